This design comes from an exercise in tuning for small area and a short achievable clock period on the open sky130 flow, not from production work.
RTL that was checked went through simulation tests only; none was proved equivalent to the original.
The runs stand in the order in which they began. Some may have run side by side, so a run need not build on the results above it, and the first need not be the original design.
The series may have gaps, and a smaller design here may also do less where the tests do not look.
Function not checked in run 2: the RTL went through the layout flow alone.
Power figures rest on the tool's default switching activity, not on a simulated workload.

File: flow/config.mk
export PLATFORM = sky130hd
export DESIGN_NAME = risc_kgp
export DESIGN_NICKNAME = risc_kgp
export VERILOG_FILES = /design/flow/design.v
export SDC_FILE = /design/flow/constraint.sdc
export NUM_CORES = 4
export LEC_CHECK = 0
export CAP_MARGIN = 20
export CORE_MARGIN = 2
export CORE_UTILIZATION = 30
export SLEW_MARGIN = 20
File: flow/constraint.sdc
create_clock -name core_clock -period 30.0 [get_ports {clk}]
set_input_delay 6.0000 -clock core_clock [delete_from_list [all_inputs] [get_ports {clk}]]
set_output_delay 6.0000 -clock core_clock [all_outputs]
set_load 0.01 [all_outputs]
File: flow/design.v
module FA_Struct(a, b, cin, cout, sum);
    input  a, b, cin;       
    output cout, sum;       
    assign sum = a^b^cin;
    assign cout = (a&b) | ((a^b)&cin);
endmodule
module rca32(A, B, cin, S, cout);
    input[31:0] A, B;
    input cin;
    output[31:0] S;
    output cout;
    wire[31:0] c;
    assign c[0] = cin;
    FA_Struct fa[31:0](A, B, c, {cout, c[31:1]}, S);
endmodule 
module Multiplexer(
		input x,
		input u,
		input v,
		output z
	 );
		assign z = x ? u : v;
endmodule
module BarrelShifter(
		input [31:0] in,
		input [4:0] shamt,
		input dir,  
		input feedinbit,
		output [31:0] out
	 );
	 wire[31:0] in1_u, in1_v, in2_u, in2_v, in3_u, in3_v, in4_u, in4_v, in5_u, in5_v;
	 wire[31:0] out1, out2, out3, out4, out5;
	 wire[31:0] temp1, temp2, temp3, temp4;
	 assign in1_u = {in[15:0], 16'b0};	 
	 assign in1_v = {{16{feedinbit}}, in[31:16]};  
	 Multiplexer mux_choose1[31:0](dir, in1_u, in1_v, out1);	 
	 Multiplexer mux_shift1[31:0](shamt[4], out1, in, temp1);	 
	 assign in2_u = {temp1[23:0], 8'b0};	 
	 assign in2_v = {{8{feedinbit}}, temp1[31:8]}; 	 
	 Multiplexer mux_choose2[31:0](dir, in2_u, in2_v, out2);	 
	 Multiplexer mux_shift2[31:0](shamt[3], out2, temp1, temp2);	 
	 assign in3_u = {temp2[27:0], 4'b0};	 
	 assign in3_v = {{4{feedinbit}}, temp2[31:4]}; 	 
	 Multiplexer mux_choose3[31:0](dir, in3_u, in3_v, out3);	 
	 Multiplexer mux_shift3[31:0](shamt[2], out3, temp2, temp3);	 
	 assign in4_u = {temp3[29:0], 2'b0};	 
	 assign in4_v = {{2{feedinbit}}, temp3[31:2]};	 
	 Multiplexer mux_choose4[31:0](dir, in4_u, in4_v, out4);	
	 Multiplexer mux_shift4[31:0](shamt[1], out4, temp3, temp4);	
	 assign in5_u = {temp4[30:0], 1'b0};	 
	 assign in5_v = {{feedinbit}, temp4[31:1]}; 	 
	 Multiplexer mux_choose5[31:0](dir, in5_u, in5_v, out5);	
	 Multiplexer mux_shift5[31:0](shamt[0], out5, temp4, out);
endmodule
module TwosComp (
            input[31:0] B, 
            output[31:0] TwosCompOut
            );
    wire[31:0] BXOR;
    assign BXOR = 32'b11111111111111111111111111111111 ^ B;
    wire cout;
    rca32 R1(32'b0, BXOR, 1'b1, TwosCompOut, cout);
endmodule
module AND(
            input[31:0] A, 
            input[31:0] B,
            output[31:0] And_out
            );
    assign And_out = A & B;
endmodule  
module XOR (
            input[31:0] A, 
            input[31:0] B,
            output[31:0] Xor_out
            );
    assign Xor_out = A ^ B;
endmodule
module LeftShift (
            input[31:0] A,
            input[31:0] B, 
            output reg[31:0] LeftShifted_A
            );
    reg [4:0] shamt;
    wire[31:0] BarrelOut;
    BarrelShifter b1(.in(A), .shamt(shamt), .dir(1'b1), .feedinbit(1'b0), .out(BarrelOut));
    always @(*) begin
        if( B > 31)
            begin
                shamt = B[4:0];
                LeftShifted_A = 0;
            end
        else
            begin
                shamt = B[4:0];
                LeftShifted_A = BarrelOut;
            end
    end
endmodule
module RightShift (
            input[31:0] A,
            input[31:0] B, 
            output reg[31:0] RightShifted_A
            );
    reg [4:0] shamt;
    wire[31:0] BarrelOut;
	 BarrelShifter b1(.in(A), .shamt(shamt), .dir(1'b0),.feedinbit(1'b0), .out(BarrelOut));
    always @(*) begin
        if( B > 31)
            begin
                shamt = B[4:0];
                RightShifted_A = 0;
            end
        else
            begin
                shamt = B[4:0];
                RightShifted_A = BarrelOut;
            end
    end
endmodule
module RightShiftArithmetic (
            input[31:0] A,
            input[31:0] B, 
            output reg[31:0] RightShiftedArithmetic_A
            );
    reg [4:0] shamt;
    wire[31:0] BarrelOut;
    BarrelShifter b1(.in(A), .shamt(shamt), .dir(1'b0), .feedinbit(A[31]), .out(BarrelOut));
    always @(*) begin
        if(B > 31)
            begin
                shamt = B[4:0];
                RightShiftedArithmetic_A = {32{A[31]}};
            end
        else
            begin
                shamt = B[4:0];
                RightShiftedArithmetic_A = BarrelOut;
            end
    end
endmodule
module LessThanZero (
            input[31:0] A, 
            output LessThanZeroFlag
            );
    assign LessThanZeroFlag = (A[31] == 1) ? 1'b1 : 1'b0;
endmodule
module EqualToZero (
            input[31:0] A, 
            output ZeroFlag
            );
    assign ZeroFlag = (A == 32'b0) ? 1'b1 : 1'b0;
endmodule
module Mux7To1 (
        input[31:0] i_a,
        input[31:0] i_b,
        input[31:0] i_c,
        input[31:0] i_d,
        input[31:0] i_e,
        input[31:0] i_f,
        input[31:0] i_g,
        input[3:0] i_sel,
        output reg[31:0] o
    );
    always @(*) begin
        case (i_sel)
            0: o = i_a;
            1: o = i_b;
            2: o = i_c;
            3: o = i_d;
            4: o = i_e;
            5: o = i_f;
            6: o = i_g;
            default: o = i_a;
        endcase
    end
endmodule
module ALU (
            input[31:0] A,
            input[31:0] B,
            input[3:0] Sel,
            output[31:0] result,
            output sign,
            output carry,
            output zero
            );
    wire [31:0] Add_out, TwosComp_out, And_out, Xor_out, LeftShift_out, RightShift_out, RightShiftArr_out; 
    wire carryInternal;
    rca32 adder(.A(A), .B(B), .cin(1'b0), .S(Add_out), .cout(carryInternal));
    TwosComp twosComp(.B(B), .TwosCompOut(TwosComp_out));
    AND and1(.A(A), .B(B), .And_out(And_out));
    XOR xor1(.A(A), .B(B), .Xor_out(Xor_out));
    LeftShift leftShift(.A(A), .B(B), .LeftShifted_A(LeftShift_out));
    RightShift rightShift(.A(A), .B(B), .RightShifted_A(RightShift_out));
    RightShiftArithmetic rightShiftArithmetic(.A(A), .B(B), .RightShiftedArithmetic_A(RightShiftArr_out));
    LessThanZero lessThanZero(.A(A), .LessThanZeroFlag(sign));
    EqualToZero equalToZero(.A(A), .ZeroFlag(zero));
    Mux7To1 muxSevenToOne(
        .i_a(Add_out),
        .i_b(TwosComp_out),
        .i_c(And_out),
        .i_d(Xor_out),
        .i_e(LeftShift_out),
        .i_f(RightShift_out),
        .i_g(RightShiftArr_out),
        .i_sel(Sel),
        .o(result)
    );
    assign carry = carryInternal;
endmodule
module ALU_control(
    input [1:0] AluOp,
    input [4:0] FuncCode,
    output reg[3:0] AluControlLine
);
    always @(*) begin
        case (AluOp)
            0:  AluControlLine = 4'b0000;
            1:  AluControlLine = {FuncCode[3:0]};
            2:  AluControlLine = 4'b0001;
            default: AluControlLine = 4'b0000;
        endcase
    end
endmodule 
module Control(
        input [4:0] opCode,
        output reg WriteData,
        output reg [1:0] Branch,
        output reg MemWrite,
        output reg MemReg,
        output reg MemRead,
        output reg [1:0] AluOp,
        output reg [1:0] AluSrc,
        output reg RegWrite,
        output reg [1:0] RegDest
    );
    always @(opCode) begin
        case (opCode)
            0: begin
                WriteData = 1'b0;
                AluSrc = 2'b00;
                MemReg = 1'b0;
                RegWrite = 1'b1;
                MemRead = 1'b1;
                MemWrite = 1'b0;
                Branch = 2'b0;
                AluOp = 2'b01;
                RegDest = 2'b00;
            end
            1: begin
                WriteData = 1'b0;
                AluSrc = 2'b10;
                MemReg = 1'b0;
                RegWrite = 1'b1;
                MemRead = 1'b1;
                MemWrite = 1'b0;
                Branch = 2'b0;
                AluOp = 2'b01;
                RegDest = 2'b00;
            end
            2: begin
                WriteData = 1'b0;
                AluSrc = 2'b01;
                MemReg = 1'b1;
                RegWrite = 1'b1;
                MemRead = 1'b1;
                MemWrite = 1'b0;
                Branch = 2'b00;
                AluOp = 2'b00;
                RegDest = 2'b01;
            end
            3: begin
                WriteData = 1'b0;
                AluSrc = 2'b01;
                MemReg = 1'b0;
                RegWrite = 1'b0;
                MemRead = 1'b1;
                MemWrite = 1'b1;
                Branch = 2'b00;
                AluOp = 2'b00;
                RegDest = 2'b00;
            end
            4: begin
                WriteData = 1'b0;
                AluSrc = 2'b01;
                MemReg = 1'b0;
                RegWrite = 1'b1;
                MemRead = 1'b1;
                MemWrite = 1'b0;
                Branch = 2'b00;
                AluOp = 2'b00;
                RegDest = 2'b00;
            end
            5: begin
                WriteData = 1'b0;
                AluSrc = 2'b01;
                MemReg = 1'b0;
                RegWrite = 1'b1;
                MemRead = 1'b1;
                MemWrite = 1'b0;
                Branch = 2'b00;
                AluOp = 2'b10;
                RegDest = 2'b00;
            end 
            6: begin
                WriteData = 1'b0;
                AluSrc = 2'b00;
                MemReg = 1'b0;
                RegWrite = 1'b0;
                MemRead = 1'b1;
                MemWrite = 1'b0;
                Branch = 2'b11;
                AluOp = 2'b00;
                RegDest = 2'b00;
            end  
            7: begin
                WriteData = 1'b0;
                AluSrc = 2'b00;
                MemReg = 1'b0;
                RegWrite = 1'b0;
                MemRead = 1'b1;
                MemWrite = 1'b0;
                Branch = 2'b01;
                AluOp = 2'b00;
                RegDest = 2'b00;
            end
            8: begin
                WriteData = 1'b0;
                AluSrc = 2'b00;
                MemReg = 1'b0;
                RegWrite = 1'b0;
                MemRead = 1'b1;
                MemWrite = 1'b0;
                Branch = 2'b11;
                AluOp = 2'b00;
                RegDest = 2'b00;
            end
            9: begin
                WriteData = 1'b1;
                AluSrc = 2'b00;
                MemReg = 1'b0;
                RegWrite = 1'b1;
                MemRead = 1'b1;
                MemWrite = 1'b0;
                Branch = 2'b11;
                AluOp = 2'b00;
                RegDest = 2'b10;
            end
            default:  begin
                WriteData = 1'b0;
                AluSrc = 2'b00;
                MemReg = 1'b0;
                RegWrite = 1'b1;
                MemRead = 1'b1;
                MemWrite = 1'b0;
                Branch = 2'b0;
                AluOp = 2'b01;
                RegDest = 2'b00;
            end
        endcase
    end
endmodule 
module Register(
        input[31:0] writeToReg,
        input enable,
        input clk,
        input reset,
        output reg [31:0] data
    );
    always @(posedge clk or posedge reset) begin
        if (reset) begin
            data <= 32'b0;
        end else begin
            if (enable) begin
                data <= writeToReg;
            end
        end
    end
endmodule 
module RegisterFile(
        input reg_write,
        input clk,
        input reset,
        input[4:0] read_register1,
        input[4:0] read_register2,
        input[4:0] write_register,
        input[31:0] write_data,
        output reg[31:0] read_data1,
        output reg[31:0] read_data2
    );
    reg[0:31] enableSignals;
    wire[31:0] data_bus[0:31];
	 always @(*) begin
			enableSignals = {32{1'b0}};
			if (reg_write) begin
					enableSignals[write_register] = 1'b1;
			end
			read_data1 = data_bus[read_register1];
         read_data2 = data_bus[read_register2];
	 end
    Register register0 (write_data, enableSignals[0], clk, reset, data_bus[0]);
    Register register1 (write_data, enableSignals[1], clk, reset, data_bus[1]);
    Register register2 (write_data, enableSignals[2], clk, reset, data_bus[2]);
    Register register3 (write_data, enableSignals[3], clk, reset, data_bus[3]);
    Register register4 (write_data, enableSignals[4], clk, reset, data_bus[4]);
    Register register5 (write_data, enableSignals[5], clk, reset, data_bus[5]);
    Register register6 (write_data, enableSignals[6], clk, reset, data_bus[6]);
    Register register7 (write_data, enableSignals[7], clk, reset, data_bus[7]);
    Register register8 (write_data, enableSignals[8], clk, reset, data_bus[8]);
    Register register9 (write_data, enableSignals[9], clk, reset, data_bus[9]);
    Register register10 (write_data, enableSignals[10], clk, reset, data_bus[10]);
    Register register11 (write_data, enableSignals[11], clk, reset, data_bus[11]);
    Register register12 (write_data, enableSignals[12], clk, reset, data_bus[12]);
    Register register13 (write_data, enableSignals[13], clk, reset, data_bus[13]);
    Register register14 (write_data, enableSignals[14], clk, reset, data_bus[14]);
    Register register15 (write_data, enableSignals[15], clk, reset, data_bus[15]);
    Register register16 (write_data, enableSignals[16], clk, reset, data_bus[16]);
    Register register17 (write_data, enableSignals[17], clk, reset, data_bus[17]);
    Register register18 (write_data, enableSignals[18], clk, reset, data_bus[18]);
    Register register19 (write_data, enableSignals[19], clk, reset, data_bus[19]);
    Register register20 (write_data, enableSignals[20], clk, reset, data_bus[20]);
    Register register21 (write_data, enableSignals[21], clk, reset, data_bus[21]);
    Register register22 (write_data, enableSignals[22], clk, reset, data_bus[22]);
    Register register23 (write_data, enableSignals[23], clk, reset, data_bus[23]);
    Register register24 (write_data, enableSignals[24], clk, reset, data_bus[24]);
    Register register25 (write_data, enableSignals[25], clk, reset, data_bus[25]);
    Register register26 (write_data, enableSignals[26], clk, reset, data_bus[26]);
    Register register27 (write_data, enableSignals[27], clk, reset, data_bus[27]);
    Register register28 (write_data, enableSignals[28], clk, reset, data_bus[28]);
    Register register29 (write_data, enableSignals[29], clk, reset, data_bus[29]);
    Register register30 (write_data, enableSignals[30], clk, reset, data_bus[30]);
    Register register31 (write_data, enableSignals[31], clk, reset, data_bus[31]);
endmodule 
module ProgramCounter(
        input[31:0] in,
        input clk,
		  input reset,
        output reg [31:0] out
    );
    always @(posedge clk or posedge reset) begin
			if (reset) begin
				out <= 32'b0;
			end
			else begin
				out <= in;
			end
	 end
endmodule 
module SignExtend17to32(input [16:0] in, output [31:0] out);
    assign out = {{15{in[16]}}, in};
endmodule
module WidthExtend5to32(input [4:0] in, output [31:0] out);
    assign out = {27'b0, in};
endmodule
module Mux3To1_5 (
        input[4:0] i_a,
        input[4:0] i_b,
        input[4:0] i_c,
        input[1:0] i_sel,
        output reg[4:0] o
    );
    always @(*) begin
        case (i_sel)
            0: o = i_a; 
            1: o = i_b; 
            2: o = i_c; 
            default: o = i_a;    
        endcase
    end
endmodule 
module Mux3To1_32 (
        input[31:0] i_a,
        input[31:0] i_b,
        input[31:0] i_c,
        input[1:0] i_sel,
        output reg[31:0] o
    );
    always @(*) begin
        case (i_sel)
            0: o = i_a; 
            1: o = i_b; 
            2: o = i_c; 
            default: o = i_a;    
        endcase
    end
endmodule 
module Mux2To1 (
        input[31:0] i_a,
        input[31:0] i_b,
        input i_sel,
        output [31:0] o
    ); 
    assign o = (i_sel)? i_a : i_b;
endmodule 
module Mux6To1 (
        input i_a,
        input i_b,
        input i_c,
        input i_d,
        input i_e,
        input i_f,
        input[4:0] i_sel,
        output reg o
    );
    always @(*) begin
        case (i_sel)
            1: o = i_b;  
            2: o = i_a;  
            3: o = i_e;  
            4: o = i_c;  
            5: o = i_f;  
            default: o = i_d;    
        endcase
    end
endmodule 
module branching(
        input [31:0] pc,
        input [31:0] read_data1,
        input [31:0] label,
        input [4:0] fcode,
        input branch,
        input branchSrc,
        input sign,
        input zero,
        input carry,
        output [31:0] next_pc,
        output [31:0] writeRegData
    );
    wire [31:0] w1, w2, w3;
    wire w4, w5;
    wire t1, t2;
    Mux2To1 branchtype(.i_a(label), .i_b(read_data1), .i_sel(branchSrc), .o(w1));
    rca32 full_adder_1(.A(32'b100), .B(pc), .cin(1'b0), .S(w2), .cout(t1));
    rca32 full_adder_2(.A(w2), .B(w1), .cin(1'b0), .S(w3), .cout(t2));
    Mux6To1 mux_6to1(.i_a(~carry), .i_b(carry), .i_c(sign), .i_d(1'b1), .i_e(zero), .i_f(~zero), .i_sel(fcode), .o(w4));
    assign w5 = w4&branch;
    Mux2To1 mux_2to1(.i_a(w3), .i_b(w2), .i_sel(w5), .o(next_pc));
    assign writeRegData = w2;    
endmodule 
module risc_kgp(input clk,
                input reset,
                output [31:0] imem_addr,
                input [31:0] imem_data,
                output [31:0] dmem_addr,
                output [31:0] dmem_wdata,
                output dmem_we,
                input [31:0] dmem_rdata);
        wire[31:0] next_pc, curr_pc;
        ProgramCounter pc(.in(next_pc), 
                        .clk(clk),
                        .reset(reset),
                        .out(curr_pc));
        wire[31:0] instr;
        assign imem_addr = curr_pc;
        assign instr = imem_data;
        wire WriteData;
        wire[1:0] Branch;
        wire MemWrite, MemReg, MemRead;
        wire[1:0] AluOp, AluSrc;
        wire RegWrite;
        wire[1:0] RegDest;
        Control cu(.opCode(instr[31:27]), 
                .WriteData(WriteData), 
                .Branch(Branch), 
                .MemWrite(MemWrite), 
                .MemReg(MemReg), 
                .MemRead(MemRead), 
                .AluOp(AluOp), 
                .AluSrc(AluSrc), 
                .RegWrite(RegWrite), 
                .RegDest(RegDest) );
        wire[4:0] write_reg_source;
        Mux3To1_5 mux3to1_5(
                        .i_a(instr[26:22]), 
                        .i_b(instr[21:17]), 
                        .i_c(5'b11111), 
                        .i_sel(RegDest), 
                        .o(write_reg_source));
        wire[31:0] read_data1, read_data2, write_back_data;
        RegisterFile rf(.reg_write(RegWrite), 
                        .clk(clk), .reset(reset), 
                        .read_register1(instr[26:22]), 
                        .read_register2(instr[21:17]), 
                        .write_register(write_reg_source), 
                        .write_data(write_back_data), 
                        .read_data1(read_data1), 
                        .read_data2(read_data2));
        wire[3:0] ALUControlLine_e;
		  wire [3:0] myAryanWire;
        ALU_control aluc(.AluOp(AluOp), 
                        .FuncCode(instr[11:7]), 
                        .AluControlLine(myAryanWire));
        wire[31:0] extendedOutput1;
        WidthExtend5to32 we5to32(.in(instr[16:12]), .out(extendedOutput1));
        wire[31:0] extendedOutput2;
        SignExtend17to32 se17to32(.in(instr[16:0]), .out(extendedOutput2));
        wire[31:0] AluInput2;
        Mux3To1_32 mux3to1_32(.i_a(read_data2), 
                                .i_b(extendedOutput2), 
                                .i_c(extendedOutput1), 
                                .i_sel(AluSrc), 
                                .o(AluInput2));
        wire[31:0] ALUResult;
        wire sign, carry, zero;
        ALU alu(.A(read_data1), 
                .B(AluInput2), 
                .Sel(myAryanWire), 
                .result(ALUResult), 
                .sign(sign), 
                .carry(carry), 
                .zero(zero));
        wire[31:0] writeRegData;
        branching branchmodule(.pc(curr_pc), 
                                .read_data1(read_data1), 
                                .label(extendedOutput2), 
                                .fcode(instr[21:17]), 
                                .branch(Branch[0]), 
                                .branchSrc(Branch[1]), 
                                .sign(sign), 
                                .zero(zero), 
                                .carry(carry), 
                                .next_pc(next_pc), 
                                .writeRegData(writeRegData));
        wire[31:0] read_data_mem;
        assign dmem_addr = ALUResult;
        assign dmem_wdata = read_data2;
        assign dmem_we = MemWrite;
        assign read_data_mem = dmem_rdata;
        wire [31:0] mux2to1_out1;
        Mux2To1 mux2to1_1(.i_a(read_data_mem), 
                        .i_b(ALUResult), 
                        .i_sel(MemReg), 
                        .o(mux2to1_out1)); 
        Mux2To1 mux2to1_2(.i_a(writeRegData), 
                        .i_b(mux2to1_out1), 
                        .i_sel(WriteData), 
                        .o(write_back_data));
endmodule
File: flow/run.sh
#!/bin/bash
# synth_recipe.tcl (not shown) runs the flow's synth.tcl, then flattens the netlist and writes it again
# the make line also repeats each setting of config.mk as NAME=value (left out here)
make -C /OpenROAD-flow-scripts/flow DESIGN_CONFIG=/design/flow/config.mk WORK_HOME=/design/flow/orfs CLKGATE_MAP_FILE= SYNTH_SCRIPT=/design/flow/synth_recipe.tcl finish
==> impl_metrics.ini, run 1 <==
[timing]
fmaxAchievable_mhz = 34.8
clock_skew_ps = 84.0
fin_crit_ps = 28730
setup_violations = 0
fin_ws_ps = 1270
slew_viol_final = 0
worst_pin_slew_ps = 1360
slew_headroom = 0.0824
finalSetupTns_ps = 0
fin_crit_sh = 0.958
rsz0062_at_grt = false
hold_violations = 0

[clocking]
cts_buffer_depth = 3
cts_tree = done
ctsHoldBuffers = 0
cts_resized = 0
cts_sinks = 1056
worst_skew_pair.late_latency_ps = 880
clk_pin_slew_ps = 60
cts_made_buffers = 120
ctsRootBufferMaster = clkbuf_16
postCtsSetupBuffers = 0
cts_max_level = 3

[pwr]
switchingPower_mw = 4.51
peakVddDrop_mv = 0.0711
power.density_nw_per_um2 = 114
internal-power_mw = 4.13
clock_power_share = 0.183
p_leak_nw = 31.4
sw_frac_of_total = 0.522
pwr-share-seq = 0.380
total_power_mw = 8.64
pwr-share-comb = 0.437

[outcome]
status = complete, no violations

[global_routing]
grt_pass1_vias = 67902
grt_max_degree = 161
grt.overflow.total = 0
grt_usage = 0.447
antenna_found_initial = 74
grt_pass1_wl_um = 674000

[setup_path]
path_class = input pin to output pin
r2r_end = pc.out[0]
worst_setup_path_end_kind = output pin
critical_path_buf_inv_count = 7
cp_top_family = adder cells
worst-path-stages = 44
cp-start-kind = input pin
worstPathRequired_ps = 24000
critical-path-max-stage-delay_ps = 600
path_common_cell = fa_1
crit_path_max_fanout = 32
critPathSlowestCell = buf_4
reg2reg_from = rf.register31.data[1]
cp.arrival_ps = 22730
worstRegToRegCells = 45
r2r_setup_slack_ps = 12010

[floorplanning]
core_um2 = 220000
die_area_um2 = 225000
io_pins = 163
die_x_um = 474
rows = 172
start_util = 0.302
die_h_um = 474

[yosys]
synth_warnings = 12
async_flop_share = 1.00
synth_cell_types = 115
syn-cell-area_um2 = 66300
syn_inst = 7782
yosysTopAreaCellShare = 0.398
synth_area_leaders = dfrtp_1, nand3_1, a21oi_1
yosys_register_bits = 1056
yosysTopAreaCell = dfrtp_1
yosysSeqAreaShare = 0.398
ys.flop_type = dfrtp_1
avgSynthCellArea_um2 = 8.52
synth_edf_count = 0

[detailed_routing]
drcViolationCount = 0
vias_per_cell = 6.88
drt_first_iter_violations = 12487
vias = 74123
post_drt_wl_per_cell_um = 48.0
drt-total-wl_um = 517000
firstDrtPassIters = 9
ant_nets = 0

[min_path]
whs_path_depth = 2
hold_end = rf.register23.data[24]
hold_path_class = flip-flop to flip-flop
hp-start = rf.register23.data[24]

[placed_design]
dp_slack_ps = 1780
dp_hpwl_um = 374000
placed_cells = 10510
globalplace.congestion = 1.08
port_buffers = 162
post_dp_cell_area_um2 = 71700

[finish]
final_cell_mix = dfrtp_1, nand3_1, nor2_1
drive_gt1_frac = 0.141
fin_area_um2 = 76000
nNetsFinal = 7906
layout_commonest_cell = dfrtp_1
area_delta_synth_final_pct = 14.6
fin_cells = 10775

[run]
cap_violations = 0
## routing by layer
layer  track usage  vias up  part of all wire
li1              -    28531                 -
met1         0.577    37541              0.39
met2         0.627     6301              0.40
met3         0.157     1708              0.12
met4         0.294       42             0.081
met5             0        -           0.00060
## power by group through the flow
stage | combinational [mW] | clock [mW] | sequential, mW
after floorplan | 2.10 | 0 | 2.49
after global placement | 3.58 | 0 | 3.21
after detailed placement | 3.61 | 0 | 3.18
after CTS | 3.62 | 1.59 | 3.16
after global routing | 3.91 | 1.64 | 3.23
final | 3.78 | 1.58 | 3.28
## kinds of logic after synthesis
family          synth area share
compound gates             0.211
xor+xnor                0.000924
fa+ha+maj                 0.0378
buf+inv                   0.0638
flops                      0.398
mux                       0.0591
simple gates               0.229
## stage by stage
step                      hold slack [ps]  utilization
after CTS                             510        0.345
after detailed placement              496        0.326
final                                 513        0.346
after floorplan                       455            -
after global placement                483        0.326
after global routing                  516        0.346
## synth_stat cells (41+ instances only)
cell	count
a2111oi_0	67
a211oi_1	41
a21oi_1	786
a22o_1	48
a22oi_1	306
a31oi_1	83
and3_1	218
buf_1	49
buf_2	202
buf_4	76
clkbuf_1	427
dfrtp_1	1056
fa_1	61
ha_1	103
inv_1	120
mux2_2	220
mux2i_1	137
nand2_1	525
nand3_1	839
nand4_1	272
nor2_1	873
nor3_1	67
nor4_1	72
o211ai_1	68
o21ai_0	320
o21ai_1	62
## area by class of cell
| cell class | count | area (µm²) |
|---|---|---|
| Antenna cell | 41 | 103 |
| Clock buffer | 151 | 3280 |
| Clock inverter | 71 | 828 |
| Fill cell | 22881 | 144000 |
| Inverter | 131 | 498 |
| Multi-Input combinational cell | 5808 | 36500 |
| Sequential cell | 1056 | 26400 |
| Tap cell | 2958 | 3700 |
| Timing Repair Buffer | 559 | 4720 |
## tightest hold or removal path, cell delays in order (launching register included)
cell and delay, ps:
dfrtp_1 370, nand2_1 50, o21ai_0 60
## worst max path at each step
| stage | start | endpoint | slack, ps |
|---|---|---|---|
| 2_1_floorplan | imem_data[20] | dmem_addr[31] | 3310 |
| 3_3_place_gp | imem_data[24] | dmem_addr[31] | 1840 |
| 3_5_place_dp | imem_data[24] | dmem_addr[31] | 1780 |
| 4_1_cts | imem_data[24] | dmem_addr[31] | 1730 |
| 5_1_grt | imem_data[24] | dmem_addr[31] | 1280 |
| 6_report | imem_data[24] | dmem_addr[31] | 1270 |
==> run 2, diff against run 1 <==
==> flow/design.v (replaced) <==
module rf_aoi222(input s0, input s1, input s2,
                 input [31:0] d0, input [31:0] d1, input [31:0] d2,
                 output [31:0] y);
    assign y = ~(({32{s0}} & d0) | ({32{s1}} & d1) | ({32{s2}} & d2));
endmodule
module rf_aoi22(input s0, input s1, input [31:0] d0, input [31:0] d1,
                output [31:0] y);
    assign y = ~(({32{s0}} & d0) | ({32{s1}} & d1));
endmodule
module rf_nand11(input [351:0] a, output [31:0] y);
    genvar i;
    generate
        for (i = 0; i < 32; i = i + 1) begin : g
            assign y[i] = ~&{a[i], a[32+i], a[64+i], a[96+i], a[128+i], a[160+i],
                             a[192+i], a[224+i], a[256+i], a[288+i], a[320+i]};
        end
    endgenerate
endmodule
module rf_read(input [31:0] sel, input [1023:0] q, output [31:0] y);
    wire [351:0] p;
    genvar k;
    generate
        for (k = 0; k < 10; k = k + 1) begin : g
            rf_aoi222 u(.s0(sel[3*k]), .s1(sel[3*k+1]), .s2(sel[3*k+2]),
                        .d0(q[3*k*32 +: 32]), .d1(q[(3*k+1)*32 +: 32]), .d2(q[(3*k+2)*32 +: 32]),
                        .y(p[k*32 +: 32]));
        end
    endgenerate
    rf_aoi22 u10(.s0(sel[30]), .s1(sel[31]), .d0(q[30*32 +: 32]), .d1(q[31*32 +: 32]),
                 .y(p[320 +: 32]));
    rf_nand11 un(.a(p), .y(y));
endmodule
module add32(input [31:0] a, input [31:0] b, output [31:0] s);
    assign s = a + b;
endmodule
module add32c(input [31:0] a, input [31:0] b, output [31:0] s, output co);
    assign {co, s} = {1'b0, a} + {1'b0, b};
endmodule
module neg32(input [31:0] x, output [31:0] y);
    assign y = 32'd0 - x;
endmodule
module risc_kgp(input clk,
                input reset,
                output [31:0] imem_addr,
                input [31:0] imem_data,
                output [31:0] dmem_addr,
                output [31:0] dmem_wdata,
                output dmem_we,
                input [31:0] dmem_rdata);
    wire [31:0] instr = imem_data;
    wire [4:0]  op = instr[31:27];
    wire [4:0]  rs = instr[26:22];
    wire [4:0]  rt = instr[21:17];
    wire [4:0]  sh = instr[16:12];
    wire [3:0]  fn = instr[10:7];
    wire [31:0] imm = {{15{instr[16]}}, instr[16:0]};
    wire op_sh   = (op == 5'd1);
    wire op_lw   = (op == 5'd2);
    wire op_sw   = (op == 5'd3);
    wire op_addi = (op == 5'd4);
    wire op_comp = (op == 5'd5);
    wire op_br   = (op == 5'd7);
    wire op_bal  = (op == 5'd9);
    wire is_branch = (op == 5'd6) | op_br | (op == 5'd8) | op_bal;
    wire op_fn   = (op == 5'd0) | op_sh | op[4] | (op[3] & op[1]) | (op[3] & op[2]);
    reg [31:0] pc;
    assign imem_addr = pc;
    wire [31:0] pc4 = {pc[31:2] + 30'd1, pc[1:0]};
    reg  [31:0]   valid;
    wire [1023:0] rfq;
    wire        rf_we = ~(op_sw | (op == 5'd6) | op_br | (op == 5'd8));
    wire [4:0]  rf_wa = op_lw ? rt : (op_bal ? 5'd31 : rs);
    wire [31:0] rf_wd;
    wire [31:0] sel_a, sel_b;
    genvar gi;
    generate
        for (gi = 0; gi < 32; gi = gi + 1) begin : g_reg
            reg [31:0] q;
            always @(posedge clk)
                if (rf_we & (rf_wa == gi)) q <= rf_wd;
            assign rfq[gi*32 +: 32] = q;
            assign sel_a[gi] = valid[gi] & (rs == gi);
            assign sel_b[gi] = valid[gi] & (rt == gi);
        end
    endgenerate
    always @(posedge clk or posedge reset) begin
        if (reset)
            valid <= 32'd0;
        else if (rf_we)
            valid[rf_wa] <= 1'b1;
    end
    wire [31:0] ra, rb;
    rf_read rda(.sel(sel_a), .q(rfq), .y(ra));
    rf_read rdb(.sel(sel_b), .q(rfq), .y(rb));
    wire [31:0] addr;
    add32 aadd(.a(ra), .b(imm), .s(addr));
    wire [31:0] X = op_sh ? {27'd0, sh} : rb;
    wire [31:0] sum;
    wire        carry;
    add32c alu_add(.a(ra), .b(X), .s(sum), .co(carry));
    wire [31:0] neg;
    neg32 alu_neg(.x(op_comp ? imm : X), .y(neg));
    wire        sh_left = (fn == 4'd4);
    wire        sh_arith = (fn == 4'd6);
    wire        sh_big = |X[31:5];
    wire        fill = sh_arith & ra[31];
    reg  [31:0] ra_rev;
    integer j;
    always @(*) for (j = 0; j < 32; j = j + 1) ra_rev[j] = ra[31 - j];
    wire [31:0] sh_in = sh_left ? ra_rev : ra;
    wire [63:0] sh_ext = {{32{fill}}, sh_in};
    wire [31:0] sh_r = sh_ext >> X[4:0];
    wire [31:0] sh_rr = sh_big ? {32{fill}} : sh_r;
    reg  [31:0] sh_out_rev;
    always @(*) for (j = 0; j < 32; j = j + 1) sh_out_rev[j] = sh_rr[31 - j];
    wire [31:0] sh_out = sh_left ? sh_out_rev : sh_rr;
    reg [31:0] alu;
    always @(*) begin
        if (op_fn) begin
            case (fn)
                4'd1: alu = neg;
                4'd2: alu = ra & X;
                4'd3: alu = ra ^ X;
                4'd4, 4'd5, 4'd6: alu = sh_out;
                default: alu = sum;
            endcase
        end else if (op_comp)
            alu = neg;
        else
            alu = addr;
    end
    assign rf_wd = op_lw ? dmem_rdata : (op_bal ? pc4 : alu);
    assign dmem_addr  = addr;
    assign dmem_wdata = rb;
    assign dmem_we    = op_sw;
    wire zero = (ra == 32'd0);
    wire sign = ra[31];
    reg  cond;
    always @(*) begin
        case (rt)
            5'd1: cond = carry;
            5'd2: cond = ~carry;
            5'd3: cond = zero;
            5'd4: cond = sign;
            5'd5: cond = ~zero;
            default: cond = 1'b1;
        endcase
    end
    wire taken = is_branch & cond;
    wire [31:0] target;
    add32 tadd(.a(pc4), .b(op_br ? ra : imm), .s(target));
    always @(posedge clk or posedge reset) begin
        if (reset)
            pc <= 32'd0;
        else
            pc <= taken ? target : pc4;
    end
endmodule
--- a/flow/config.mk
+++ b/flow/config.mk
@@ -9,3 +9,4 @@
 export CORE_MARGIN = 2
-export CORE_UTILIZATION = 30
+export CORE_UTILIZATION = 50
 export SLEW_MARGIN = 20
+export SYNTH_HIERARCHICAL = 1
==> run 2 against run 1 <==
Critical endpoint is now dmem_addr[18]. Clock power fell by 13%. Sequential power decreased by about 40%. Maximum frequency grew 57%. Non-clock buffer count down 222.
==> impl_metrics.ini, run 2 <==
[outcome]
status = complete, no violations

[floorplanning]
die_x_um = 344
io_pins = 163
core_um2 = 115000
die_h_um = 344
rows = 124
start_util = 0.505
die_area_um2 = 118000

[setup_path]
reg2reg_from = valid[4]
path_class = input pin to output pin
critPathSlowestCell = and3_2
worstRegToRegCells = 23
critical-path-max-stage-delay_ps = 940
worstPathCellList = clkdlybuf4s50_1, nor2b_1, nor2b_1, and3_2, a222oi_1, nand4_1, or3_1, ha_1, fa_1, a21o_1, a31o_2, nand4_1, a21oi_1, nand3_1, a311oi_1, xor2_1, clkdlybuf4s50_1
r2r_setup_slack_ps = 21990
cp.arrival_ps = 12350
cp-start-kind = input pin
r2r_end = g_reg[15].q[25]
crit_path_max_fanout = 32
worstPathRequired_ps = 24000
worst_setup_path_end_kind = output pin

[pwr]
power.density_nw_per_um2 = 80.9
total_power_mw = 5.21
peakVddDrop_mv = 0.0615
p_leak_nw = 22.2

[timing]
fin_crit_sh = 0.612
fmaxAchievable_mhz = 54.5
fin_crit_ps = 18350
slew_viol_final = 0
worst_pin_slew_ps = 1240
hold_violations = 0
finalSetupTns_ps = 0
clock_skew_ps = 49.9
fin_ws_ps = 11650
rsz0062_at_grt = false
setup_violations = 0
slew_headroom = 0.163

[clocking]
postCtsSetupBuffers = 0
cts_resized = 0
cts_sinks = 1088
clk_pin_slew_ps = 60
ctsRootBufferMaster = clkbuf_16
cts_made_buffers = 109
worst_skew_pair.late_latency_ps = 740
cts_tree = done
cts_buffer_depth = 3
cts_max_level = 3
ctsHoldBuffers = 0

[global_routing]
antenna_found_initial = 18
grt_usage = 0.422
grt_max_degree = 65
grt_pass1_vias = 45218
grt_pass1_wl_um = 351000
grt.overflow.total = 0

[finish]
fin_util = 0.562
final_cell_mix = edfxtp_1, a222oi_1, nand2_1
layout_commonest_cell = edfxtp_1
largest_register_ffs = 1024
area_delta_synth_final_pct = 11.4
top_regs = g.q (1024), pc (32), valid (32)
nNetsFinal = 4828
regMostFlops = g.q
drive_gt1_frac = 0.126

[yosys]
synthAdderAreaFrac = 0.0301
synth_top_cells_by_count = edfxtp_1, a222oi_1, nand2_1
synth_simple_gate_area_share = 0.111
yosysMostFrequentCell = edfxtp_1
synth_warnings = 7
synth_cell_types = 110
yosysTopAreaCellShare = 0.532
synth.area.mux_share = 0.0243
synth_top_family_by_area = compound AO/OA/AOI/OAI gates
ys.flop_type = edfxtp_1
yosysTopAreaCell = edfxtp_1
synth_compound_area_frac = 0.208
yosys_register_bits = 1088
syn-cell-area_um2 = 57800
async_flop_share = 0.0588
synth_area_leaders = edfxtp_1, a222oi_1, ha_1
synth_xor_area_frac = 0.0218
synth_edf_count = 1024
syn_inst = 4530
yosysSeqAreaShare = 0.560
avgSynthCellArea_um2 = 12.8

[min_path]
hold_end = valid[10]
hold_path_class = flip-flop to flip-flop
hp-start = valid[10]
whs_path_depth = 1

[detailed_routing]
ant_nets = 0
drcViolationCount = 0
vias_per_cell = 7.89
firstDrtPassIters = 14
drt-total-wl_um = 255000
vias = 49164
drt_first_iter_violations = 11430
post_drt_wl_per_cell_um = 40.9

[run]
cap_violations = 0

[placed_design]
globalplace.congestion = 1.07
dp_hpwl_um = 166000
port_buffers = 162
dp_slack_ps = 11940
## run 2: power breakdown
group	switching, mW	total (mW)	internal [mW]
Combinational	1.28	1.88	0.599
Sequential	0.0645	1.96	1.90
Clock	0.599	1.37	0.769
Total	1.94	5.21	3.27
## run 2: worst max-delay path: cells and delay by family
| family | cells | cell delay, ps |
|---|---|---|
| buffers and inverters | 2 | 1410 |
| adders and majority gates | 2 | 540 |
| and+or+nand+nor | 7 | 2710 |
| xor gates and xnor gates | 1 | 410 |
| AOI/OAI and AO/OA | 5 | 1250 |
## run 2: worst max path at each step
stage                              from             to  slack [ps]  cells past startpoint
after detailed placement  imem_data[26]  dmem_addr[18]       11940                     17
after CTS                 imem_data[26]  dmem_addr[18]       11930                     17
final                     imem_data[26]  dmem_addr[18]       11650                     17
after floorplan           imem_data[25]  dmem_addr[26]       14260                     17
after global routing      imem_data[26]  dmem_addr[18]       11500                     17
after global placement    imem_data[26]  dmem_addr[22]       12010                     17
## run 2: final cells by class
cell class / instances / area, µm²
Inverter: 43 / 161
Clock inverter: 55 / 551
Multi-Input combinational cell: 3046 / 23400
Sequential cell: 1088 / 32400
Timing Repair Buffer: 337 / 2980
Clock buffer: 142 / 2990
Antenna cell: 12 / 30.0
Tap cell: 1512 / 1890
Fill cell: 9454 / 50100
## run 2: per-module statistics from Yosys (local to each module, per instance), a selection
module / copies in the design / flip-flops and latches / cells inside / cell area [µm²]
rf_nand11: 2 / 0 / 128 / 761
add32: 2 / 0 / 241 / 1740
rf_aoi22: 2 / 0 / 38 / 289
rf_aoi222: 20 / 0 / 41 / 403
neg32: 1 / 0 / 88 / 718
add32c: 1 / 0 / 272 / 1930
risc_kgp: 1 / 1088 / 2536 / 41500
## run 2: cells by family after synthesis
logic type / Yosys count
XOR/XNOR: 144
AO/OA/AOI/OAI: 1436
multiplexers: 119
AND/OR/NAND/NOR: 1210
flip-flops: 1088
adder cells (fa/ha/maj): 137
buffers and inverters: 396
## run 2: metrics by stage
step	area, µm²	instances	hold WS, ps
after global placement	60800	6024	462
after global routing	64300	6223	499
after CTS	64300	6221	476
after detailed placement	60800	6024	463
final	64400	6235	479
after floorplan	57800	4530	433
## run 2: per-layer routing
layer	routed length [µm]	track usage	part of all wire
met2	104000	0.593	0.41
met5	117	0	0.00046
met4	21800	0.291	0.086
met1	89400	0.557	0.35
met3	40100	0.133	0.16
==> run 3, diff against run 2 <==
--- a/flow/design.v
+++ b/flow/design.v
@@ -9,3 +9,3 @@
 endmodule
-module rf_nand11(input [351:0] a, output [31:0] y);
+module rf_nand11(input [351:0] a, output [95:0] h);
     genvar i;
@@ -13,4 +13,5 @@
         for (i = 0; i < 32; i = i + 1) begin : g
-            assign y[i] = ~&{a[i], a[32+i], a[64+i], a[96+i], a[128+i], a[160+i],
-                             a[192+i], a[224+i], a[256+i], a[288+i], a[320+i]};
+            assign h[i]      = ~&{a[i], a[32+i], a[64+i], a[96+i]};
+            assign h[32+i]   = ~&{a[128+i], a[160+i], a[192+i], a[224+i]};
+            assign h[64+i]   = ~&{a[256+i], a[288+i], a[320+i]};
         end
@@ -18,3 +19,6 @@
 endmodule
-module rf_read(input [31:0] sel, input [1023:0] q, output [31:0] y);
+module or3x32(input [95:0] h, output [31:0] y);
+    assign y = h[31:0] | h[63:32] | h[95:64];
+endmodule
+module rf_read(input [31:0] sel, input [1023:0] q, output [95:0] h);
     wire [351:0] p;
@@ -30,12 +34,60 @@
                  .y(p[320 +: 32]));
-    rf_nand11 un(.a(p), .y(y));
+    rf_nand11 un(.a(p), .h(h));
+endmodule
+module pg32(input [31:0] a, input [31:0] b, output [31:0] g, output [31:0] p);
+    assign g = a & b;
+    assign p = a ^ b;
+endmodule
+module xor32(input [31:0] a, input [31:0] b, output [31:0] y);
+    assign y = a ^ b;
+endmodule
+module sk32(input [31:0] g0, input [31:0] p0, output [31:0] G);
+    reg [31:0] g, p;
+    integer l, i;
+    always @(*) begin
+        g = g0;
+        p = p0;
+        for (l = 0; l < 5; l = l + 1)
+            for (i = 0; i < 32; i = i + 1)
+                if ((i >> l) & 1) begin
+                    g[i] = g[i] | (p[i] & g[((i >> l) << l) - 1]);
+                    p[i] = p[i] & p[((i >> l) << l) - 1];
+                end
+    end
+    assign G = g;
+endmodule
+module skand32(input [31:0] x, output [31:0] A);
+    reg [31:0] p;
+    integer l, i;
+    always @(*) begin
+        p = x;
+        for (l = 0; l < 5; l = l + 1)
+            for (i = 0; i < 32; i = i + 1)
+                if ((i >> l) & 1)
+                    p[i] = p[i] & p[((i >> l) << l) - 1];
+    end
+    assign A = p;
 endmodule
 module add32(input [31:0] a, input [31:0] b, output [31:0] s);
-    assign s = a + b;
+    wire [31:0] g, p, G;
+    pg32 u0(.a(a), .b(b), .g(g), .p(p));
+    sk32 u1(.g0(g), .p0(p), .G(G));
+    xor32 u2(.a(p), .b({G[30:0], 1'b0}), .y(s));
 endmodule
 module add32c(input [31:0] a, input [31:0] b, output [31:0] s, output co);
-    assign {co, s} = {1'b0, a} + {1'b0, b};
+    wire [31:0] g, p, G;
+    pg32 u0(.a(a), .b(b), .g(g), .p(p));
+    sk32 u1(.g0(g), .p0(p), .G(G));
+    xor32 u2(.a(p), .b({G[30:0], 1'b0}), .y(s));
+    assign co = G[31];
 endmodule
 module neg32(input [31:0] x, output [31:0] y);
-    assign y = 32'd0 - x;
+    wire [31:0] z;
+    skand32 u0(.x(~x), .A(z));
+    xor32 u1(.a(x), .b({~z[30:0], 1'b0}), .y(y));
+endmodule
+module inc4(input [31:0] x, output [31:0] y);
+    wire [31:0] z;
+    skand32 u0(.x({2'b11, x[31:2]}), .A(z));
+    xor32 u1(.a(x), .b({z[28:0], 3'b100}), .y(y));
 endmodule
@@ -67,3 +119,4 @@
     assign imem_addr = pc;
-    wire [31:0] pc4 = {pc[31:2] + 30'd1, pc[1:0]};
+    wire [31:0] pc4;
+    inc4 pcinc(.x(pc), .y(pc4));
     reg  [31:0]   valid;
@@ -91,7 +144,11 @@
     end
-    wire [31:0] ra, rb;
-    rf_read rda(.sel(sel_a), .q(rfq), .y(ra));
-    rf_read rdb(.sel(sel_b), .q(rfq), .y(rb));
+    wire [95:0] ha, hb;
+    wire [31:0] ra, rb, ra_addr;
+    rf_read rda(.sel(sel_a), .q(rfq), .h(ha));
+    rf_read rdb(.sel(sel_b), .q(rfq), .h(hb));
+    or3x32 ora(.h(ha), .y(ra));
+    or3x32 ora2(.h(ha), .y(ra_addr));
+    or3x32 orb(.h(hb), .y(rb));
     wire [31:0] addr;
-    add32 aadd(.a(ra), .b(imm), .s(addr));
+    add32 aadd(.a(ra_addr), .b(imm), .s(addr));
     wire [31:0] X = op_sh ? {27'd0, sh} : rb;
==> flow/flow/run.sh (new file) <==
#!/bin/bash
# Own layout flow: the standard ORFS flow (standard.sh, standard synthesis
# unchanged) with different optimisation settings:
#  - timing repair aims for a setup margin, so that the resizer works on the
#    input-to-output paths even though the 30 ns clock is met without it;
#  - ports are buffered with buf_4 rather than the default delay cell;
#  - a clock tree of clkbuf_8 leaf buffers without dummy loads.
# Every ORFS step keeps its own full log under orfs/logs/; make's output is in
# run_make.log.
set -euo pipefail
cd "$(dirname "$0")/.."
MARGIN=${MARGIN:-15}
export CTS_ARGS="-sink_clustering_enable -repair_clock_nets -dont_use_dummy_load -buf_list {sky130_fd_sc_hd__clkbuf_8 sky130_fd_sc_hd__clkbuf_16} -root_buf sky130_fd_sc_hd__clkbuf_16"
bash standard.sh \
    SETUP_SLACK_MARGIN=$MARGIN \
    "BUFFER_PORTS_ARGS=-buffer_cell sky130_fd_sc_hd__buf_4" \
    finish > run_make.log 2>&1
==> flow/standard.sh (new file) <==
#!/bin/bash
# synth_recipe.tcl (not shown) runs the flow's synth.tcl, then flattens the netlist and writes it again
# the make line also repeats each setting of config.mk as NAME=value (left out here)
make -C /OpenROAD-flow-scripts/flow DESIGN_CONFIG=/design/flow/config.mk WORK_HOME=/design/flow/orfs CLKGATE_MAP_FILE= SYNTH_SCRIPT=/design/flow/synth_recipe.tcl "${@:-finish}"
--- a/flow/config.mk
+++ b/flow/config.mk
@@ -9,3 +9,3 @@
 export CORE_MARGIN = 2
-export CORE_UTILIZATION = 50
+export CORE_UTILIZATION = 45
 export SLEW_MARGIN = 20
removed: flow/run.sh
==> run 3 against run 2 <==
Critical path depth stayed put. Global-route usage is 3.5 points lower. Final cell count increased by 0.98%. Cell area up 1.9%. Synthesized cell count decreased by 4.7%. Highest routed layer unchanged. Area after synthesis shrank 2.5%. Sequential power is 3% higher. Clock power is 15% lower.
==> impl_metrics.ini, run 3 <==
[outcome]
status = complete, no violations

[timing]
setup_violations = 0
fin_ws_ps = 13890
slew_headroom = 0.0557
rsz0062_at_grt = true
slew_viol_final = 0
clock_skew_ps = 53.4
hold_violations = 0
fin_crit_sh = 0.537
worst_pin_slew_ps = 1410
fmaxAchievable_mhz = 62.1
finalSetupTns_ps = 0
fin_crit_ps = 16110

[finish]
area_delta_synth_final_pct = 16.4
final_cell_mix = edfxtp_1, a222oi_1, buf_4
top_regs = g.q (1024), pc (32), valid (32)
regMostFlops = g.q
fill_cells = 10311
drive_gt1_frac = 0.222
layout_commonest_cell = edfxtp_1
nNetsFinal = 4853
largest_register_ffs = 1024

[detailed_routing]
drt-total-wl_um = 255000
post_drt_wl_per_cell_um = 40.5
vias = 48266
vias_per_cell = 7.67
drt_first_iter_violations = 11508
drcViolationCount = 0
firstDrtPassIters = 14
ant_nets = 0

[pwr]
switchingPower_mw = 1.72
pwr-share-comb = 0.342
pwr-share-seq = 0.417
clock_power_share = 0.241
power.density_nw_per_um2 = 73.5
total_power_mw = 4.82
p_leak_nw = 23.6
internal-power_mw = 3.11
sw_frac_of_total = 0.356
peakVddDrop_mv = 0.0464

[clocking]
worst_skew_pair.late_latency_ps = 740
cts_sinks = 1088
cts_max_level = 3
cts_buffer_depth = 3
cts_tree = done
ctsRootBufferMaster = clkbuf_16
ctsHoldBuffers = 0
clk_pin_slew_ps = 60
cts_made_buffers = 108

[placed_design]
dp_hpwl_um = 147000
globalplace.congestion = 1.04
port_buffers = 162
dp_slack_ps = 13310

[setup_path]
cp_top_family = simple AND/OR/NAND/NOR gates
cp-start-kind = input pin
cp.arrival_ps = 10110
path_common_cell = buf_4
worst_setup_path_end_kind = output pin
critical-path-max-stage-delay_ps = 560
critPathSlowestCell = o31ai_4
worstPathRequired_ps = 24000
critical_path_buf_inv_count = 5
worstPathCellList = clkbuf_16, nor3_4, buf_6, and3_4, buf_4, a222oi_1, nand4_1, or3_4, ha_4, nand4_1, o31ai_4, buf_4, nand3_4, and3_4, o31ai_4, xor2_2, buf_4
path_class = input pin to output pin
crit_path_max_fanout = 8

[yosys]
syn_inst = 4319
synth_warnings = 9
syn-cell-area_um2 = 56400
avgSynthCellArea_um2 = 13.1

[global_routing]
grt_max_degree = 65
grt.overflow.total = 0
antenna_found_initial = 22
grt_usage = 0.387
grt_pass1_vias = 44855
grt_pass1_wl_um = 347000

[min_path]
hold_path_class = flip-flop to flip-flop

[run]
cap_violations = 0

[floorplanning]
die_h_um = 358
core_um2 = 124000
io_pins = 163
die_x_um = 358
start_util = 0.455
rows = 129
die_area_um2 = 128000
-- run 3: path summary, 6_finish.rpt --
path	to	from	slack, ps	cells past startpoint
setup / recovery	dmem_addr[23]	imem_data[24]	13890	17
hold / removal	valid[25]	valid[25]	510	1
setup reg to reg	pc[22]	valid[6]	20830	20
hold reg to reg	valid[25]	valid[25]	510	1
max in group asynchronous	valid[16]	reset	23780	3
min in group asynchronous	pc[0]	reset	5570	3
-- run 3: power by group through the flow --
stage	registers [mW]	clock network, mW	logic [mW]
after detailed placement	2.00	0	1.47
after global placement	2.00	0	1.46
after global routing	2.01	1.22	1.73
after floorplan	2.00	0	0.863
final	2.01	1.16	1.65
after CTS	2.00	1.16	1.55
-- run 3: layout make-up --
type	count	area, µm²	share of cell area
clock buffer	108	2700	0.0412
multi-input combinational	2831	23100	0.352
inverter	118	450	0.00687
timing repair buffer	506	4910	0.0748
sequential	1088	32400	0.493
tap	1637	2050	0.0312
antenna	8	20.0	0.000305
-- run 3: stage by stage --
step | instances | util | hold WS [ps] | area [µm²]
finish | 6296 | 0.529 | 506 | 65600
CTS | 6252 | 0.524 | 506 | 64900
floorplan | 4320 | - | 433 | 56800
global route | 6288 | 0.529 | 525 | 65600
detailed placement | 5949 | 0.478 | 487 | 59200
global placement | 5949 | 0.478 | 485 | 59200
-- run 3: metal layers --
metal	part of all wire	track usage	vias to the layer above
met5	0.00041	0	-
met4	0.092	0.281	16
met3	0.15	0.124	1088
met2	0.43	0.587	4631
met1	0.33	0.464	23395
li1	-	-	19136
-- run 3: what timing repair did --
action	4_1_cts	5_1_grt
setup buffers	146	33
gates cloned	49	2
pin swaps	131	70
setup endpoints to repair	38	43
resized for setup	168	63
==> run 4, diff against run 3 <==
==> flow/flow/run.sh (replaced) <==
#!/bin/bash
# Own layout flow: the standard ORFS flow (standard.sh, standard synthesis
# unchanged) with different optimisation settings:
#  - timing repair aims for a setup margin, so that the resizer works on the
#    input-to-output paths even though the 30 ns clock is met without it;
#  - ports are buffered with buf_2 rather than the default delay cell (the
#    resizer upsizes the ones on critical paths);
#  - a clock tree with fewer, larger leaf clusters and no dummy loads.
# Every ORFS step keeps its own full log under orfs/logs/; make's output is in
# run_make.log.
set -euo pipefail
cd "$(dirname "$0")/.."
MARGIN=${MARGIN:-15}
export CTS_ARGS="-sink_clustering_enable -repair_clock_nets -dont_use_dummy_load -buf_list {sky130_fd_sc_hd__clkbuf_16} -root_buf sky130_fd_sc_hd__clkbuf_16 -sink_clustering_size 24 -sink_clustering_max_diameter 120"
bash standard.sh \
    SETUP_SLACK_MARGIN=$MARGIN \
    "BUFFER_PORTS_ARGS=-buffer_cell sky130_fd_sc_hd__buf_2" \
    finish > run_make.log 2>&1
==> run 4 against run 3 <==
Now fails the layout checks on max-capacitance violations, max-slew violations. Critical path depth decreased by 1. Clock-buffer cell count decreased by 55. Register-to-register slack got worse by 930 ps. Final cell count decreased by 0.25%. Non-clock buffer count increased by 32. Utilization decreased by 1.5 points. Synthesized cell count unchanged. Cell area decreased by 2.8%. Via count about the same. Clock power decreased by 32%. Worst hold slack improved by 6.6 ps. Area after synthesis unchanged. Critical path type unchanged. Highest routed layer unchanged.
==> impl_metrics.ini, run 4 <==
[run]
cap_violations = 1

[placed_design]
port_buffers = 162
post_dp_cell_area_um2 = 58800
placed_cells = 5945
dp_hpwl_um = 148000
globalplace.congestion = 1.03
dp_slack_ps = 13270

[global_routing]
antenna_found_initial = 31
grt_pass1_wl_um = 344000
grt.overflow.total = 0
grt_pass1_vias = 45033
grt_usage = 0.382
grt_max_degree = 65

[finish]
fin_cells = 6280
drive_gt1_frac = 0.219
nNetsFinal = 4829
layout_commonest_cell = edfxtp_1
top_regs = g.q (1024), pc (32), valid (32)
fin_area_um2 = 63800
fill_cells = 10508
fin_util = 0.515
final_cell_mix = edfxtp_1, a222oi_1, buf_4
area_delta_synth_final_pct = 13.1
regMostFlops = g.q
largest_register_ffs = 1024

[timing]
whs_ps = 513
clock_skew_ps = 58.2
fmaxAchievable_mhz = 61.9
fin_crit_sh = 0.539
rsz0062_at_grt = true
fin_crit_ps = 16160
worst_pin_slew_ps = 1580
slew_headroom = -0.0652
finalSetupTns_ps = 0
hold_violations = 0
fin_ws_ps = 13840
slew_viol_final = 3
setup_violations = 0

[detailed_routing]
post_drt_wl_per_cell_um = 40.4
ant_nets = 0
firstDrtPassIters = 15
drcViolationCount = 0
vias_per_cell = 7.68
vias = 48235
drt-total-wl_um = 254000
drt_first_iter_violations = 11017

[floorplanning]
die_x_um = 358
die_h_um = 358
core_um2 = 124000
die_area_um2 = 128000
io_pins = 163
rows = 129
start_util = 0.455

[setup_path]
cp-start-kind = input pin
reg2reg_from = valid[12]
r2r_setup_slack_ps = 19900
cp.arrival_ps = 10160
worst_setup_path_end_kind = output pin
crit_start = imem_data[22]
path_class = input pin to output pin
worstPathRequired_ps = 24000
crit_path_max_fanout = 16

[clocking]
ctsRootBufferMaster = clkbuf_16
cts_made_buffers = 53
clk_pin_slew_ps = 110
ctsHoldBuffers = 0
cts_tree = done
worst_skew_pair.late_latency_ps = 700
cts_buffer_depth = 3
cts_max_level = 2
cts_sinks = 1088

[outcome]
failed_layout_checks = max-capacitance violations, max-slew violations
status = complete, but fails checks

[min_path]
hp-start = valid[25]
hold_path_class = flip-flop to flip-flop

[yosys]
syn-cell-area_um2 = 56400
syn_inst = 4319
avgSynthCellArea_um2 = 13.1
synth_warnings = 9

[pwr]
power.density_nw_per_um2 = 69.6
peakVddDrop_mv = 0.0441
p_leak_nw = 22.9
total_power_mw = 4.44
## run 4: cell types whose count changed in the layout (fill, tap and decap cells not counted), sizes merged
cell | before | now
clkbuf | 110 | 53
buf | 497 | 534
diode | 8 | 16
bufbuf | 7 | 4
and2 | 63 | 61
and3 | 119 | 121
a311o | 1 | 2
nor2b | 13 | 12
nor3b | 9 | 8
## run 4: what timing repair did
action | 4_1_cts | 5_1_grt
pin swaps | 148 | 68
resized for setup | 188 | 50
setup buffers | 189 | 36
endpoints found under the setup margin | 34 | 234
cloned | 40 | 1
## run 4: layout make-up
| class | instances | area (µm²) | share of cell area |
|---|---|---|---|
| flip-flops and latches | 1088 | 32400 | 0.507 |
| repair buffers | 538 | 4480 | 0.0702 |
| well taps | 1637 | 2050 | 0.0321 |
| diodes | 16 | 40.0 | 0.000628 |
| clock buffers | 53 | 1330 | 0.0208 |
| multi-input cells | 2830 | 23100 | 0.362 |
| inverters | 118 | 445 | 0.00698 |
## run 4: critical path, cell delays in order
cell and delay [ps]:
buf_12 110, nor2b_4 160, buf_8 150, and3_2 340
a222oi_1 560, nand4_1 340, or3_4 500, ha_1 380
nand3_1 140, o221ai_1 230, a21o_1 190, a31oi_4 60
o211a_1 270, o31ai_2 270, xor2_1 240, buf_2 170
## run 4: metal layers
layer / vias up / track usage / part of all wire
met1: 23647 / 0.459 / 0.33
li1: 19074 / - / -
met4: 18 / 0.281 / 0.093
met2: 4427 / 0.579 / 0.43
met3: 1069 / 0.120 / 0.14
met5: - / 0 / 0.00047
## run 4: report_power, final
group / switching (mW) / leakage (nW) / internal, mW
logic: 1.08 / 12.1 / 0.558
clock network: 0.471 / 0.653 / 0.315
registers: 0.108 / 10.1 / 1.90
total: 1.66 / 22.9 / 2.77
## run 4: final timing paths
path	to	depth (start not counted)
setup / recovery	dmem_addr[31]	16
hold / removal	valid[25]	1
setup reg to reg	pc[14]	47
hold reg to reg	valid[25]	1
max in group asynchronous	valid[3]	3
min in group asynchronous	pc[9]	3
==> run 5, diff against run 4 <==
--- a/flow/design.v
+++ b/flow/design.v
@@ -153,3 +153,3 @@
     add32 aadd(.a(ra_addr), .b(imm), .s(addr));
-    wire [31:0] X = op_sh ? {27'd0, sh} : rb;
+    wire [31:0] X = op_sh ? {27'd0, sh} : ((op_addi | op_comp) ? imm : rb);
     wire [31:0] sum;
@@ -158,3 +158,3 @@
     wire [31:0] neg;
-    neg32 alu_neg(.x(op_comp ? imm : X), .y(neg));
+    neg32 alu_neg(.x(X), .y(neg));
     wire        sh_left = (fn == 4'd4);
@@ -186,3 +186,3 @@
         else
-            alu = addr;
+            alu = sum;
     end
--- a/flow/flow/run.sh
+++ b/flow/flow/run.sh
@@ -12,3 +12,3 @@
 cd "$(dirname "$0")/.."
-MARGIN=${MARGIN:-15}
+MARGIN=${MARGIN:-13.9}
 export CTS_ARGS="-sink_clustering_enable -repair_clock_nets -dont_use_dummy_load -buf_list {sky130_fd_sc_hd__clkbuf_16} -root_buf sky130_fd_sc_hd__clkbuf_16 -sink_clustering_size 24 -sink_clustering_max_diameter 120"
--- a/flow/config.mk
+++ b/flow/config.mk
@@ -9,3 +9,3 @@
 export CORE_MARGIN = 2
-export CORE_UTILIZATION = 45
+export CORE_UTILIZATION = 40
 export SLEW_MARGIN = 20
==> run 5 against run 4 <==
Now clean on timing, DRC and antenna. Clock skew increased by 16 ps. First-iteration DRC count rose by 2.2%. Critical endpoint is now dmem_addr[15]. Largest power group unchanged. Combinational power rose by 2%. Sequential share of layout area rose by 2.0 points. Maximum frequency is 0.50% higher. Worst hold slack improved by 77 ps. Critical path depth up 1.
==> impl_metrics.ini, run 5 <==
[setup_path]
path_class = input pin to output pin
worstPathCellList = buf_6, nor2b_4, and3_2, buf_6, a222oi_1, nand4_1, or3_4, ha_4, a21o_1, a31o_4, a31oi_4, o21bai_2, a21o_1, a21o_1, a21o_1, xor2_2, buf_2
crit_path_max_fanout = 32
critical-path-max-stage-delay_ps = 470
worst_setup_path_end_kind = output pin
crit_start = imem_data[23]
cp-start-kind = input pin
reg2reg_from = valid[22]
cp.arrival_ps = 10080
path_common_cell = a21o_1
worstPathRequired_ps = 24000
critPathSlowestCell = or3_4

[finish]
top_regs = g.q (1024), pc (32), valid (32)
final_cell_mix = edfxtp_1, a222oi_1, nand2_1
layout_commonest_cell = edfxtp_1
seq_area_um2 = 32400
area_delta_synth_final_pct = 9.07
largest_register_ffs = 1024
regMostFlops = g.q
nNetsFinal = 4620
multiInputGateArea_um2 = 22100
fill_cells = 12853
drive_gt1_frac = 0.170
fin_cells = 6303
fin_util = 0.440

[placed_design]
globalplace.congestion = 1.06
port_buffers = 162
dp_hpwl_um = 159000
placed_cells = 6186

[detailed_routing]
vias = 46063
drt_first_iter_violations = 11254
firstDrtPassIters = 17
post_drt_wl_per_cell_um = 38.5
ant_nets = 0
drt-total-wl_um = 242000
drcViolationCount = 0
vias_per_cell = 7.31

[timing]
slew_viol_final = 0
slew_headroom = 0.193
setup_violations = 0
fmaxAchievable_mhz = 62.2
worst_pin_slew_ps = 1180
hold_violations = 0
clock_skew_ps = 74.3
finalSetupTns_ps = 0
fin_crit_ps = 16080
whs_ps = 589
fin_crit_sh = 0.536
rsz0062_at_grt = true

[clocking]
cts_tree = done
cts_made_buffers = 53
cts_sinks = 1088
clk_pin_slew_ps = 90
cts_buffer_depth = 3
ctsHoldBuffers = 0
cts_max_level = 2
ctsRootBufferMaster = clkbuf_16
worst_skew_pair.late_latency_ps = 710

[outcome]
status = complete, no violations

[global_routing]
grt_usage = 0.327
grt.overflow.total = 0
antenna_found_initial = 19
grt_max_degree = 65
grt_pass1_wl_um = 332000
grt_pass1_vias = 42062

[pwr]
p_leak_nw = 21.5
power.density_nw_per_um2 = 72.8
peakVddDrop_mv = 0.0499
total_power_mw = 4.46

[floorplanning]
die_area_um2 = 144000
start_util = 0.403
rows = 137
io_pins = 163
core_um2 = 140000
die_h_um = 379
die_x_um = 379

[yosys]
syn_inst = 4291
avgSynthCellArea_um2 = 13.1
syn-cell-area_um2 = 56200
synth_warnings = 9

[run]
cap_violations = 0

[min_path]
hold_path_class = flip-flop to flip-flop
hp-start = valid[24]
## run 5: layer usage
metal	wire (µm)	up-vias	global-route usage
met5	77	-	0.00206
met4	17400	12	0.185
met3	37700	660	0.0869
met2	99000	4173	0.466
met1	88300	22677	0.448
li1	-	18541	-
## run 5: critical path, delay by kind of cell
family	cells	cell delay (ps)
buf+inv	3	560
fa+ha+maj	1	260
simple gates	4	1230
xor+xnor	1	290
compound gates	8	1710
## run 5: what timing repair did
action	4_1_cts	5_1_grt
pin swaps	55	45
gates resized for setup	97	32
setup endpoints to repair	24	18
gates cloned	10	2
buffers inserted	31	11
endpoints found under the hold margin	0	0
## run 5: layout make-up
type,instances,share of cell area
Clock buffer,53,0.0216
Sequential cell,1088,0.527
Multi-Input combinational cell,2788,0.361
Timing Repair Buffer,378,0.0446
Tap cell,1876,0.0383
Antenna cell,9,0.000367
Inverter,111,0.00683
## run 5: worst paths after layout
| path | endpoint | slack, ps | cells past startpoint |
|---|---|---|---|
| max reg2reg | g_reg[17].q[31] | 21290 | 23 |
| min | valid[24] | 590 | 1 |
| min in group asynchronous | pc[7] | 5560 | 3 |
| min reg2reg | valid[24] | 590 | 1 |
| max | dmem_addr[15] | 13920 | 17 |
| max in group asynchronous | pc[15] | 23850 | 3 |
## run 5: metrics by stage
stage | cell area, µm² | setup slack (ps)
2_1_floorplan | 56200 | 14400
3_3_place_gp | 58800 | 13170
3_5_place_dp | 58800 | 13150
4_1_cts | 61000 | 13880
5_1_grt | 61300 | 13840
6_report | 61300 | 13920
## run 5: power breakdown
group	switching, mW	leakage, nW	total, mW	internal (mW)
clock network	0.461	0.653	0.775	0.314
logic	1.18	10.8	1.68	0.503
registers	0.0877	10.1	2.01	1.92
total	1.72	21.5	4.46	2.74
==> run 6, diff against run 5 <==
--- a/flow/flow/run.sh
+++ b/flow/flow/run.sh
@@ -5,3 +5,3 @@
 #    input-to-output paths even though the 30 ns clock is met without it;
-#  - ports are buffered with buf_2 rather than the default delay cell (the
+#  - ports are buffered with buf_1 rather than the default delay cell (the
 #    resizer upsizes the ones on critical paths);
@@ -16,3 +16,3 @@
     SETUP_SLACK_MARGIN=$MARGIN \
-    "BUFFER_PORTS_ARGS=-buffer_cell sky130_fd_sc_hd__buf_2" \
+    "BUFFER_PORTS_ARGS=-buffer_cell sky130_fd_sc_hd__buf_1" \
     finish > run_make.log 2>&1
--- a/flow/config.mk
+++ b/flow/config.mk
@@ -7,6 +7,6 @@
 export LEC_CHECK = 0
-export CAP_MARGIN = 20
+export CAP_MARGIN = 10
 export CORE_MARGIN = 2
-export CORE_UTILIZATION = 40
-export SLEW_MARGIN = 20
+export CORE_UTILIZATION = 45
+export SLEW_MARGIN = 10
 export SYNTH_HIERARCHICAL = 1
==> run 6 against run 5 <==
Clock power increased by 1%. Area after synthesis is the same. Sequential power hardly changed. Largest power group unchanged. Wire length is 1.5% higher. Worst hold slack got worse by 82 ps. Final cell count fell by 2.9%. Maximum frequency decreased by 0.65%. Clock skew is 16 ps higher. Synthesized cell count stayed put. Still clean on timing, DRC and antenna. First-iteration DRC count fell by 4.2%. Combinational power barely moved. Via count grew 0.10%.
==> impl_metrics.ini, run 6 <==
[outcome]
status = complete, no violations

[detailed_routing]
ant_nets = 0
post_drt_wl_per_cell_um = 40.2
firstDrtPassIters = 13
vias = 46111
vias_per_cell = 7.53
drcViolationCount = 0
drt_first_iter_violations = 10778
drt-total-wl_um = 246000

[global_routing]
grt.overflow.total = 0
grt_pass1_wl_um = 330000
grt_usage = 0.367
grt_max_degree = 65
antenna_found_initial = 27
grt_pass1_vias = 41983

[finish]
top_regs = g.q (1024), pc (32), valid (32)
layout_commonest_cell = edfxtp_1
final_cell_mix = edfxtp_1, a222oi_1, nand2_1
drive_gt1_frac = 0.148
largest_register_ffs = 1024
nNetsFinal = 4666
regMostFlops = g.q
area_delta_synth_final_pct = 9.54

[timing]
finalSetupTns_ps = 0
fin_crit_ps = 16190
fmaxAchievable_mhz = 61.8
rsz0062_at_grt = true
hold_violations = 0
slew_headroom = 0.192
slew_viol_final = 0
worst_pin_slew_ps = 1210
setup_violations = 0
fin_crit_sh = 0.540
clock_skew_ps = 89.8

[setup_path]
r2r_setup_slack_ps = 21660
critPathSlowestCell = and3_4
path_class = input pin to output pin
cp_top_family = simple AND/OR/NAND/NOR gates
reg2reg_from = valid[13]
worstRegToRegCells = 25
cp-start-kind = input pin
path_common_cell = a21o_1
r2r_end = g_reg[3].q[10]
critical-path-max-stage-delay_ps = 730
crit_path_max_fanout = 32
worstPathRequired_ps = 24000
crit_start = imem_data[26]
critical_path_buf_inv_count = 3
worst_setup_path_end_kind = output pin
cp.arrival_ps = 10190
worstPathCellList = buf_12, nor3b_4, and3_4, a222oi_1, nand4_1, or3_4, ha_4, a21o_4, a31o_4, a31oi_4, inv_2, a21o_1, a21o_1, a21o_1, xor2_2, buf_2

[min_path]
hp-start = valid[27]
hold_end = valid[27]
whs_path_depth = 1
hold_path_class = flip-flop to flip-flop

[floorplanning]
core_um2 = 124000
die_h_um = 357
io_pins = 163
die_x_um = 357
rows = 129
start_util = 0.454
die_area_um2 = 128000

[placed_design]
globalplace.congestion = 1.11
dp_hpwl_um = 155000
port_buffers = 162

[pwr]
p_leak_nw = 21.4
total_power_mw = 4.45
power.density_nw_per_um2 = 72.3
peakVddDrop_mv = 0.0575

[yosys]
syn_inst = 4291
avgSynthCellArea_um2 = 13.1
syn-cell-area_um2 = 56200
synth_warnings = 9

[clocking]
cts_buffer_depth = 3
clk_pin_slew_ps = 80
cts_sinks = 1088
ctsHoldBuffers = 0
worst_skew_pair.late_latency_ps = 710
cts_tree = done
ctsRootBufferMaster = clkbuf_16
cts_made_buffers = 54
cts_max_level = 2

[run]
cap_violations = 0
## run 6: area by class of cell
class | count | area (µm²)
Multi-Input combinational cell | 2788 | 22300
Sequential cell | 1088 | 32400
Tap cell | 1637 | 2050
Inverter | 111 | 419
Antenna cell | 21 | 52.6
Fill cell | 10718 | 62200
Timing Repair Buffer | 423 | 3110
Clock buffer | 54 | 1350
## run 6: timing repair
item                                    in CTS  in global routing
gates resized for setup                    109                 91
pin swaps                                   68                 64
endpoints found under the setup margin      26                 19
gates cloned                                 7                 10
buffers inserted                            36                 32
## run 6: per-stage QoR
step	instance area [µm²]	worst slack [ps]	util	hold slack [ps]	std cells
detailed placement	58400	12930	0.472	480	5962
global placement	58400	12920	0.472	470	5962
floorplan	56200	14400	-	442	4292
global route	61600	13840	0.497	525	6107
CTS	60700	13850	0.490	502	6059
finish	61600	13810	0.498	507	6122
## run 6: power by group
group          total (mW)  leakage [nW]  internal (mW)  switching [mW]
Clock               0.786         0.666          0.320           0.466
Sequential           2.00          10.1           1.92          0.0773
Combinational        1.67          10.7          0.499            1.17
## run 6: worst max path at each step
stage                    end  cells after the start
3_3_place_gp   dmem_addr[31]                     16
4_1_cts        dmem_addr[31]                     18
6_report       dmem_addr[11]                     16
5_1_grt        dmem_addr[31]                     17
3_5_place_dp   dmem_addr[31]                     16
2_1_floorplan  dmem_addr[31]                     16
## run 6: layer usage
metal,vias to the layer above,GRT usage,share of wire
met3,836,0.114,0.15
met2,4002,0.561,0.43
met4,14,0.243,0.084
met5,-,0.000370,0.0012
met1,22617,0.450,0.33
li1,18642,-,-
==> run 7, diff against run 6 <==
--- a/flow/flow/run.sh
+++ b/flow/flow/run.sh
@@ -5,5 +5,7 @@
 #    input-to-output paths even though the 30 ns clock is met without it;
-#  - ports are buffered with buf_1 rather than the default delay cell (the
+#  - ports are buffered with buf_2 rather than the default delay cell (the
 #    resizer upsizes the ones on critical paths);
-#  - a clock tree with fewer, larger leaf clusters and no dummy loads.
+#  - a clock tree with fewer, larger leaf clusters and no dummy loads;
+#  - no gate cloning in timing repair: after global routing nothing repairs
+#    the slew of a net that a far-placed clone lengthens.
 # Every ORFS step keeps its own full log under orfs/logs/; make's output is in
@@ -16,3 +18,4 @@
     SETUP_SLACK_MARGIN=$MARGIN \
-    "BUFFER_PORTS_ARGS=-buffer_cell sky130_fd_sc_hd__buf_1" \
+    SKIP_GATE_CLONING=1 \
+    "BUFFER_PORTS_ARGS=-buffer_cell sky130_fd_sc_hd__buf_2" \
     finish > run_make.log 2>&1
--- a/flow/config.mk
+++ b/flow/config.mk
@@ -7,6 +7,6 @@
 export LEC_CHECK = 0
-export CAP_MARGIN = 10
+export CAP_MARGIN = 20
 export CORE_MARGIN = 2
-export CORE_UTILIZATION = 45
-export SLEW_MARGIN = 10
+export CORE_UTILIZATION = 40
+export SLEW_MARGIN = 20
 export SYNTH_HIERARCHICAL = 1
==> run 7 against run 6 <==
Worst setup slack lost 11 ps. Clock-buffer cell count shrank 1. Sequential cell count is the same. Wire length shrank 1.0%. Via count grew 0.49%. Still clean on timing, DRC and antenna. Highest routed layer unchanged. Die area grew 12%. Area after synthesis is the same. Sequential power is essentially flat. Global-route usage shrank 4.0 points. Combinational power is essentially flat.
==> impl_metrics.ini, run 7 <==
[outcome]
status = complete, no violations

[min_path]
hold_path_class = flip-flop to flip-flop
whs_path_depth = 1
hold_end = valid[24]
hp-start = valid[24]

[run]
cap_violations = 0

[setup_path]
r2r_setup_slack_ps = 21480
critPathSlowestCell = or3_4
critical-path-max-stage-delay_ps = 480
cp_top_family = simple AND/OR/NAND/NOR gates
reg2reg_from = valid[18]
path_common_cell = buf_12
r2r_end = g_reg[29].q[21]
worstPathCellList = buf_12, buf_12, and3b_2, and3_4, buf_16, a222oi_1, nand4_1, or3_4, ha_4, and3_4, a31oi_4, buf_6, o31ai_4, buf_12, a31oi_4, o211a_1, o31ai_2, xor2_1, buf_2
worst_setup_path_end_kind = output pin
worstPathRequired_ps = 24000
cp.arrival_ps = 10200
critical_path_buf_inv_count = 6
path_class = input pin to output pin
crit_path_max_fanout = 16
cp-start-kind = input pin
worst-path-stages = 19
worstRegToRegCells = 24

[finish]
top_regs = g.q (1024), pc (32), valid (32)
seq_area_um2 = 32400
multiInputGateArea_um2 = 22200
fin_cells = 6320
area_delta_synth_final_pct = 9.99
regMostFlops = g.q
nNetsFinal = 4637
layout_commonest_cell = edfxtp_1
drive_gt1_frac = 0.176
final_cell_mix = edfxtp_1, a222oi_1, nand2_1
fin_area_um2 = 61800
fill_cells = 12782
largest_register_ffs = 1024
fin_util = 0.443

[placed_design]
dp_hpwl_um = 159000
post_dp_cell_area_um2 = 58800
placed_cells = 6186
globalplace.congestion = 1.06
dp_slack_ps = 13150
port_buffers = 162

[global_routing]
grt.overflow.total = 0
grt_pass1_wl_um = 332000
grt_max_degree = 65
antenna_found_initial = 20
grt_usage = 0.328
grt_pass1_vias = 42087

[clocking]
cts_made_buffers = 53
ctsRootBufferMaster = clkbuf_16
cts_tree = done
ctsHoldBuffers = 0
clk_pin_slew_ps = 100
cts_buffer_depth = 3
worst_skew_pair.late_latency_ps = 710
cts_sinks = 1088
cts_max_level = 2

[floorplanning]
core_um2 = 140000
die_h_um = 379
io_pins = 163
start_util = 0.403
rows = 137
die_x_um = 379
die_area_um2 = 144000

[timing]
rsz0062_at_grt = true
slew_headroom = 0.213
finalSetupTns_ps = 0
hold_violations = 0
fin_ws_ps = 13800
whs_ps = 586
slew_viol_final = 0
fmaxAchievable_mhz = 61.7
setup_violations = 0
clock_skew_ps = 79.6
fin_crit_ps = 16200
fin_crit_sh = 0.540
worst_pin_slew_ps = 1180

[detailed_routing]
vias = 46339
drt_first_iter_violations = 11353
drt-total-wl_um = 244000
ant_nets = 0
vias_per_cell = 7.33
drcViolationCount = 0
firstDrtPassIters = 14
post_drt_wl_per_cell_um = 38.5

[yosys]
avgSynthCellArea_um2 = 13.1
syn-cell-area_um2 = 56200
synth_warnings = 9
syn_inst = 4291

[pwr]
total_power_mw = 4.47
p_leak_nw = 21.7
peakVddDrop_mv = 0.0503
power.density_nw_per_um2 = 72.3
-- run 7: routing by layer --
metal / up-vias / track usage / wire length, µm
li1: 18575 / - / -
met1: 22676 / 0.445 / 87700
met2: 4362 / 0.465 / 98900
met3: 712 / 0.0906 / 38900
met4: 14 / 0.193 / 18100
met5: - / 0.00103 / 76
-- run 7: worst max-delay path by stage --
stage                  startpoint       endpoint  slack (ps)
floorplan           imem_data[25]  dmem_addr[31]       14400
global placement    imem_data[23]  dmem_addr[31]       13170
detailed placement  imem_data[25]  dmem_addr[26]       13150
CTS                 imem_data[25]  dmem_addr[26]       13890
global route        imem_data[24]  dmem_addr[26]       13820
finish              imem_data[25]  dmem_addr[31]       13800
-- run 7: area by class of cell --
type,instances,area share
Inverter,111,0.00678
Antenna cell,9,0.000364
Clock buffer,53,0.0214
Timing Repair Buffer,403,0.0520
Multi-Input combinational cell,2780,0.358
Sequential cell,1088,0.523
Tap cell,1876,0.0380
-- run 7: worst register-to-register path, delay by kind of cell, from the launching register on --
kind,cells,cell delay (ps)
multiplexers,1,590
XOR/XNOR,1,230
flip-flops,1,450
buffers and inverters,4,1180
AND/OR/NAND/NOR,8,2810
adder cells (fa/ha/maj),1,410
AO/OA/AOI/OAI,9,2550
-- run 7: timing repair --
action	4_1_cts	5_1_grt
endpoints found under the setup margin	24	16
hold endpoints to repair	0	0
resized for setup	109	44
pin swaps	66	54
setup buffers	48	24
gates cloned	0	0
-- run 7: report_power, final --
| group | switching, mW | total [mW] | internal (mW) |
|---|---|---|---|
| sequential | 0.0793 | 2.00 | 1.92 |
| clock | 0.462 | 0.776 | 0.314 |
| combinational | 1.18 | 1.69 | 0.511 |
==> run 8, diff against run 7 <==
--- a/flow/design.v
+++ b/flow/design.v
@@ -76,13 +76,8 @@
 endmodule
-module add32c(input [31:0] a, input [31:0] b, output [31:0] s, output co);
+module add32c(input [31:0] a, input [31:0] b, input ci, output [31:0] s, output co);
     wire [31:0] g, p, G;
     pg32 u0(.a(a), .b(b), .g(g), .p(p));
-    sk32 u1(.g0(g), .p0(p), .G(G));
-    xor32 u2(.a(p), .b({G[30:0], 1'b0}), .y(s));
+    sk32 u1(.g0({g[31:1], g[0] | (p[0] & ci)}), .p0(p), .G(G));
+    xor32 u2(.a(p), .b({G[30:0], ci}), .y(s));
     assign co = G[31];
-endmodule
-module neg32(input [31:0] x, output [31:0] y);
-    wire [31:0] z;
-    skand32 u0(.x(~x), .A(z));
-    xor32 u1(.a(x), .b({~z[30:0], 1'b0}), .y(y));
 endmodule
@@ -154,7 +149,6 @@
     wire [31:0] X = op_sh ? {27'd0, sh} : ((op_addi | op_comp) ? imm : rb);
+    wire        op_neg = (op_fn & (fn == 4'd1)) | op_comp;
     wire [31:0] sum;
     wire        carry;
-    add32c alu_add(.a(ra), .b(X), .s(sum), .co(carry));
-    wire [31:0] neg;
-    neg32 alu_neg(.x(X), .y(neg));
+    add32c alu_add(.a(ra & {32{~op_neg}}), .b(X ^ {32{op_neg}}), .ci(op_neg), .s(sum), .co(carry));
     wire        sh_left = (fn == 4'd4);
@@ -177,3 +171,2 @@
             case (fn)
-                4'd1: alu = neg;
                 4'd2: alu = ra & X;
@@ -183,5 +176,3 @@
             endcase
-        end else if (op_comp)
-            alu = neg;
-        else
+        end else
             alu = sum;
@@ -206,4 +197,5 @@
     wire taken = is_branch & cond;
-    wire [31:0] target;
-    add32 tadd(.a(pc4), .b(op_br ? ra : imm), .s(target));
+    wire [31:0] pc_off = taken ? (op_br ? ra : imm) : 32'd0;
+    wire [31:0] next_pc;
+    add32 tadd(.a(pc4), .b(pc_off), .s(next_pc));
     always @(posedge clk or posedge reset) begin
@@ -212,4 +204,4 @@
         else
-            pc <= taken ? target : pc4;
-    end
-endmodule
+            pc <= next_pc;
+    end
+endmodule
==> run 8 against run 7 <==
Synthesized cell count down 3.3%. Clock power increased by 1%. Highest routed layer unchanged. Register-to-register slack got worse by 1800 ps. Clock skew is 7.6 ps higher. Utilization increased by 0.11 points. Worst setup slack worse by 2.6 ps. Die area decreased by 1.3%. Critical path depth down 1. Via count is 2.6% lower. Non-clock buffer count increased by 4. Cell area fell by 1.2%. Largest power group unchanged. First-iteration DRC count is 15% lower.
==> impl_metrics.ini, run 8 <==
[setup_path]
cp-start-kind = input pin
crit_path_max_fanout = 8
path_class = input pin to output pin
cp.arrival_ps = 10200
worst_setup_path_end_kind = output pin
worstPathRequired_ps = 24000

[detailed_routing]
vias = 45120
firstDrtPassIters = 14
post_drt_wl_per_cell_um = 38.4
vias_per_cell = 7.40
drt-total-wl_um = 234000
drcViolationCount = 0
ant_nets = 0
drt_first_iter_violations = 9605

[clocking]
worst_skew_pair.late_latency_ps = 720
cts_buffer_depth = 3
cts_sinks = 1088
cts_max_level = 2
ctsRootBufferMaster = clkbuf_16
clk_pin_slew_ps = 100
cts_made_buffers = 54
cts_tree = done

[global_routing]
grt.met3_usage = 0.0843
grt_pass1_wl_um = 317000
grt_usage = 0.312
grt.overflow.total = 0
busiest_layer = met2
use_met2 = 0.480
use_met1 = 0.405
grt_pass1_vias = 41827
grt_max_degree = 65
antenna_found_initial = 19

[pwr]
peakVddDrop_mv = 0.0574
clock_power_share = 0.179
pwr-share-seq = 0.467
pwr-share-comb = 0.354
power.density_nw_per_um2 = 71.8
p_leak_nw = 21.6
internal-power_mw = 2.77
switchingPower_mw = 1.62
sw_frac_of_total = 0.369

[yosys]
syn_inst = 4150
avgSynthCellArea_um2 = 13.4
synth_warnings = 9
syn-cell-area_um2 = 55500

[finish]
nNetsFinal = 4498
fin_cells = 6100
top_regs = g.q (1024), pc (32), valid (32)
drive_gt1_frac = 0.166
layout_commonest_cell = edfxtp_1
regMostFlops = g.q
final_cell_mix = edfxtp_1, a222oi_1, nand2_1
largest_register_ffs = 1024
area_delta_synth_final_pct = 10.1
fill_cells = 12343

[timing]
fin_ws_ps = 13800
setup_violations = 0
slew_headroom = 0.246
whs_ps = 489
rsz0062_at_grt = true
fmaxAchievable_mhz = 61.7
finalSetupTns_ps = 0
fin_crit_ps = 16200
clock_skew_ps = 87.2
worst_pin_slew_ps = 1120
hold_violations = 0
slew_viol_final = 0
fin_crit_sh = 0.540

[placed_design]
dp_hpwl_um = 148000
placed_cells = 5965
port_buffers = 162
dp_slack_ps = 13250
globalplace.congestion = 1.02

[floorplanning]
die_h_um = 376
start_util = 0.404
die_x_um = 376
core_um2 = 137000
io_pins = 163
die_area_um2 = 142000
rows = 136

[run]
cap_violations = 0

[min_path]
hold_path_class = flip-flop to flip-flop

[outcome]
status = complete, no violations
[run 8: stage by stage]
stage	power [mW]	instance area [µm²]	utilization
3_5_place_dp	3.52	57900	0.421
6_report	4.39	61100	0.444
4_1_cts	4.31	59900	0.435
5_1_grt	4.53	61100	0.444
2_1_floorplan	2.88	55500	-
3_3_place_gp	3.51	57900	0.421
[run 8: power by group through the flow]
stage                     registers, mW  logic [mW]  clock network (mW)
final                              2.05        1.55               0.787
after global routing               2.06        1.63               0.844
after CTS                          2.04        1.47               0.796
after detailed placement           2.08        1.44                   0
after global placement             2.08        1.43                   0
after floorplan                    2.08       0.800                   0
[run 8: final timing paths]
kind                                  to  depth (start not counted)  slack, ps           from
max                        dmem_addr[31]                         18      13800  imem_data[22]
min                            valid[17]                          1        490      valid[17]
max reg2reg                       pc[29]                         32      19660      valid[10]
min reg2reg                    valid[17]                          1        490      valid[17]
max in group asynchronous         pc[16]                          3      23770          reset
min in group asynchronous         pc[27]                          3       5580          reset
[run 8: layout make-up]
| type | instances | area (µm²) | share of cell area |
|---|---|---|---|
| tap | 1794 | 2240 | 0.0367 |
| antenna | 10 | 25.0 | 0.000410 |
| sequential | 1088 | 32400 | 0.530 |
| clock buffer | 54 | 1350 | 0.0221 |
| multi-input combinational | 2704 | 21500 | 0.353 |
| inverter | 43 | 166 | 0.00272 |
| timing repair buffer | 407 | 3410 | 0.0557 |
[run 8: worst max-delay path, cell delays in order]
cell and delay [ps]:
buf_6 120, and2_4 200, and3_4 170, buf_12 150, buf_12 150, a222oi_1 360, nand4_1 170, buf_6 170
or3_4 390, ha_4 290, and3_4 190, a31oi_4 150, o31ai_4 620, a31oi_4 180, o211a_1 300, o31ai_2 270
xor2_1 160, buf_2 140
[run 8: what timing repair did]
item                                    4_1_cts  5_1_grt
hold endpoints to repair                      0        0
endpoints found under the setup margin       24       22
pin swaps                                    33      100
resized for setup                            80      112
hold buffers                                  0        0
buffers inserted                             14       57
[run 8: layer usage]
layer / share of wire / vias to the layer above / routed length [µm]
li1: - / 18098 / -
met1: 0.35 / 22387 / 82900
met2: 0.44 / 3921 / 103000
met3: 0.14 / 712 / 32600
met4: 0.066 / 2 / 15400
met5: 0.000056 / - / 13

-- port drivers added, routing unchanged --
How much do the figures lean on ideal ports? The routed layouts below were timed once more, with nothing changed but the port constraints. Step 1 assumes that a clkbuf_16 drives the clock port and a buf_2 every other input. Step 2 adds t to the input delays and takes it off the output delays; t is the mean of the earliest and latest rising clock arrival at the registers after step 1. Input paths then give back, and output paths get back, about the clock's delay inside the block. a / b / c = ideal / step 1 / step 2; a / b = the first two.
| run | shift t [ns] | setup WS [ns] | latest minus earliest clock arrival (ns) | worst slew at a driven data input, ns |
|---|---|---|---|---|
| run 1 | 0.933 | 1.274 / 1.242 / 1.242 | 0.084 / 0.084 | 0.08 |
| run 2 | 0.788 | 11.650 / 11.489 / 11.489 | 0.050 / 0.049 | 0.16 |
| run 3 | 0.786 | 13.887 / 13.714 / 13.714 | 0.054 / 0.054 | 0.20 |
| run 4 | 0.750 | 13.837 / 13.723 / 13.723 | 0.058 / 0.058 | 0.15 |
| run 5 | 0.758 | 13.917 / 13.675 / 13.675 | 0.074 / 0.075 | 0.30 |
| run 6 | 0.740 | 13.812 / 13.674 / 13.674 | 0.090 / 0.090 | 0.17 |
| run 7 | 0.757 | 13.801 / 13.640 / 13.640 | 0.080 / 0.080 | 0.33 |
| run 8 | 0.750 | 13.798 / 13.595 / 13.595 | 0.087 / 0.087 | 0.27 |
For run 5, which loses most, drivers alone change the setup slack by -0.242 ns; drivers and shift together by -0.242 ns.
